Source: an optimization exercise on an open RTL-to-GDS flow (aim: a short achievable clock period and few clock cycles). Production flows keep margins and buffers that such runs may drop.
Only simulation tests tie the RTL to the original design; equivalence was not proved.
Order is by start time. A run may have started before the one above it ended, and the first run may already hold edits.
The series may have gaps, and a smaller design here may also do less where the tests do not look.
Power figures rest on the tool's default switching activity, not on a simulated workload.

===== flow/design.v =====
module Reg #(WIDTH = 1, RESET_VAL = 0) (
  input clk,
  input rst,
  input [WIDTH-1:0] din,
  output reg [WIDTH-1:0] dout,
  input wen
);
  always @(posedge clk) begin
    if (rst) dout <= RESET_VAL;
    else if (wen) dout <= din;
  end
endmodule
module MuxKeyInternal #(NR_KEY = 2, KEY_LEN = 1, DATA_LEN = 1, HAS_DEFAULT = 0) (
  output reg [DATA_LEN-1:0] out,
  input [KEY_LEN-1:0] key,
  input [DATA_LEN-1:0] default_out,
  input [NR_KEY*(KEY_LEN + DATA_LEN)-1:0] lut
);
  localparam PAIR_LEN = KEY_LEN + DATA_LEN;
  wire [PAIR_LEN-1:0] pair_list [NR_KEY-1:0];
  wire [KEY_LEN-1:0] key_list [NR_KEY-1:0];
  wire [DATA_LEN-1:0] data_list [NR_KEY-1:0];
  generate
    for (genvar n = 0; n < NR_KEY; n = n + 1) begin
      assign pair_list[n] = lut[PAIR_LEN*(n+1)-1 : PAIR_LEN*n];
      assign data_list[n] = pair_list[n][DATA_LEN-1:0];
      assign key_list[n]  = pair_list[n][PAIR_LEN-1:DATA_LEN];
    end
  endgenerate
  reg [DATA_LEN-1 : 0] lut_out;
  reg hit;
  integer i;
  always @(*) begin
    lut_out = 0;
    hit = 0;
    for (i = 0; i < NR_KEY; i = i + 1) begin
      lut_out = lut_out | ({DATA_LEN{key == key_list[i]}} & data_list[i]);
      hit = hit | (key == key_list[i]);
    end
    if (!HAS_DEFAULT) out = lut_out;
    else out = (hit ? lut_out : default_out);
  end
endmodule
module MuxKey #(NR_KEY = 2, KEY_LEN = 1, DATA_LEN = 1) (
  output [DATA_LEN-1:0] out,
  input [KEY_LEN-1:0] key,
  input [NR_KEY*(KEY_LEN + DATA_LEN)-1:0] lut
);
  MuxKeyInternal #(NR_KEY, KEY_LEN, DATA_LEN, 0) i0 (out, key, {DATA_LEN{1'b0}}, lut);
endmodule
module ysyx_040729_IDU_Decoder #(INST_WIDTH = 32, DATA_WIDTH = 64) (
  input  [INST_WIDTH-1:0] instruction,
  output ecall,
  output mret,
  output csr_enable,
  output rf_we,  
  output [2:0] rf_wdata_src,
  output [1:0] npc_src,
  output alu_len_dw,
  output alu_src2_ri,
  output mem_wen,
  output [DATA_WIDTH-1:0] immediate
);
localparam R_TYPE    = 3'd1;
localparam I_TYPE    = 3'd2;
localparam S_TYPE    = 3'd3;
localparam B_TYPE    = 3'd4;
localparam U_TYPE    = 3'd5;
localparam J_TYPE    = 3'd6;
localparam SYS_TYPE  = 3'd7;
wire [6:0] opcode;
assign opcode = instruction[6:0];
wire [2:0] inst_type;
assign ecall = instruction==32'h00000073;
assign mret  = instruction==32'h30200073;
assign csr_enable = inst_type==SYS_TYPE;
MuxKey #(12, 7, 9) opcode_decode (
  {rf_wdata_src, npc_src, alu_len_dw, inst_type},
  opcode[6:0], {
  7'b0110111, 3'b010, 2'b00, 1'b0, U_TYPE,      
  7'b0010111, 3'b100, 2'b00, 1'b0, U_TYPE,      
  7'b1101111, 3'b101, 2'b01, 1'b0, J_TYPE,      
  7'b1100111, 3'b101, 2'b10, 1'b0, I_TYPE,      
  7'b1100011, 3'b000, 2'b11, 1'b0, B_TYPE,      
  7'b0000011, 3'b001, 2'b00, 1'b0, I_TYPE,      
  7'b0100011, 3'b000, 2'b00, 1'b0, S_TYPE,      
  7'b0010011, 3'b000, 2'b00, 1'b0, I_TYPE,      
  7'b0110011, 3'b000, 2'b00, 1'b0, R_TYPE,      
  7'b0011011, 3'b000, 2'b00, 1'b1, I_TYPE,      
  7'b0111011, 3'b000, 2'b00, 1'b1, R_TYPE,      
  7'b1110011, 3'b000, 2'b00, 1'b0, SYS_TYPE}    
);
MuxKey #(7, 3, 3) inst_type_decode (
  {rf_we, mem_wen, alu_src2_ri},
  inst_type, {
  R_TYPE,   1'b1, 1'b0, 1'b0,
  I_TYPE,   1'b1, 1'b0, 1'b1,
  S_TYPE,   1'b0, 1'b1, 1'b1,
  B_TYPE,   1'b0, 1'b0, 1'b0,
  U_TYPE,   1'b1, 1'b0, 1'b0,
  J_TYPE,   1'b1, 1'b0, 1'b0,
  SYS_TYPE, 1'b1, 1'b0, 1'b1}
);
assign immediate[63:31] = {33{instruction[31]}};
assign immediate[30:20] = inst_type==U_TYPE ? instruction[30:20] : {11{instruction[31]}};
assign immediate[19:12] = (inst_type==U_TYPE || inst_type==J_TYPE) ? instruction[19:12] : {8{instruction[31]}};
assign immediate[11:11] = (inst_type==I_TYPE || inst_type==S_TYPE) ? instruction[31] :
                          (inst_type==J_TYPE) ? instruction[20] :
                          (inst_type==B_TYPE) ? instruction[7] : 1'b0;
assign immediate[10: 5] = (inst_type==I_TYPE || inst_type==S_TYPE || inst_type==B_TYPE || inst_type==J_TYPE) ? instruction[30:25] : 6'b0;
assign immediate[ 4: 1] = (inst_type==I_TYPE || inst_type==J_TYPE) ? instruction[24:21] : (inst_type==S_TYPE || inst_type==B_TYPE) ? instruction[11:8] : 4'b0;
assign immediate[ 0: 0] = inst_type==I_TYPE ? instruction[20] : inst_type==S_TYPE ? instruction[7] : 1'b0;
endmodule
module ysyx_040729_IDU_RegisterFile #(REGI_DEPTH = 32, DATA_WIDTH = 64) (
  input  clock,
  input  reset,
  input  wen,
  input  [$clog2(REGI_DEPTH)-1:0] waddr,
  input  [$clog2(REGI_DEPTH)-1:0] raddr1,
  input  [$clog2(REGI_DEPTH)-1:0] raddr2,
  input  [DATA_WIDTH-1:0] wdata,
  output [DATA_WIDTH-1:0] rdata1,
  output [DATA_WIDTH-1:0] rdata2
);
reg [DATA_WIDTH-1:0] rf [REGI_DEPTH-1:0];
assign rdata1 = reset ? '0 : raddr1=='0 ? '0 : (wen & raddr1==waddr) ? wdata : rf[raddr1];
assign rdata2 = reset ? '0 : raddr2=='0 ? '0 : (wen & raddr2==waddr) ? wdata : rf[raddr2];
always @(posedge clock) begin
  if (wen&!reset) rf[waddr] <= waddr=='0 ? '0 : wdata;
end
endmodule
module ysyx_040729_IDU #(
    parameter DATA_WIDTH = 64,
    parameter ADDR_WIDTH = 64,
    parameter INST_WIDTH = 32,
    parameter REG_ADDR_W = 5
)(
  input  clock,
  input  reset,
  input  [INST_WIDTH-1:0] instruction_i,
  input  [ADDR_WIDTH-1:0] pc_i,
  input  system_jump_i,
  input  [ADDR_WIDTH-1:0] system_jump_entry_i,
  input  rf_we_i,
  input  [REG_ADDR_W-1:0] rf_waddr_i,
  input  [DATA_WIDTH-1:0] rf_wdata_i,
  input                   rf_we_exe_i,
  input                   rf_we_mem_i,
  input  [2:0]            rf_wdata_src_exe_i,
  input  [2:0]            rf_wdata_src_mem_i,
  input  [REG_ADDR_W-1:0] dst_addr_exe_i,
  input  [REG_ADDR_W-1:0] dst_addr_mem_i,
  input  [DATA_WIDTH-1:0] ALU_result_exe_i,
  input  [DATA_WIDTH-1:0] immediate_exe_i,
  input  [DATA_WIDTH-1:0] pc_exe_i,
  input  [DATA_WIDTH-1:0] ALU_result_mem_i,
  input  [DATA_WIDTH-1:0] immediate_mem_i,
  input  [DATA_WIDTH-1:0] pc_mem_i,
  output                  mem_hazard_o,
  output rf_we_o,
  output [REG_ADDR_W-1:0] rf_waddr_o,
  output [DATA_WIDTH-1:0] rf_rdata1_o,
  output [DATA_WIDTH-1:0] rf_rdata2_o,
  output mem_wen_o,
  output alu_src2_ri_o,
  output alu_len_dw_o,
  output ecall_o,
  output mret_o,
  output csr_enable_o,
  output [2:0] rf_wdata_src_o,
  output [DATA_WIDTH-1:0] immediate_o,
  output [ADDR_WIDTH-1:0] npc,
  output [ADDR_WIDTH-1:0] pc_next_o
);
wire [1:0] npc_src;
ysyx_040729_IDU_Decoder #(32, 64) Decoder_inst(
  .instruction  (instruction_i),
  .ecall        (ecall_o),
  .mret         (mret_o),
  .csr_enable   (csr_enable_o),
  .rf_we        (rf_we_o),
  .rf_wdata_src (rf_wdata_src_o),
  .npc_src      (npc_src),
  .alu_len_dw   (alu_len_dw_o),
  .mem_wen      (mem_wen_o),
  .alu_src2_ri  (alu_src2_ri_o),
  .immediate    (immediate_o)
);
wire [REG_ADDR_W-1:0] rf_raddr1, rf_raddr2;
wire [DATA_WIDTH-1:0] rf_rdata1, rf_rdata2;
ysyx_040729_IDU_RegisterFile #(32, DATA_WIDTH) RF_inst (
  .clock    (clock),
  .reset    (reset),
  .wen      (rf_we_i),
  .waddr    (rf_waddr_i),
  .wdata    (rf_wdata_i),
  .raddr1   (rf_raddr1),
  .rdata1   (rf_rdata1),
  .raddr2   (rf_raddr2),
  .rdata2   (rf_rdata2)
);
assign rf_raddr1  = instruction_i[19:15];
assign rf_raddr2  = instruction_i[24:20];
assign rf_waddr_o = instruction_i[11:7];
wire                  rf_we_exe    = rf_we_exe_i;
wire                  rf_we_mem    = rf_we_mem_i;
wire [REG_ADDR_W-1:0] dst_addr_exe = dst_addr_exe_i;
wire [REG_ADDR_W-1:0] dst_addr_mem = dst_addr_mem_i;
wire [DATA_WIDTH-1:0] rf_wdata_exe = ({DATA_WIDTH{rf_wdata_src_exe_i == 3'b000}} & (ALU_result_exe_i  )) |
                                     ({DATA_WIDTH{rf_wdata_src_exe_i == 3'b010}} & (immediate_exe_i   )) |
                                     ({DATA_WIDTH{rf_wdata_src_exe_i == 3'b100}} & (pc_exe_i + immediate_exe_i)) |
                                     ({DATA_WIDTH{rf_wdata_src_exe_i == 3'b101}} & (pc_exe_i + 64'd4  ));
wire [DATA_WIDTH-1:0] rf_wdata_mem = ({DATA_WIDTH{rf_wdata_src_mem_i == 3'b000}} & (ALU_result_mem_i  )) |
                                     ({DATA_WIDTH{rf_wdata_src_mem_i == 3'b010}} & (immediate_mem_i   )) |
                                     ({DATA_WIDTH{rf_wdata_src_mem_i == 3'b100}} & (pc_mem_i + immediate_mem_i)) |
                                     ({DATA_WIDTH{rf_wdata_src_mem_i == 3'b101}} & (pc_mem_i + 64'd4  ));
wire src1_forward_exe = (|rf_raddr1) & (rf_raddr1==dst_addr_exe) & rf_we_exe;
wire src1_forward_mem = (|rf_raddr1) & (rf_raddr1==dst_addr_mem) & rf_we_mem;
wire src2_forward_exe = (|rf_raddr2) & (rf_raddr2==dst_addr_exe) & rf_we_exe;
wire src2_forward_mem = (|rf_raddr2) & (rf_raddr2==dst_addr_mem) & rf_we_mem;
assign rf_rdata1_o = src1_forward_exe ? rf_wdata_exe : src1_forward_mem ? rf_wdata_mem : rf_rdata1;
assign rf_rdata2_o = src2_forward_exe ? rf_wdata_exe : src2_forward_mem ? rf_wdata_mem : rf_rdata2;
assign mem_hazard_o = (rf_wdata_src_mem_i==3'b001 | rf_wdata_src_exe_i==3'b001) &
                      (npc_src[1] | (csr_enable_o&~instruction_i[14])) &  
                      (src1_forward_mem | src2_forward_mem | src1_forward_exe | src2_forward_exe);
wire [DATA_WIDTH-1:0] snpc, dnpc, rnpc, bnpc;
wire branch_switch;
wire [DATA_WIDTH:0] sub_result = rf_rdata1_o - rf_rdata2_o;
wire signed_lt = (rf_rdata1_o[DATA_WIDTH-1] ^ rf_rdata2_o[DATA_WIDTH-1]) ? rf_rdata1_o[DATA_WIDTH-1] : sub_result[DATA_WIDTH-1];
MuxKey #(6, 3, 1) mux_branch (
  branch_switch,
  instruction_i[14:12], {
    3'b000, !(|sub_result),               
    3'b001, |sub_result,                  
    3'b100, signed_lt,                    
    3'b101, !signed_lt,                   
    3'b110, sub_result[DATA_WIDTH],       
    3'b111, !sub_result[DATA_WIDTH]}      
);
assign snpc = pc_i + 4;
assign dnpc = pc_i + immediate_o;
assign rnpc = rf_rdata1_o + immediate_o;
assign bnpc = branch_switch ? dnpc : snpc;
assign pc_next_o =  system_jump_i ? system_jump_entry_i : npc;
assign npc =  ({DATA_WIDTH{npc_src == 2'b00}} & snpc) |
              ({DATA_WIDTH{npc_src == 2'b01}} & dnpc) |
              ({DATA_WIDTH{npc_src == 2'b10}} & rnpc) |
              ({DATA_WIDTH{npc_src == 2'b11}} & bnpc) ;
endmodule
module ysyx_040729_EXE_ALU_Multiplier#(
	 parameter	Multiplier_WIDTH		= 64
)(
	input	wire         clock		, 
	input	wire         reset		, 
	input	wire         mul_valid	, 
	input	wire         flush		, 
	input	wire         mulw		, 
	input	wire  [1:0]  mul_signed	, 
	input	wire  [Multiplier_WIDTH-1:0]   multiplicand	, 
	input	wire  [Multiplier_WIDTH-1:0]   multiplier	, 
	output	wire         mul_ready	, 
	output	wire         out_valid	, 
	output	wire  [Multiplier_WIDTH-1:0]   result_hi, 
	output	wire  [Multiplier_WIDTH-1:0]   result_lo  
);
wire[Multiplier_WIDTH*2+3:0] x_ext;
wire[Multiplier_WIDTH+2:0]   y_ext; 
assign x_ext = mulw ? {(mul_signed[1] ? {(Multiplier_WIDTH+36){multiplicand[31]}} : {(Multiplier_WIDTH+36){1'b0}}), multiplicand[31:0]} :
						{(mul_signed[1] ? {(Multiplier_WIDTH+4){multiplicand[63]}} : {(Multiplier_WIDTH+4){1'b0}}), multiplicand};
assign y_ext = mulw ? {(mul_signed[0] ? {34{multiplier[31]}} : 34'b0), multiplier[31:0], 1'b0} :
						{(mul_signed[0] ? {2{multiplier[63]}} : 2'b0), multiplier, 1'b0};
wire mul_doing;
wire [Multiplier_WIDTH*2+3:0] res;
wire [Multiplier_WIDTH+2  :0] y_shift;
wire [Multiplier_WIDTH*2+3:0] x_shift;
wire [5:0]                    cnt;
wire[131:0] x_comp = (~x_shift) + 1;
wire[131:0] z = {132{y_shift[2:0] == 3'b000 || y_shift[2:0] == 3'b111}} & 132'b0  |
  				{132{y_shift[2:0] == 3'b001 || y_shift[2:0] == 3'b010}} & x_shift |
  				{132{y_shift[2:0] == 3'b101 || y_shift[2:0] == 3'b110}} & x_comp  |
  				{132{y_shift[2:0] == 3'b011}} & {x_shift[130:0], 1'b0}            |
  				{132{y_shift[2:0] == 3'b100}} & {x_comp[130:0], 1'b0};
assign mul_ready = ~mul_doing;
wire mul_done = ~|y_shift | cnt==(mulw?6'd17:6'd33);
assign out_valid = mul_done & mul_doing;
Reg #(Multiplier_WIDTH*2+4, {(Multiplier_WIDTH*2+4){1'b0}}) x_shift_inst (clock, reset, mul_valid ? x_ext : x_shift<<2, x_shift, mul_valid | mul_doing);
Reg #(Multiplier_WIDTH+3, {(Multiplier_WIDTH+3){1'b0}}) y_shift_inst (clock, reset, mul_valid ? y_ext : y_shift>>2, y_shift, mul_valid | mul_doing);
Reg #(Multiplier_WIDTH*2+4, {(Multiplier_WIDTH*2+4){1'b0}}) res_inst (clock, reset, mul_valid ? {(Multiplier_WIDTH*2+4){1'b0}} : z + res, res, mul_valid | (mul_doing&!mul_done));
Reg #(6, 6'b0) cnt_inst (clock, reset, mul_valid ? 6'b0 : cnt+1'b1, cnt, mul_valid | mul_doing);
Reg #(1, 1'b0) mul_doing_inst (clock, reset, mul_valid & mul_ready & ~flush, mul_doing, (mul_valid & mul_ready) | flush | mul_done);
assign result_hi = res[127:64];
assign result_lo = res[63:0];
endmodule
module ysyx_040729_EXE_ALU_Divider#(
	parameter	DIVISOR_WIDTH		= 32,
	parameter	DIVIDEND_WIDTH		= 32
)(
	input  clock,
    input  reset,
	input  [DIVISOR_WIDTH-1:0]	dividend,
	input  [DIVIDEND_WIDTH-1:0]	divisor,
    input  div_valid,
    input  divw,
    input  flush,
    output div_ready,
    output out_valid,
	output [DIVIDEND_WIDTH-1:0]	quotient,
	output [DIVISOR_WIDTH-1:0]	remainder
);
wire [DIVISOR_WIDTH+DIVIDEND_WIDTH-1:0] dividend_shift, dividend_shift_next;
wire [DIVISOR_WIDTH-1:0]  divisor_shift;
wire [$clog2(DIVIDEND_WIDTH):0] cnt;
wire div_doing;
wire div_done = cnt==(divw?DIVIDEND_WIDTH/2:DIVIDEND_WIDTH);
assign div_ready = ~div_doing;
assign out_valid = div_done & div_doing;
Reg #(DIVISOR_WIDTH+DIVIDEND_WIDTH, {(DIVISOR_WIDTH+DIVIDEND_WIDTH){1'b0}}) dividend_shift_inst (clock, reset, dividend_shift_next, dividend_shift, div_valid | (div_doing&!div_done));
Reg #(DIVISOR_WIDTH, {(DIVISOR_WIDTH){1'b0}}) divisor_shift_inst (clock, reset, divw?{{DIVIDEND_WIDTH/2{1'b0}},divisor[DIVIDEND_WIDTH-1:DIVIDEND_WIDTH/2]}:divisor, divisor_shift, div_valid);
Reg #($clog2(DIVIDEND_WIDTH)+1, {($clog2(DIVIDEND_WIDTH)+1){1'b0}}) cnt_inst (clock, reset,
	div_valid ? {($clog2(DIVIDEND_WIDTH)+1){1'b0}} : cnt+1'b1, cnt, div_valid | div_doing);
Reg #(1, 1'b0) div_doing_inst (clock, reset, div_valid & div_ready & ~flush, div_doing, (div_valid & div_ready) | flush | div_done);
assign dividend_shift_next = div_valid ? {{(DIVISOR_WIDTH){1'b0}}, dividend} :
                             subres[DIVISOR_WIDTH] ? {dividend_shift[DIVISOR_WIDTH+DIVIDEND_WIDTH-2:0], 1'b0} :
							 {subres[DIVISOR_WIDTH-1:0], dividend_shift[DIVIDEND_WIDTH-2:0], 1'b1};
wire [DIVISOR_WIDTH:0] subres;
assign subres = {dividend_shift[DIVISOR_WIDTH+DIVIDEND_WIDTH-2:DIVIDEND_WIDTH-1]} - divisor_shift; 
assign remainder = dividend_shift[DIVISOR_WIDTH+DIVIDEND_WIDTH-1:DIVIDEND_WIDTH];
assign quotient  = dividend_shift[DIVIDEND_WIDTH-1:0];
endmodule
module ysyx_040729_EXE_ALU #(DATA_WIDTH = 64)(
  input  clock,
  input  reset,
  input  exe_flow,
  input  [DATA_WIDTH-1:0] src1,
  input  [DATA_WIDTH-1:0] src2,
  input  [2:0] alu_func3,
  input  [6:0] alu_func7,
  input  alu_src2_ri,
  input  alu_len_dw,
  input  alu_m_en,
  input  mem_hazard,
  output alu_busy,
  output [DATA_WIDTH-1:0] result
);
wire [DATA_WIDTH-1:0] result_before_dw;
assign result = alu_len_dw ? {{33{result_before_dw[31]}}, result_before_dw[30:0]} : result_before_dw;
wire [DATA_WIDTH-1:0] result_rbasic, result_ibasic;
assign result_before_dw = alu_src2_ri ? result_ibasic : result_rbasic;
wire [DATA_WIDTH:0] add_result;
assign add_result = src1 + src2;
wire [DATA_WIDTH:0] sub_result;
assign sub_result = src1 - src2;
wire [DATA_WIDTH-1:0] sll_result;
assign sll_result = src1 << {alu_len_dw ? 1'b0 : src2[5], src2[4:0]};  
wire [DATA_WIDTH-1:0] slt_result;
assign slt_result = {{DATA_WIDTH-1{1'b0}}, (src1[DATA_WIDTH-1] ^ src2[DATA_WIDTH-1]) ? src1[DATA_WIDTH-1] : sub_result[DATA_WIDTH-1]};  
wire [DATA_WIDTH-1:0] sltu_result;
assign sltu_result = {{DATA_WIDTH-1{1'b0}}, sub_result[DATA_WIDTH]};
wire [DATA_WIDTH-1:0] xor_result;
assign xor_result = src1 ^ src2;
wire [DATA_WIDTH-1:0] srla_result, srl_result, sra_result, srl_result_t, srlw_result_t, sra_result_t, sraw_result_t, eff_mask, eff_mask_w;
wire [5:0] shift_amount = {alu_len_dw ? 1'b0 : src2[5], src2[4:0]};
assign eff_mask = {DATA_WIDTH{1'b1}} >> shift_amount;
assign eff_mask_w = {{DATA_WIDTH/2{1'b0}}, eff_mask[DATA_WIDTH-1:DATA_WIDTH/2]};
assign srl_result_t = src1 >> shift_amount;
assign srlw_result_t = srl_result_t & eff_mask_w;
assign sra_result_t = (srl_result_t & eff_mask) | ({DATA_WIDTH{src1[DATA_WIDTH-1]}} & (~eff_mask));
assign sraw_result_t = (srl_result_t & eff_mask_w) | ({DATA_WIDTH{src1[DATA_WIDTH/2-1]}} & (~eff_mask_w));
assign srl_result = alu_len_dw ? srlw_result_t : srl_result_t;
assign sra_result = alu_len_dw ? sraw_result_t : sra_result_t;
assign srla_result = alu_func7[5] ? sra_result : srl_result;
wire [DATA_WIDTH-1:0] or_result;
assign or_result = src1 | src2;
wire [DATA_WIDTH-1:0] and_result;
assign and_result = src1 & src2;
wire [2*DATA_WIDTH-1:0] mul_result;
wire mul_src1_sign, mul_src2_sign;
wire mul_cal, mul_ready, mul_out_valid, mul_valid;
Reg #(1, 1'b0) mul_cal_inst (clock, reset, exe_flow, mul_cal, exe_flow | mul_out_valid);
wire mul_busy = alu_m_en & {alu_func7[0],alu_func3[2]}==2'b10 & mul_cal & !mul_out_valid & ~mem_hazard;
assign mul_valid = alu_m_en & {alu_func7[0],alu_func3[2]}==2'b10 & mul_cal & mul_ready & ~mem_hazard;
assign mul_src1_sign = alu_func3[1:0]!=2'b11;
assign mul_src2_sign = !alu_func3[1];
ysyx_040729_EXE_ALU_Multiplier #(DATA_WIDTH) multiplier_inst(
  .clock          (clock),
	.reset          (reset),
	.mul_valid      (mul_valid),
	.flush          (exe_flow),
	.mulw	          (alu_len_dw),
	.mul_signed     ({mul_src1_sign, mul_src2_sign}),
	.multiplicand   (src1),
	.multiplier     (src2),
	.mul_ready      (mul_ready),
	.out_valid      (mul_out_valid),
	.result_hi      (mul_result[127:64]),
	.result_lo      (mul_result[63:0])
);
wire [DATA_WIDTH-1:0] div_quo, div_rem, div_quo_temp, div_rem_temp, div_dividend, div_divisor;
wire div_sign;
wire div_cal, div_ready, div_out_valid, div_valid;
Reg #(1, 1'b0) div_cal_inst (clock, reset, exe_flow, div_cal, exe_flow | div_out_valid);
wire div_busy = alu_m_en & {alu_func7[0],alu_func3[2]}==2'b11 & div_cal & !div_out_valid & ~mem_hazard;
assign div_valid = alu_m_en & {alu_func7[0],alu_func3[2]}==2'b11 & div_cal & div_ready & ~mem_hazard;
ysyx_040729_EXE_ALU_Divider #(DATA_WIDTH, DATA_WIDTH) divider_inst( 
  .clock       (clock),
  .reset       (reset),
  .dividend    (div_dividend),
  .divisor     (div_divisor),
  .div_valid   (div_valid),
  .divw        (alu_len_dw),
  .flush       (exe_flow),
  .div_ready   (div_ready),
  .out_valid   (div_out_valid),
  .quotient    (div_quo_temp),
  .remainder   (div_rem_temp)
);
wire [DATA_WIDTH-1:0] div_dividend_t = alu_len_dw ? {src1[DATA_WIDTH/2-1:0], {DATA_WIDTH/2{1'b0}}} : src1;
wire [DATA_WIDTH-1:0] div_divisor_t  = alu_len_dw ? {src2[DATA_WIDTH/2-1:0], {DATA_WIDTH/2{1'b0}}} : src2;
assign div_sign = !alu_func3[0];
assign div_dividend = div_sign & div_dividend_t[DATA_WIDTH-1] ? ~div_dividend_t + 1'b1 : div_dividend_t;
assign div_divisor  = div_sign & div_divisor_t[DATA_WIDTH-1] ? ~div_divisor_t + 1'b1 : div_divisor_t;
assign div_quo      = ~|div_divisor_t ? {DATA_WIDTH{1'b1}} :  
                      (div_sign & (div_dividend_t[DATA_WIDTH-1] ^ div_divisor_t[DATA_WIDTH-1])) ? ~div_quo_temp + 1'b1 : div_quo_temp;
assign div_rem      = (div_sign & div_dividend_t[DATA_WIDTH-1]) ? ~div_rem_temp + 1'b1 : div_rem_temp;
assign alu_busy = mul_busy | div_busy;
MuxKey #(16, 4, DATA_WIDTH) mux_rbasic (
  result_rbasic,
  {alu_func7[0],alu_func3}, {
    4'b0000, alu_func7[5] ? sub_result[DATA_WIDTH-1:0] : add_result[DATA_WIDTH-1:0],  
    4'b0001, sll_result,     
    4'b0010, slt_result,     
    4'b0011, sltu_result,    
    4'b0100, xor_result,     
    4'b0101, srla_result,    
    4'b0110, or_result,      
    4'b0111, and_result,     
    4'b1000, mul_result[DATA_WIDTH-1:0],               
    4'b1001, mul_result[2*DATA_WIDTH-1:DATA_WIDTH],    
    4'b1010, mul_result[2*DATA_WIDTH-1:DATA_WIDTH],    
    4'b1011, mul_result[2*DATA_WIDTH-1:DATA_WIDTH],    
    4'b1100, div_quo,                                  
    4'b1101, div_quo,                                  
    4'b1110, div_rem,                                  
    4'b1111, div_rem}                                  
);
MuxKey #(8, 3, DATA_WIDTH) mux_ibasic (
  result_ibasic,
  alu_func3, {
    3'b000, add_result[DATA_WIDTH-1:0],   
    3'b001, sll_result,                   
    3'b010, slt_result,                   
    3'b011, sltu_result,                  
    3'b100, xor_result,                   
    3'b101, srla_result,                  
    3'b110, or_result,                    
    3'b111, and_result}                   
);
endmodule
module ysyx_040729_EXE #(
    parameter DATA_WIDTH = 64,
    parameter INST_WIDTH = 32,
    parameter REG_ADDR_W = 5
)(
  input  clock,
  input  reset,
  input  exe_flow,
  input  [DATA_WIDTH-1:0] rf_rdata1_i,
  input  [DATA_WIDTH-1:0] rf_rdata2_i,
  input  alu_src2_ri_i,
  input  alu_len_dw_i,
  input  [DATA_WIDTH-1:0] immediate_i,
  input  [INST_WIDTH-1:0] instruction_i,
  input  [DATA_WIDTH-1:0] csr_rdata_i,
  input                   rf_we_wb_i,
  input                   rf_we_mem_i,
  input  [2:0]            rf_wdata_src_mem_i,
  input  [REG_ADDR_W-1:0] dst_addr_wb_i,
  input  [REG_ADDR_W-1:0] dst_addr_mem_i,
  input  [DATA_WIDTH-1:0] rf_wdata_wb_i,
  output                  alu_busy,
  output                  mem_hazard_o,
  output [DATA_WIDTH-1:0] mem_wdata_exe_o,
  output [DATA_WIDTH-1:0] ALU_result_o
);
wire mem_cmd = {instruction_i[6], instruction_i[4:2]}==4'b0;
wire csr_cmd = instruction_i[6:2]==5'b11100;
wire std_cmd = !(mem_cmd | csr_cmd);
wire m_cmd = instruction_i[6:0]==7'b0110011 | instruction_i[6:0]==7'b0111011;
wire [REG_ADDR_W-1:0] src1_addr    = instruction_i[19:15];
wire [REG_ADDR_W-1:0] src2_addr    = instruction_i[24:20];
wire                  rf_we_wb     = rf_we_wb_i;
wire                  rf_we_mem    = rf_we_mem_i;
wire [REG_ADDR_W-1:0] dst_addr_wb  = dst_addr_wb_i;
wire [REG_ADDR_W-1:0] dst_addr_mem = dst_addr_mem_i;
wire [DATA_WIDTH-1:0] rf_wdata_wb  = rf_wdata_wb_i;
wire src1_forward_wb  = (|src1_addr) & (src1_addr==dst_addr_wb ) & rf_we_wb ;
wire src1_forward_mem = (|src1_addr) & (src1_addr==dst_addr_mem) & rf_we_mem;
wire src2_forward_wb  = (|src2_addr) & (src2_addr==dst_addr_wb ) & rf_we_wb ;
wire src2_forward_mem = (|src2_addr) & (src2_addr==dst_addr_mem) & rf_we_mem;
wire src1_forward_wbed, src2_forward_wbed;
wire [DATA_WIDTH-1:0] rf_wdata_wbed;
Reg #(1, 1'b0) src1_forward_wbed_inst (clock, reset, (mem_hazard_o&src1_forward_wb) | (src1_forward_wbed&~exe_flow), src1_forward_wbed, 1);
Reg #(1, 1'b0) src2_forward_wbed_inst (clock, reset, (mem_hazard_o&src2_forward_wb) | (src2_forward_wbed&~exe_flow), src2_forward_wbed, 1);
Reg #(DATA_WIDTH, {DATA_WIDTH{1'b0}}) rf_wdata_wbed_inst (clock, reset, rf_wdata_wb, rf_wdata_wbed, mem_hazard_o&(src1_forward_wb|src2_forward_wb));
assign mem_wdata_exe_o = src2_forward_wb ? rf_wdata_wb : rf_rdata2_i;
assign mem_hazard_o = (rf_wdata_src_mem_i == 3'b001) & (src1_forward_mem|src2_forward_mem) & ~mem_cmd;
wire [DATA_WIDTH-1:0] ALU_src1, ALU_src2, ALU_result;
wire [2:0] alu_func3 = instruction_i[14:12];
wire [6:0] alu_func7 = instruction_i[31:25];
ysyx_040729_EXE_ALU #(DATA_WIDTH) ALU_inst (
  .clock        (clock),
	.reset        (reset),
  .exe_flow     (exe_flow),
  .src1         (ALU_src1),
  .src2         (ALU_src2),
  .alu_func3    (alu_func3),
  .alu_func7    (alu_func7),
  .alu_src2_ri  (alu_src2_ri_i),
  .alu_len_dw   (alu_len_dw_i),
  .alu_m_en     (m_cmd),
  .mem_hazard   (mem_hazard_o),
  .alu_busy     (alu_busy),
  .result       (ALU_result)
);
assign ALU_src1 = src1_forward_mem ? rf_rdata1_i :
                  src1_forward_wb ? rf_wdata_wb : 
                  src1_forward_wbed ? rf_wdata_wbed : rf_rdata1_i;
assign ALU_src2 = alu_src2_ri_i ? immediate_i : 
                  src2_forward_mem ? rf_rdata2_i :
                  src2_forward_wb ? rf_wdata_wb :
                  src2_forward_wbed ? rf_wdata_wbed : rf_rdata2_i;
assign ALU_result_o = ({DATA_WIDTH{std_cmd}} & (ALU_result )) |
                      ({DATA_WIDTH{mem_cmd}} & (ALU_src1   )) |
                      ({DATA_WIDTH{csr_cmd}} & (csr_rdata_i));
endmodule
module ysyx_040729_CSR #(DATA_WIDTH = 64)(
    input  [11:0] csr_addr,
    input  [2:0]  csr_wfunc,
    input  [4:0]  csr_uimm,
    input  [DATA_WIDTH-1:0] csr_wsrc,
    output [DATA_WIDTH-1:0] csr_rdata,
    output [DATA_WIDTH-1:0] csr_mtvec_vis,
    output [DATA_WIDTH-1:0] csr_mepc_vis,
    input  [DATA_WIDTH-1:0] csr_mepc_hwdata,
    input  [DATA_WIDTH-1:0] csr_mcause_hwdata,
    input  exception,
    input  mret,
    input  eirp_i,
    input  tirp_i,
    output eirp_o,
    output tirp_o,
    input  flow_i,
    input  clock,
    input  reset
);
wire [DATA_WIDTH-1:0] csr_wdata, csr_wdata_temp;
assign csr_wdata_temp = csr_wfunc[2] ? {{DATA_WIDTH-5{1'b0}}, csr_uimm} : csr_wsrc;
assign csr_wdata  = ({DATA_WIDTH{csr_wfunc[1:0]==2'b01}} & ( csr_wdata_temp            )) |
                    ({DATA_WIDTH{csr_wfunc[1:0]==2'b10}} & ( csr_wdata_temp | csr_rdata)) |
                    ({DATA_WIDTH{csr_wfunc[1:0]==2'b11}} & (~csr_wdata_temp & csr_rdata)) ;
assign csr_rdata =  ({DATA_WIDTH{csr_mstatus_sel}} &  csr_mstatus) |
                    ({DATA_WIDTH{csr_mie_sel    }} &  csr_mie    ) |
                    ({DATA_WIDTH{csr_mtvec_sel  }} &  csr_mtvec  ) |
                    ({DATA_WIDTH{csr_mepc_sel   }} &  csr_mepc   ) |
                    ({DATA_WIDTH{csr_mcause_sel }} &  csr_mcause ) |
                    ({DATA_WIDTH{csr_mip_sel    }} &  csr_mip    ) ;
wire [DATA_WIDTH-1:0] csr_mstatus; 
wire csr_mstatus_sel = csr_addr==12'h300;
wire csr_mstatus_mie, csr_mstatus_mie_next, csr_mstatus_mie_hwdata;  
wire csr_mstatus_mie_wen, csr_mstatus_mie_hwwen;
Reg #(1, 1'b0) CSR_mstatus_mie (clock, reset, csr_mstatus_mie_next, csr_mstatus_mie, csr_mstatus_mie_wen);
assign csr_mstatus_mie_next = csr_mstatus_mie_hwwen ? csr_mstatus_mie_hwdata : csr_wdata[3];
assign csr_mstatus_mie_hwdata = mret ? csr_mstatus_mpie : 0;
assign csr_mstatus_mie_wen = (csr_mstatus_sel & |csr_wfunc[1:0]) | csr_mstatus_mie_hwwen;
assign csr_mstatus_mie_hwwen = (exception | mret) & flow_i;
wire csr_mstatus_mpie, csr_mstatus_mpie_next, csr_mstatus_mpie_hwdata;  
wire csr_mstatus_mpie_wen, csr_mstatus_mpie_hwwen;
Reg #(1, 1'b0) CSR_mstatus_mpie (clock, reset, csr_mstatus_mpie_next, csr_mstatus_mpie, csr_mstatus_mpie_wen);
assign csr_mstatus_mpie_next = csr_mstatus_mpie_hwwen ? csr_mstatus_mpie_hwdata : csr_wdata[7];
assign csr_mstatus_mpie_hwdata = csr_mstatus_mie & flow_i;
assign csr_mstatus_mpie_wen = (csr_mstatus_sel & |csr_wfunc[1:0]) | csr_mstatus_mpie_hwwen;
assign csr_mstatus_mpie_hwwen = exception & flow_i;  
assign csr_mstatus = {28'h0, 2'b10, 2'b10, 19'b0, 2'b11, 3'b0, csr_mstatus_mpie, 3'b0, csr_mstatus_mie, 3'b0};
wire [DATA_WIDTH-1:0] csr_mie_next, csr_mie; 
wire csr_mie_wen, csr_mie_sel;
wire csr_mie_meie, csr_mie_mtie;
Reg #(1, 1'b0) CSR_mie_meie (clock, reset, csr_mie_next[11], csr_mie_meie, csr_mie_wen);
Reg #(1, 1'b0) CSR_mie_mtie (clock, reset, csr_mie_next[ 7], csr_mie_mtie, csr_mie_wen);
assign csr_mie = {52'b0, csr_mie_meie, 3'b0, csr_mie_mtie, 7'b0};
assign csr_mie_next = csr_wdata;
assign csr_mie_sel = csr_addr==12'h304;
assign csr_mie_wen = csr_mie_sel & |csr_wfunc[1:0];
assign eirp_o = csr_mstatus_mie & csr_mie_meie & eirp_i;
assign tirp_o = csr_mstatus_mie & csr_mie_mtie & tirp_i;
wire [DATA_WIDTH-1:0] csr_mtvec_next, csr_mtvec; 
wire csr_mtvec_wen, csr_mtvec_sel;
Reg #(DATA_WIDTH, {DATA_WIDTH{1'b0}}) CSR_mtvec (clock, reset, csr_mtvec_next, csr_mtvec, csr_mtvec_wen);
assign csr_mtvec_next = csr_wdata;
assign csr_mtvec_sel = csr_addr==12'h305;
assign csr_mtvec_wen = csr_mtvec_sel & |csr_wfunc[1:0];
assign csr_mtvec_vis = csr_mtvec;
wire [DATA_WIDTH-1:0] csr_mepc_next, csr_mepc; 
wire csr_mepc_wen, csr_mepc_wen_hw, csr_mepc_sel;
Reg #(DATA_WIDTH, {DATA_WIDTH{1'b0}}) CSR_mepc (clock, reset, csr_mepc_next, csr_mepc, csr_mepc_wen);
assign csr_mepc_next = csr_mepc_wen_hw ? csr_mepc_hwdata : csr_wdata;
assign csr_mepc_sel = csr_addr==12'h341;
assign csr_mepc_wen = (csr_mepc_sel & |csr_wfunc[1:0]) | csr_mepc_wen_hw;
assign csr_mepc_wen_hw = exception & flow_i;
assign csr_mepc_vis = csr_mepc;
wire [DATA_WIDTH-1:0] csr_mcause_next, csr_mcause; 
wire csr_mcause_wen, csr_mcause_wen_hw, csr_mcause_sel;
Reg #(DATA_WIDTH, {DATA_WIDTH{1'b0}}) CSR_mcause (clock, reset, csr_mcause_next, csr_mcause, csr_mcause_wen);
assign csr_mcause_next = csr_mcause_wen_hw ? csr_mcause_hwdata : csr_wdata;
assign csr_mcause_sel = csr_addr==12'h342;
assign csr_mcause_wen = (csr_mcause_sel & |csr_wfunc[1:0]) | csr_mcause_wen_hw;
assign csr_mcause_wen_hw = exception & flow_i;
wire [DATA_WIDTH-1:0] csr_mip; 
wire csr_mip_sel;
wire csr_mip_meip, csr_mip_mtip;
Reg #(1, 1'b0) CSR_mip_meip (clock, reset, eirp_i, csr_mip_meip, 1'b1);
Reg #(1, 1'b0) CSR_mip_mtip (clock, reset, tirp_i, csr_mip_mtip, 1'b1);
assign csr_mip = {52'b0, csr_mip_meip, 3'b0, csr_mip_mtip, 7'b0};
assign csr_mip_sel = csr_addr==12'h344;
endmodule
module ysyx_040729_Excp #(DATA_WIDTH = 64)(
    input  ext_irq,
    input  tmr_irq,
    input  ecall,
    output [DATA_WIDTH-1:0]excp_mcause,
    output epc_select,
    output exception
);
wire interrupt = ext_irq | tmr_irq;
wire [3:0] itrpt_cause, error_cause;
assign exception = ext_irq | tmr_irq | ecall;
assign epc_select = interrupt;
assign excp_mcause[DATA_WIDTH-1] = interrupt;
assign excp_mcause[DATA_WIDTH-2:4] = {DATA_WIDTH-5{1'b0}};
assign excp_mcause[3:0] = interrupt ? itrpt_cause : error_cause;
assign itrpt_cause = ext_irq ? 4'hb :
                     tmr_irq ? 4'h7 :
                     4'h0;
assign error_cause = 4'hb;
endmodule
module ysyx_040729_CPU #(
    parameter DATA_WIDTH = 64,
    parameter ADDR_WIDTH = 32,
    parameter INST_WIDTH = 32,
    parameter REG_ADDR_W = 5,
    parameter RESET_ADDR = 64'h80000000,
    parameter RESET_INST = 32'h00000013
)(
  input  clock,
  input  reset,
  output fence_o,
  output                      mem_valid,
  input                       mem_ready,
  input   [DATA_WIDTH-1:0]    mem_data_read,
  output  [DATA_WIDTH-1:0]    mem_data_write,
  output  [ADDR_WIDTH-1:0]    mem_addr,
  output  [2:0]               mem_size,
  output                      mem_wen,
  output                      if_valid,
  input                       if_ready,
  input   [INST_WIDTH-1:0]    if_data_read,
  output  [ADDR_WIDTH-1:0]    if_addr
);
wire flow_if, flow_id, flow_exe, flow_mem, flow_wb;
wire flush_if, flush_id, flush_exe, flush_mem;  
wire stall_if, stall_id, stall_exe, stall_mem, stall_wb;
wire if_hs  = if_valid & if_ready;
wire mem_hs = mem_valid & mem_ready;
wire alu_busy;
wire flow   = (if_hs | ~if_valid) & (mem_hs | ~mem_valid) & (~fence_o | mem_ready) & !alu_busy;
wire mem_hazard_id, mem_hazard_exe;
assign flow_if   = flow & ~stall_if;
assign flow_id   = flow & ~stall_id;
assign flow_exe  = flow & ~stall_exe;
assign flow_mem  = flow & ~stall_mem;
assign flow_wb   = flow & ~stall_wb;
assign stall_if  = mem_hazard_exe | mem_hazard_id;
assign stall_id  = mem_hazard_exe | mem_hazard_id;
assign stall_exe = mem_hazard_exe;
assign stall_mem = 0;
assign stall_wb  = 0;
wire boot;
wire [INST_WIDTH-1:0] instruction, instruction_load;
wire [DATA_WIDTH-1:0] pc, pc_next, pc_id;
Reg #(1, 1'b1) if_valid_inst (clock, reset, flow_if, if_valid, flow_if | if_ready);
assign if_addr = pc[ADDR_WIDTH-1:0];
Reg #(1, 0) boot_inst (clock, reset, 1, boot, flow_if);
Reg #(DATA_WIDTH, RESET_ADDR) PC_inst (clock, reset, flush_if ? pc_next : pc+4, pc, flow_if);
assign instruction = boot ? if_data_read : RESET_INST;
Reg #(INST_WIDTH, RESET_INST) instruction_load_inst (clock, reset, instruction, instruction_load, if_hs);
assign flush_if = !(pc_next==pc | flush_id | ~boot) | system_jump;
assign instruction_id = flush_id ? RESET_INST : if_hs ? instruction : instruction_load;
Reg #(1, 1'b0) flush_id_stage_inst (clock, reset, flush_if, flush_id, flow_id);
Reg #(DATA_WIDTH, {DATA_WIDTH{1'b0}}) PC_stage_inst (clock, reset, pc, pc_id, flow_id);
wire rf_we_exe, mem_wen_exe, alu_src2_ri_exe, alu_len_dw_exe;
wire rf_we_id, mem_wen_id, alu_src2_ri_id, alu_len_dw_id;
wire [2:0] rf_wdata_src_exe, rf_wdata_src_id;
wire [REG_ADDR_W-1:0] rf_waddr_exe, rf_waddr_id;
wire [INST_WIDTH-1:0] instruction_id, instruction_exe;
wire [DATA_WIDTH-1:0] immediate_exe, immediate_id, pc_exe;
wire [DATA_WIDTH-1:0] rf_rdata1_exe, rf_rdata2_exe, rf_rdata1_id, rf_rdata2_id;
wire rf_we_wb;
wire [REG_ADDR_W-1:0] rf_waddr_wb;
wire [DATA_WIDTH-1:0] rf_wdata_wb;
wire [DATA_WIDTH-1:0] npc;
wire ecall, mret, csr_enable;
wire system_jump;
wire [DATA_WIDTH-1:0] system_jump_entry;
ysyx_040729_IDU #(
  .DATA_WIDTH(DATA_WIDTH),
  .ADDR_WIDTH(DATA_WIDTH),
  .INST_WIDTH(INST_WIDTH),
  .REG_ADDR_W(REG_ADDR_W)
) IDU_inst (
  .clock                  (clock),
  .reset                  (reset),
  .instruction_i          (instruction_id),
  .pc_i                   (pc_id),
  .system_jump_i          (system_jump),
  .system_jump_entry_i    (system_jump_entry),
  .rf_we_i                (rf_we_wb),
  .rf_waddr_i             (rf_waddr_wb),
  .rf_wdata_i             (rf_wdata_wb),
  .rf_we_exe_i            (rf_we_exe),
  .rf_we_mem_i            (rf_we_mem),
  .rf_wdata_src_exe_i     (rf_wdata_src_exe),
  .rf_wdata_src_mem_i     (rf_wdata_src_mem),
  .dst_addr_exe_i         (rf_waddr_exe),
  .dst_addr_mem_i         (rf_waddr_mem),
  .ALU_result_exe_i       (ALU_result_exe),
  .immediate_exe_i        (immediate_exe),
  .pc_exe_i               (pc_exe),
  .ALU_result_mem_i       (ALU_result_mem),
  .immediate_mem_i        (immediate_mem),
  .pc_mem_i               (pc_mem),
  .mem_hazard_o           (mem_hazard_id),
  .rf_we_o                (rf_we_id),
  .rf_waddr_o             (rf_waddr_id),
  .rf_rdata1_o            (rf_rdata1_id),
  .rf_rdata2_o            (rf_rdata2_id),
  .mem_wen_o              (mem_wen_id),
  .alu_src2_ri_o          (alu_src2_ri_id),
  .alu_len_dw_o           (alu_len_dw_id),
  .rf_wdata_src_o         (rf_wdata_src_id),
  .immediate_o            (immediate_id),
  .ecall_o                (ecall),
  .mret_o                 (mret),
  .csr_enable_o           (csr_enable),
  .npc                    (npc),
  .pc_next_o              (pc_next)
);
wire exception, ext_irq, tmr_irq, epc_select;
wire [DATA_WIDTH-1:0] excp_mcause;
ysyx_040729_Excp Excp_inst(
  .ext_irq      (ext_irq),
  .tmr_irq      (tmr_irq),
  .ecall        (ecall),
  .excp_mcause  (excp_mcause),
  .epc_select   (epc_select),
  .exception    (exception)
);
wire [2:0] csr_wfunc;
wire clint_tirq;
wire [DATA_WIDTH-1:0] csr_rdata_id, csr_rdata_exe, csr_mtvec_vis, csr_mepc_hwdata, csr_mcause_hwdata, csr_mepc_vis;
ysyx_040729_CSR CSR_inst(
  .csr_addr           (instruction_id[31:20]),
  .csr_wfunc          (csr_wfunc),
  .csr_uimm           (instruction_id[19:15]),
  .csr_wsrc           (rf_rdata1_id),
  .csr_rdata          (csr_rdata_id),
  .csr_mtvec_vis      (csr_mtvec_vis),
  .csr_mepc_vis       (csr_mepc_vis),
  .csr_mepc_hwdata    (csr_mepc_hwdata),
  .csr_mcause_hwdata  (csr_mcause_hwdata),
  .exception          (exception),
  .mret               (mret),
  .eirp_i             (0),
  .tirp_i             (clint_tirq),
  .eirp_o             (ext_irq),
  .tirp_o             (tmr_irq),
  .flow_i             (flow_id),
  .clock              (clock),
  .reset              (reset)
);
assign system_jump_entry =({DATA_WIDTH{exception}} & csr_mtvec_vis) |
                          ({DATA_WIDTH{mret     }} & csr_mepc_vis ) |
                          ({DATA_WIDTH{!(mret | exception)}} & RESET_ADDR);
assign csr_wfunc = instruction_id[14:12] & {3{csr_enable & flow_id}};  
assign csr_mepc_hwdata = epc_select ? flush_id ? pc : npc : pc_id;
assign csr_mcause_hwdata = excp_mcause;
assign system_jump = exception | mret;
Reg #(1, 1'b0) flush_exe_stage_inst (clock, reset, flush_id | mem_hazard_id, flush_exe, flow_exe);
Reg #(1, 1'b0) rf_we_exe_stage_inst (clock, reset, mem_hazard_id?1'b0:rf_we_id, rf_we_exe, flow_exe);
Reg #(1, 1'b0) mem_wen_exe_stage_inst (clock, reset, mem_hazard_id?1'b0:mem_wen_id, mem_wen_exe, flow_exe);
Reg #(1, 1'b0) alu_src2_ri_exe_stage_inst (clock, reset, alu_src2_ri_id, alu_src2_ri_exe, flow_exe);
Reg #(1, 1'b0) alu_len_dw_exe_stage_inst (clock, reset, alu_len_dw_id, alu_len_dw_exe, flow_exe);
Reg #(3, 3'b0) rf_wdata_src_exe_stage_inst (clock, reset, mem_hazard_id?3'b0:rf_wdata_src_id, rf_wdata_src_exe, flow_exe);
Reg #(REG_ADDR_W, {REG_ADDR_W{1'b0}}) rf_waddr_exe_stage_inst (clock, reset, rf_waddr_id, rf_waddr_exe, flow_exe);
Reg #(INST_WIDTH, RESET_INST) instruction_exe_stage_inst (clock, reset, instruction_id, instruction_exe, flow_exe);
Reg #(DATA_WIDTH, {DATA_WIDTH{1'b0}}) rf_rdata1_exe_stage_inst (clock, reset, rf_rdata1_id, rf_rdata1_exe, flow_exe);
Reg #(DATA_WIDTH, {DATA_WIDTH{1'b0}}) rf_rdata2_exe_stage_inst (clock, reset, rf_rdata2_id, rf_rdata2_exe, flow_exe);
Reg #(DATA_WIDTH, {DATA_WIDTH{1'b0}}) csr_rdata_exe_stage_inst (clock, reset, csr_rdata_id, csr_rdata_exe, flow_exe);
Reg #(DATA_WIDTH, {DATA_WIDTH{1'b0}}) immediate_exe_stage_inst (clock, reset, immediate_id, immediate_exe, flow_exe);
Reg #(DATA_WIDTH, {DATA_WIDTH{1'b0}}) pc_exe_stage_inst (clock, reset, pc_id, pc_exe, flow_exe);
wire rf_we_mem, mem_wen_mem;
wire [2:0] rf_wdata_src_mem;
wire [REG_ADDR_W-1:0] rf_waddr_mem;
wire [INST_WIDTH-1:0] instruction_mem;
wire [DATA_WIDTH-1:0] mem_wdata_exe, mem_wdata_mem, pc_mem, immediate_mem;
wire [DATA_WIDTH-1:0] ALU_result_mem, ALU_result_exe;
ysyx_040729_EXE #(
  .DATA_WIDTH(DATA_WIDTH),
  .INST_WIDTH(INST_WIDTH),
  .REG_ADDR_W(REG_ADDR_W)
) EXE_inst(
  .clock               (clock),
  .reset               (reset),
  .exe_flow            (flow_exe),
  .rf_rdata1_i         (rf_rdata1_exe),
  .rf_rdata2_i         (rf_rdata2_exe),
  .alu_src2_ri_i       (alu_src2_ri_exe),
  .alu_len_dw_i        (alu_len_dw_exe),
  .immediate_i         (immediate_exe),
  .instruction_i       (instruction_exe),
  .csr_rdata_i         (csr_rdata_exe),
  .rf_we_wb_i          (rf_we_wb        ),
  .rf_we_mem_i         (rf_we_mem       ),
  .rf_wdata_src_mem_i  (rf_wdata_src_mem),
  .dst_addr_wb_i       (rf_waddr_wb     ),
  .dst_addr_mem_i      (rf_waddr_mem    ),
  .rf_wdata_wb_i       (rf_wdata_wb     ),
  .alu_busy            (alu_busy),
  .mem_hazard_o        (mem_hazard_exe),
  .mem_wdata_exe_o     (mem_wdata_exe),
  .ALU_result_o        (ALU_result_exe)
);
Reg #(1, 1'b0) flush_mem_stage_inst (clock, reset, flush_exe|mem_hazard_exe, flush_mem, flow_mem);
Reg #(1, 1'b0) rf_we_mem_stage_inst (clock, reset, mem_hazard_exe?1'b0:rf_we_exe, rf_we_mem, flow_mem);
Reg #(1, 1'b0) mem_wen_mem_stage_inst (clock, reset, mem_hazard_exe?1'b0:mem_wen_exe, mem_wen_mem, flow_mem);
Reg #(3, 3'b0) rf_wdata_src_mem_stage_inst (clock, reset, mem_hazard_exe?3'b0:rf_wdata_src_exe, rf_wdata_src_mem, flow_mem);
Reg #(REG_ADDR_W, {REG_ADDR_W{1'b0}}) rf_waddr_mem_stage_inst (clock, reset, rf_waddr_exe, rf_waddr_mem, flow_mem);
Reg #(DATA_WIDTH, {DATA_WIDTH{1'b0}}) ALU_result_mem_stage_inst (clock, reset, ALU_result_exe, ALU_result_mem, flow_mem);
Reg #(DATA_WIDTH, {DATA_WIDTH{1'b0}}) mem_wdata_mem_stage_inst (clock, reset, mem_wdata_exe, mem_wdata_mem, flow_mem);
Reg #(DATA_WIDTH, {DATA_WIDTH{1'b0}}) immediate_mem_stage_inst (clock, reset, immediate_exe, immediate_mem, flow_mem);
Reg #(DATA_WIDTH, {DATA_WIDTH{1'b0}}) pc_mem_stage_inst (clock, reset, pc_exe, pc_mem, flow_mem);
Reg #(INST_WIDTH, {INST_WIDTH{1'b0}}) instruction_mem_stage_inst (clock, reset, instruction_exe, instruction_mem, flow_mem);
wire [2:0] rf_wdata_src_wb;
wire [DATA_WIDTH-1:0] pc_wb, immediate_wb, ALU_result_wb, mem_rdata_wb;
wire mem_wdata_forward = (|instruction_mem[24:20]) & (instruction_mem[24:20]==rf_waddr_wb ) & rf_we_wb;
wire mem_addr_forward  = (|instruction_mem[19:15]) & (instruction_mem[19:15]==rf_waddr_wb ) & rf_we_wb;
wire clint_sel, clint_sel_wb;
wire mem_valid_set, mem_valid_clr, mem_valid_reg;
Reg #(1, 1'b0) mem_valid_inst (clock, reset, mem_valid_set, mem_valid_reg, mem_valid_set | mem_valid_clr);
assign mem_valid_set  = ((rf_wdata_src_exe==3'b001) | mem_wen_exe) & flow_mem;
assign mem_valid_clr  = mem_ready | clint_sel;
assign mem_valid      = mem_valid_reg & ~clint_sel;
assign mem_data_write = mem_wdata_forward ? rf_wdata_wb : mem_wdata_mem;  
assign mem_addr       = (mem_addr_forward ? rf_wdata_wb[31:0] : ALU_result_mem[31:0]) + immediate_mem[31:0];
assign mem_wen        = mem_wen_mem;
assign mem_size       = instruction_mem[14:12];
assign fence_o = {instruction_mem[14:12], instruction_mem[6:0]} == 10'b0010001111;
assign clint_tirq = 1'b0;
assign clint_sel = 1'b0;
Reg #(1, 1'b0) clint_sel_wb_stage_inst (clock, reset, clint_sel, clint_sel_wb, flow_wb);
assign mem_rdata_wb = mem_data_read;
Reg #(1, 1'b0) rf_we_wb_stage_inst (clock, reset, rf_we_mem, rf_we_wb, flow_wb);
Reg #(3, 3'b0) rf_wdata_src_wb_stage_inst (clock, reset, rf_wdata_src_mem, rf_wdata_src_wb, flow_wb);
Reg #(REG_ADDR_W, {REG_ADDR_W{1'b0}}) rf_waddr_wb_stage_inst (clock, reset, rf_waddr_mem, rf_waddr_wb, flow_wb);
Reg #(DATA_WIDTH, {DATA_WIDTH{1'b0}}) ALU_result_wb_stage_inst (clock, reset, ALU_result_mem, ALU_result_wb, flow_wb);
Reg #(DATA_WIDTH, {DATA_WIDTH{1'b0}}) immediate_wb_stage_inst (clock, reset, immediate_mem, immediate_wb, flow_wb);
Reg #(DATA_WIDTH, {DATA_WIDTH{1'b0}}) pc_wb_stage_inst (clock, reset, pc_mem, pc_wb, flow_wb);
wire exec_once;
wire [DATA_WIDTH-1:0] rf_wdata_wb_t, rf_wdata_wb_load;
assign rf_wdata_wb_t = ({DATA_WIDTH{rf_wdata_src_wb == 3'b000}} & (ALU_result_wb  )) |
                       ({DATA_WIDTH{rf_wdata_src_wb == 3'b001}} & (mem_rdata_wb   )) |
                       ({DATA_WIDTH{rf_wdata_src_wb == 3'b010}} & (immediate_wb   )) |
                       ({DATA_WIDTH{rf_wdata_src_wb == 3'b100}} & (pc_wb + immediate_wb)) |
                       ({DATA_WIDTH{rf_wdata_src_wb == 3'b101}} & (pc_wb + 64'd4  )) ;
Reg #(DATA_WIDTH, {DATA_WIDTH{1'b0}}) rf_wdata_wb_load_inst (clock, reset, rf_wdata_wb_t, rf_wdata_wb_load, exec_once);
assign rf_wdata_wb = exec_once ? rf_wdata_wb_t : rf_wdata_wb_load;
Reg #(1, 1'b0) exec_once_inst (clock, reset, flow_wb&~flush_mem, exec_once, 1);
endmodule

===== flow/constraint.sdc =====
create_clock -name core_clock -period 22.0 [get_ports {clock}]
set_input_delay 4.4000 -clock core_clock [delete_from_list [all_inputs] [get_ports {clock}]]
set_output_delay 4.4000 -clock core_clock [all_outputs]
set_load 0.01 [all_outputs]

===== flow/config.mk =====
export PLATFORM = sky130hd
export DESIGN_NAME = ysyx_040729_CPU
export DESIGN_NICKNAME = ysyx_040729_CPU
export VERILOG_FILES = /design/flow/design.v
export SDC_FILE = /design/flow/constraint.sdc
export NUM_CORES = 8
export LEC_CHECK = 0
export ABC_CLOCK_PERIOD_IN_PS = 16000
export CAP_MARGIN = 40
export CORE_MARGIN = 2
export CORE_UTILIZATION = 30
export SETUP_SLACK_MARGIN = 1.0
export SLEW_MARGIN = 40

===== flow/run.sh =====
#!/bin/bash
# synth_recipe.tcl (not shown) runs the flow's synth.tcl, then flattens the netlist and writes it again
# the make line also repeats each setting of config.mk as NAME=value (left out here)
make -C /OpenROAD-flow-scripts/flow DESIGN_CONFIG=/design/flow/config.mk WORK_HOME=/design/flow/orfs CLKGATE_MAP_FILE= SYNTH_SCRIPT=/design/flow/synth_recipe.tcl finish

==> results by group, run 1 <==
Run status
  – Run status: timing/DRC/antenna clean

Die
  – Initial standard-cell utilization of the core: 30.1%
  – Die Y: 936 µm
  – Die outline area: 0.876 mm²
  – Die W: 936 µm
  – Site Rows: ~340
  – IO Pins: 235
  – Standard cell core area: 0.867 mm²

Critical path
  – Slowest stage delay, CP: 0.62 ns
  – CP required: 22.96 ns
  – Element type at the critical path end: flip-flop
  – CP Buf/Inv Count: 16
  – WP data arrival: 21.88 ns
  – Most Frequent Cell on Critical Path: buf_4
  – Largest fanout of any net on the critical path: 13
  – Critical setup path kind: in2reg
  – Kind of cell adding the most delay to the critical path: compound AO/OA/AOI/OAI gates
  – Crit path launch type: input pin
  – Cell type of the slowest stage on the worst timing path: a221oi_1

Detailed routing
  – Drt first pass iters: 8
  – Routed length per instance: 43.9 µm
  – Iter 0 DRT Violations: 49.1k
  – Routed wire length: slightly below 2000000 µm
  – DRC errors left: 0
  – Vias after detailed routing: between 200k and 300k
  – Number of antenna-violating nets in the routed design: 0
  – Average via count per standard cell: 6.69

CTS
  – Maximum root-to-sink buffer count: 4
  – Number of clock buffers inserted by TritonCTS: 446
  – Clock Tree Root: clkbuf_16
  – CTS tree: done
  – Source-to-sink clock delay at the later pin of the worst-skew pair: 1.21 ns
  – Worst-path clk slew: about 0.060 ns
  – H-tree level count: 5
  – Sink count of the clock tree: 3817

Placement
  – Post-Place Setup Slack: -2.11 ns
  – Number of buffers added on ports: 234
  – RD Place Congestion: 1.14
  – HPWL after DPL: 1480000 µm

Timing
  – Clock period minus final worst setup slack: 20.92 ns
  – Normalized max-slew margin: 24.6%
  – Number of failing hold endpoints at the final stage: 0
  – Post-route fraction of the period consumed by the critical path: 95.1%
  – Tightest Pin Transition: 1.13 ns
  – Setup repair after global routing missed its margin: false
  – Highest attainable clock frequency: 47.8 MHz
  – Final WS setup: between 1 and 1.5 ns
  – Fin Clk Skew: 0.187 ns
  – Total count of max-transition violations in the final report: 0
  – Total of endpoints with negative setup slack in the final report: 0

Power and ir drop
  – Power density normalized to cell area: 76.4 mW/mm²
  – Peak VDD IR: 0.0817 mV
  – Total power: about 0.024 W
  – Switching part of the total power: ~40%
  – Gate power share: 33.5%
  – Part of the power in registers: 32.6%
  – Pleak: about 110 nW
  – Internal power component: 0.0143 W
  – Power dissipated by switching net loads: 0.00936 W
  – Portion of total power attributed to the clock network: between 30% and 40%

Synthesis
  – Netlist area before placement: between 0.2 and 0.3 mm²
  – Portion of the post-synthesis area used by sequential elements: between 30% and 40%
  – Synthesized netlist cell count: roughly 32k
  – Synth Flop Type: edfxtp_1
  – Total number of yosys warnings: 25
  – Average cell area after synthesis: 8.21 µm²
  – Number of flops mapped to enable cells by yosys: 2048
  – Async set-reset flop share out of synthesis: 0%
  – Synth cell types: 118
  – Post-synthesis register bit count: 3817
  – Syn nets: 32.6k

GRT
  – Vias in the first global route: 269k
  – Sum of overflow across all layers after global routing: 0
  – Pin count of the biggest net entering global routing: approximately 130
  – GRT Overall Usage: 42.5%
  – Antenna violations before repair: 300
  – First-pass GRT wire length: 2550000 µm

Layout
  – Filler Cells Inserted: roughly 90k
  – Layout net count: 33.3k
  – Area taken by flip-flops and latches: 0.0970 mm²
  – Share of post-route cells with drive strength above 1: 13.7%
  – Area growth from synthesis to final layout: 18.7%
  – Leading cell type in the layout, fill and taps excluded: nand2_1
  – Commonest cells after routing, fill and taps aside: nand2_1 (4361), nor2_1 (2776), a21oi_1 (2522)
  – Multi-input logic area: 0.156 mm²
  – Final standard cell utilization of the core: 35.7%

Worst hold path
  – Hold Crit Class: reg2reg

Run
  – Maxcap violations: 0
-- state kept, by name, summed over array words and instances, names as in the netlist, 66 cells and up --
register and count:
IDU_inst.RF_inst.rf 2048, EXE_inst.ALU_inst.divider_inst.dividend_shift_inst.dout 128, EXE_inst.ALU_inst.multiplier_inst.res_inst.dout 128, EXE_inst.ALU_inst.multiplier_inst.x_shift_inst.dout 128, EXE_inst.ALU_inst.multiplier_inst.y_shift_inst.dout 66
-- power by group through the flow --
stage	clock network (W)	registers [W]	logic, W
2_1_floorplan	0	0.00773	0.00288
3_3_place_gp	0	0.00784	0.00734
3_5_place_dp	0	0.00784	0.00732
4_1_cts	0.00798	0.00768	0.00737
5_1_grt	0.00823	0.00769	0.00777
6_report	0.00799	0.00770	0.00792
-- area by class of cell --
type                       count  share of cell area, %
clock inverter               250                  0.976
clock buffer                 576                   3.93
multi-input combinational  24700                   50.3
sequential                  3817                   31.4
inverter                     571                  0.699
antenna                      278                  0.225
tap                        11500                   4.66
timing repair buffer        2864                   7.81
-- stage by stage --
step,hold WS [ns],cell area [µm²],TNS [ns],cells
after floorplan,0.402,260000,0,31700
after global placement,0.408,290000,-156.95,43400
after detailed placement,0.425,292000,-127.22,43400
after CTS,0.454,307000,0,44300
after global routing,0.465,309000,0,44400
final,0.450,309000,0,44600
-- timing repair --
action | CTS | global route
setup endpoints to repair | 65 | 65
gates resized for setup | 45 | 70
cloned | 0 | 0
setup buffers | 3 | 1
hold buffers | 0 | 0
hold endpoints to repair | 0 | 0
pin swaps | 8 | 18
-- final timing paths --
kind	from	end	slack, ns	depth (start not counted)
max reg2reg	immediate_wb_stage_inst.dout[19]	PC_inst.dout[54]	1.77	71
max	mem_data_read[6]	PC_inst.dout[54]	1.08	71
min reg2reg	CSR_inst.CSR_mcause.dout[15]	CSR_inst.CSR_mcause.dout[15]	0.45	2
min	CSR_inst.CSR_mcause.dout[15]	CSR_inst.CSR_mcause.dout[15]	0.45	2
-- tightest hold or removal path, cell delays in order, from the launching register on --
cell     delay [ns]
dfxtp_1        0.31
nand2_1        0.06
nand2_1        0.04
-- kinds of logic (layout without fill, tap and decap cells) --
logic type	Yosys count	after routing	synth area share, %
AO/OA/AOI/OAI	11100	11100	27.8
flip-flops	3817	3817	37.2
buffers and inverters	3205	4261	4.72
XOR/XNOR	1244	1244	4.18
adder cells (fa/ha/maj)	821	821	3.98
AND/OR/NAND/NOR	10700	10700	18.4
other	0	278	0
multiplexers	795	795	3.74
-- routing by layer --
| layer | vias up | share of wire (%) | global-route usage, % |
|---|---|---|---|
| met3 | 6638 | 12 | 13.9 |
| met1 | 147000 | 35 | 48.5 |
| met4 | 100 | 12 | 42.3 |
| li1 | 120000 | - | - |
| met5 | - | 0.057 | 0.507 |
| met2 | 23900 | 41 | 61.4 |
-- Yosys cell counts, types with 143 or more instances --
| library cell | n | area, µm² |
|---|---|---|
| nand2_1 | 4383 | 16500 |
| nor2_1 | 2941 | 11000 |
| o21ai_0 | 2591 | 13000 |
| a21oi_1 | 2584 | 12900 |
| clkbuf_1 | 2189 | 8220 |
| edfxtp_1 | 2048 | 61500 |
| dfxtp_1 | 1769 | 35400 |
| ha_1 | 808 | 10100 |
| a31oi_1 | 789 | 4940 |
| xnor2_1 | 761 | 6670 |
| nand3_1 | 721 | 3610 |
| a211oi_1 | 636 | 4770 |
| a221oi_1 | 600 | 5260 |
| nor3_1 | 569 | 2850 |
| mux2i_1 | 558 | 5590 |
| inv_1 | 552 | 2070 |
| o22ai_1 | 515 | 3220 |
| xor2_1 | 483 | 4230 |
| a22oi_1 | 469 | 3520 |
| a21o_1 | 431 | 3240 |
| buf_1 | 332 | 1250 |
| o221ai_1 | 332 | 2910 |
| nand4_1 | 309 | 1930 |
| nor3b_1 | 294 | 2210 |
| and3_1 | 281 | 1760 |
| o211ai_1 | 254 | 1910 |
| a22o_1 | 238 | 2080 |
| or3_1 | 210 | 1310 |
| o21a_1 | 201 | 1510 |
| nand2b_1 | 181 | 1130 |
| o31ai_1 | 179 | 1340 |
| nor4_1 | 151 | 945 |
| o21bai_1 | 143 | 1070 |
Testbench counts, summed over its fixed seeds: cycles 1,669,400.
==> run 2: changes to the inputs <==
--- a/flow/config.mk
+++ b/flow/config.mk
@@ -10,4 +10,4 @@
 export CORE_MARGIN = 2
 export CORE_UTILIZATION = 30
-export SETUP_SLACK_MARGIN = 1.0
+export SETUP_SLACK_MARGIN = 5
 export SLEW_MARGIN = 40
==> run 2 against run 1 <==
  * Still clean
  * Sequential share of layout area fell by 0.29 points
  * Sequential power is essentially flat
  * Flip-flop and latch count did not move
  * Non-clock buffer count rose by 29
  * Clock skew fell by 0.037 ns
  * First-iteration DRC count shrank 7.5%
==> results by group, run 2 <==
Placement
  – RD Place Congestion: 1.10
  – HPWL after DPL: 1610000 µm
  – Number of buffers added on ports: 234

Timing
  – Number of failing hold endpoints at the final stage: 0
  – Total count of max-transition violations in the final report: 0
  – Clock period minus final worst setup slack: 19.43 ns
  – Fin Clk Skew: 0.150 ns
  – Tightest Pin Transition: 1.13 ns
  – Normalized max-slew margin: between 20% and 30%
  – Post-route fraction of the period consumed by the critical path: between 80% and 90%
  – Total of endpoints with negative setup slack in the final report: 0
  – Highest attainable clock frequency: 51.5 MHz
  – Setup repair after global routing missed its margin: true

Run
  – Maxcap violations: 0

Synthesis
  – Async set-reset flop share out of synthesis: 0%
  – Cell type with the largest total area after synthesis: edfxtp_1
  – Portion of the post-synthesis area used by sequential elements: 37.2%
  – Synth Flop Type: edfxtp_1
  – Total number of yosys warnings: 25
  – Post-synthesis register bit count: ~3.8k
  – Average cell area after synthesis: around 8.2 µm²
  – Number of flops mapped to enable cells by yosys: 2048
  – Proportion of netlist area held by the largest area contributor: 23.6%
  – Most area-consuming cells after synthesis: edfxtp_1 (24%), dfxtp_1 (14%), nand2_1 (6.3%), o21ai_0 (5.0%), a21oi_1 (5.0%)
  – Syn nets: 32.6k
  – Top cells by instance count after synthesis: nand2_1 (4383), nor2_1 (2941), o21ai_0 (2591)
  – Synth cell types: 118
  – Netlist area before placement: 0.260 mm²
  – Synthesized netlist cell count: 31.7k
  – Most common cell in the netlist: nand2_1

CTS
  – H-tree level count: 5
  – Hold buffers post-CTS: 0
  – Source-to-sink clock delay at the later pin of the worst-skew pair: 1.22 ns
  – Number of clock buffers inserted by TritonCTS: approximately 450
  – Maximum root-to-sink buffer count: 4
  – Sink count of the clock tree: 3817
  – CTS tree: done
  – Clock Tree Root: clkbuf_16
  – Worst-path clk slew: 0.06 ns

Critical path
  – Most Frequent Cell on Critical Path: buf_4
  – Slowest stage delay, CP: about 0.64 ns
  – Element type at the critical path end: flip-flop
  – Critical path origin: mem_data_read[45]
  – Critical setup path kind: in2reg
  – Crit Reg-Reg Startpoint: pc_wb_stage_inst.dout[19]
  – Largest fanout of any net on the critical path: 9
  – CP required: 23.00 ns
  – Crit path launch type: input pin
  – Cell type of the slowest stage on the worst timing path: a311oi_1
  – WP data arrival: 20.43 ns

Layout
  – Filler Cells Inserted: approximately 90k
  – Flip-flop count of the largest register, all copies and words added: roughly 2k
  – Leading cell type in the layout, fill and taps excluded: nand2_1
  – Commonest cells after routing, fill and taps aside: nand2_1 (4339), nor2_1 (2760), a21oi_1 (2475)
  – Area growth from synthesis to final layout: 19.8%
  – Layout net count: 33.3k
  – Reg with most FFs: IDU_inst.RF_inst.rf
  – Final standard cell utilization of the core: a little over a third
  – Share of post-route cells with drive strength above 1: 14.8%

Power and ir drop
  – Pleak: 109 nW
  – Total power: 0.0236 W
  – Power density normalized to cell area: approximately 76 mW/mm²
  – Peak VDD IR: ~0.085 mV

Die
  – Die W: slightly above 900 µm
  – Die Y: 936 µm
  – Die outline area: 0.876 mm²
  – Standard cell core area: 0.867 mm²
  – IO Pins: 235
  – Site Rows: 342
  – Initial standard-cell utilization of the core: 30.1%

Run status
  – Run status: timing/DRC/antenna clean

Detailed routing
  – Routed length per instance: 46.9 µm
  – Vias after detailed routing: 297k
  – Routed wire length: approximately 2100000 µm
  – Number of antenna-violating nets in the routed design: 0
  – DRC errors left: 0
  – Average via count per standard cell: 6.65
  – Iter 0 DRT Violations: 45.4k
  – Drt first pass iters: 9

Worst hold path
  – Min-delay src: CSR_inst.CSR_mcause.dout[15]
  – Hold Crit Class: reg2reg

GRT
  – Antenna violations before repair: around 360
  – Sum of overflow across all layers after global routing: 0
  – First-pass GRT wire length: 2700000 µm
  – GRT Overall Usage: 45.6%
  – Vias in the first global route: roughly 270k
  – Pin count of the biggest net entering global routing: 140
-- run 2: cell counts after synthesis --
No cell type changed its count.
-- run 2: timing repair --
item	4_1_cts	5_1_grt
cloned	2	1
pin swaps	133	84
endpoints found under the setup margin	66	67
setup buffers	129	31
gates resized for setup	373	143
-- run 2: through the flow --
step | TNS [ns] | hold WS [ns] | std cells | worst slack, ns | cell area [µm²]
after global placement | -47.80 | 0.431 | 43200 | -0.838 | 289000
final | 0 | 0.448 | 44700 | 2.57 | 312000
after CTS | 0 | 0.441 | 44300 | 3.17 | 310000
after detailed placement | -21.23 | 0.433 | 43300 | -0.433 | 292000
after floorplan | 0 | 0.402 | 31700 | 4.93 | 261000
after global routing | 0 | 0.452 | 44400 | 2.64 | 311000
-- run 2: layer usage --
layer | global-route usage [%] | share of wire (%) | vias up
li1 | - | - | 120000
met5 | 0.00545 | 0.039 | -
met1 | 53.6 | 36 | 149000
met4 | 42.0 | 11 | 124
met2 | 67.0 | 42 | 22100
met3 | 13.1 | 10 | 5604
-- run 2: worst max-delay path: cells and delay by family --
family                     cells  cell delay [ns]
adders and majority gates      2             0.90
and+or+nand+nor               15             3.27
AOI/OAI and AO/OA             30             7.94
muxes                          2             0.65
buffers and inverters         13             3.00
xor gates and xnor gates       1             0.13
-- run 2: path summary, 6_finish.rpt --
check	end	slack, ns	cells past startpoint
hold / removal	CSR_inst.CSR_mcause.dout[15]	0.45	2
setup reg to reg	PC_inst.dout[25]	2.88	77
hold reg to reg	CSR_inst.CSR_mcause.dout[15]	0.45	2
setup / recovery	PC_inst.dout[25]	2.57	63
-- run 2: area by class of cell --
type | instances | area (µm²) | share of cell area (%)
tap | 11500 | 14400 | 4.62
antenna | 326 | 816 | 0.262
clock buffer | 590 | 12400 | 3.99
multi-input combinational | 24700 | 158000 | 50.6
sequential | 3817 | 97000 | 31.1
inverter | 571 | 2180 | 0.699
clock inverter | 248 | 2590 | 0.829
timing repair buffer | 2893 | 24800 | 7.95
-- run 2: cells by family (layout without fill, tap and decap cells) --
logic type / Yosys count / count (layout) / synth area share (%)
multiplexers: 795 / 795 / 3.74
AND/OR/NAND/NOR: 10700 / 10700 / 18.4
flip-flops: 3817 / 3817 / 37.2
adder cells (fa/ha/maj): 821 / 821 / 3.98
XOR/XNOR: 1244 / 1244 / 4.18
buffers and inverters: 3205 / 4302 / 4.72
other: 0 / 326 / 0
AO/OA/AOI/OAI: 11100 / 11100 / 27.8
-- run 2: where the power goes --
group	switching (W)	leakage [nW]	internal [W]
sequential	0.000169	28.7	0.00753
combinational	0.00584	73.0	0.00218
clock	0.00356	7.37	0.00435
==> run 3: changes to the inputs <==
==> flow/flow/run.sh (new file) <==
#!/bin/bash
# Standard synthesis, then the standard ORFS layout with timing repair aimed
# below the clock period (larger setup slack margin) and ports buffered with
# buf_4 cells, with cell sizing not limited to the same footprint. Each tool's output goes to its own log file in the work folder.
set -euo pipefail
bash standard.sh synth > synth.log 2>&1
bash standard.sh SETUP_SLACK_MARGIN=16 TNS_END_PERCENT=100 MATCH_CELL_FOOTPRINT=0 \
  "BUFFER_PORTS_ARGS=-buffer_cell sky130_fd_sc_hd__buf_4" finish > layout.log 2>&1
==> flow/standard.sh (new file) <==
#!/bin/bash
# synth_recipe.tcl (not shown) runs the flow's synth.tcl, then flattens the netlist and writes it again
# the make line also repeats each setting of config.mk as NAME=value (left out here)
make -C /OpenROAD-flow-scripts/flow DESIGN_CONFIG=/design/flow/config.mk WORK_HOME=/design/flow/orfs CLKGATE_MAP_FILE= SYNTH_SCRIPT=/design/flow/synth_recipe.tcl "${@:-finish}"
--- a/flow/config.mk
+++ b/flow/config.mk
@@ -10,4 +10,4 @@
 export CORE_MARGIN = 2
 export CORE_UTILIZATION = 30
-export SETUP_SLACK_MARGIN = 5
+export SETUP_SLACK_MARGIN = 1.0
 export SLEW_MARGIN = 40
removed: flow/run.sh
==> run 3 against run 2 <==
  * The flow now stops in global routing (5_1_grt)
  * Synthesized cell count stayed put
  * Area after synthesis stayed put
==> results by group, run 3 <==
Synthesis
  – Cell type with the largest total area after synthesis: edfxtp_1
  – Simple-gate share of the synthesized area: 18.4%
  – Share of the synthesized area in compound gates (AO/OA/AOI/OAI): between 20% and 30%
  – Syn nets: approximately 33k
  – Synth Flop Type: edfxtp_1
  – Synthesized netlist cell count: 31.7k
  – Async set-reset flop share out of synthesis: 0%
  – Post-synthesis share of cell area spent on xor and xnor gates: 4.18%
  – Portion of the post-synthesis area used by sequential elements: 37.2%
  – Number of flops mapped to enable cells by yosys: 2048
  – Average cell area after synthesis: around 8.2 µm²
  – Post-synthesis register bit count: ~3.8k
  – Total number of yosys warnings: 25
  – Proportion of netlist area held by the largest area contributor: 23.6%
  – Top cells by instance count after synthesis: nand2_1 (4383), nor2_1 (2941), o21ai_0 (2591)
  – Adder-cell share of the synthesized area: 3.98%
  – Dominant combinational cell family by area after synthesis: compound AO/OA/AOI/OAI gates
  – Most common cell in the netlist: nand2_1
  – Most area-consuming cells after synthesis: edfxtp_1 (24%), dfxtp_1 (14%), nand2_1 (6.3%), o21ai_0 (5.0%), a21oi_1 (5.0%)
  – Mux share of post-synthesis cell area: 3.74%
  – Synth cell types: 118
  – Netlist area before placement: about 0.26 mm²

Die
  – Die W: between 900 and 1000 µm
  – Site Rows: 342
  – Initial standard-cell utilization of the core: 30.1%
  – Die Y: 936 µm
  – IO Pins: 235

Run status
  – Run status: aborted with a tool error
  – Step where the flow halted: global routing (5_1_grt)
  – Stop Error: [ERROR GRT-0232] Routing congestion too high. Check the congestion heatmap in the GUI.

GRT
  – Pin count of the biggest net entering global routing: 145
  – GRT Overall Usage: 44.6%
  – Sum of overflow across all layers after global routing: 1

Placement
  – Cell area after placement: roughly 0.29 mm²
  – HPWL after DPL: 1480000 µm
  – RD Place Congestion: 1.14
  – Number of buffers added on ports: 234
  – Number of placed cells counting well taps: 42.7k

CTS
  – H-tree level count: 5
  – Number of clock buffers inserted by TritonCTS: 452
  – Sink count of the clock tree: roughly 3.8k
  – Maximum root-to-sink buffer count: 4
  – Clock Tree Root: clkbuf_16
  – Hold buffers post-CTS: 0
## run 3: metrics by stage
stage               setup TNS (ns)  setup slack [ns]  utilization [%]
floorplan                        0              4.99                -
global placement           -124.55             -2.03             33.2
detailed placement          -47.80            -0.861             33.4
CTS                              0              2.81             37.9
## run 3: how the worst max path moves through the flow
| stage | start | end | cells past startpoint |
|---|---|---|---|
| CTS | mem_data_read[14] | PC_inst.dout[50] | 77 |
| detailed placement | mem_data_read[18] | PC_inst.dout[49] | 74 |
| global placement | mem_data_read[14] | PC_inst.dout[33] | 74 |
| floorplan | mem_data_read[1] | PC_inst.dout[60] | 74 |
## run 3: layer usage
layer / GRT usage [%] / GRT overflow
met1: 50.2 / 0
met2: 63.6 / 0
met3: 16.1 / 1
met4: 45.7 / 0
met5: 0.169 / 0
## run 3: cells by family after synthesis
family                   after synthesis
AO/OA/AOI/OAI                      11100
buffers and inverters               3205
AND/OR/NAND/NOR                    10700
flip-flops                          3817
multiplexers                         795
XOR/XNOR                            1244
adder cells (fa/ha/maj)              821
## run 3: what timing repair did
item / CTS
pin swaps: 829
setup endpoints to repair: 2547
setup buffers: 932
gates resized for setup: 3034
endpoints found under the hold margin: 0
cloned: 124
==> run 4: too many edits to list; what changed since run 3 <==
flow/design.v: 886 -> 8588 lines; modules unchanged: 10
  ysyx_040729_mul_tree_a: new, 6328 lines, shown in part
  ysyx_040729_mul_tree_b: new, 1240 lines, not shown
  ysyx_040729_div: new, 193 lines
  ysyx_040729_div_setup: new, 30 lines
  ysyx_040729_EXE_ALU: edited, 129 -> 120 lines
  removed: ysyx_040729_EXE_ALU_Multiplier, ysyx_040729_EXE_ALU_Divider
==> module ysyx_040729_mul_tree_a as of run 4, first 37 of 6328 lines <==
module ysyx_040729_mul_tree_a (
  input  [64:0]  a,
  input  [64:0]  b,
  output [767:0] rows
);
wire neg0 = b[1];
wire one0 = b[0] ^ 1'b0;
wire two0 = (b[1] & ~b[0] & ~1'b0) | (~b[1] & b[0] & 1'b0);
wire t1 = (((one0 & a[0]) | (two0 & 1'b0)) ^ neg0);
wire t2 = (((one0 & a[1]) | (two0 & a[0])) ^ neg0);
wire t3 = (((one0 & a[2]) | (two0 & a[1])) ^ neg0);
wire t4 = (((one0 & a[3]) | (two0 & a[2])) ^ neg0);
wire t5 = (((one0 & a[4]) | (two0 & a[3])) ^ neg0);
wire t6 = (((one0 & a[5]) | (two0 & a[4])) ^ neg0);
wire t7 = (((one0 & a[6]) | (two0 & a[5])) ^ neg0);
wire t8 = (((one0 & a[7]) | (two0 & a[6])) ^ neg0);
wire t9 = (((one0 & a[8]) | (two0 & a[7])) ^ neg0);
wire t10 = (((one0 & a[9]) | (two0 & a[8])) ^ neg0);
wire t11 = (((one0 & a[10]) | (two0 & a[9])) ^ neg0);
wire t12 = (((one0 & a[11]) | (two0 & a[10])) ^ neg0);
wire t13 = (((one0 & a[12]) | (two0 & a[11])) ^ neg0);
wire t14 = (((one0 & a[13]) | (two0 & a[12])) ^ neg0);
wire t15 = (((one0 & a[14]) | (two0 & a[13])) ^ neg0);
wire t16 = (((one0 & a[15]) | (two0 & a[14])) ^ neg0);
wire t17 = (((one0 & a[16]) | (two0 & a[15])) ^ neg0);
wire t18 = (((one0 & a[17]) | (two0 & a[16])) ^ neg0);
wire t19 = (((one0 & a[18]) | (two0 & a[17])) ^ neg0);
wire t20 = (((one0 & a[19]) | (two0 & a[18])) ^ neg0);
wire t21 = (((one0 & a[20]) | (two0 & a[19])) ^ neg0);
wire t22 = (((one0 & a[21]) | (two0 & a[20])) ^ neg0);
wire t23 = (((one0 & a[22]) | (two0 & a[21])) ^ neg0);
wire t24 = (((one0 & a[23]) | (two0 & a[22])) ^ neg0);
wire t25 = (((one0 & a[24]) | (two0 & a[23])) ^ neg0);
wire t26 = (((one0 & a[25]) | (two0 & a[24])) ^ neg0);
wire t27 = (((one0 & a[26]) | (two0 & a[25])) ^ neg0);
wire t28 = (((one0 & a[27]) | (two0 & a[26])) ^ neg0);
wire t29 = (((one0 & a[28]) | (two0 & a[27])) ^ neg0);
==> module ysyx_040729_div as of run 4 <==
module ysyx_040729_div (
  input         clock,
  input         reset,
  input         req,         
  input  [63:0] a,
  input  [63:0] b,
  input  [2:0]  f3,          
  input         is_w,
  input         hit,         
  input         lz_ok,       
  input  [6:0]  lzx_in,
  input  [6:0]  lzy_in,
  output        done,
  output        fin,         
  output [63:0] fin_q,
  output [63:0] fin_r,
  output [63:0] result       
);
  localparam ST_IDLE = 3'd0, ST_SETUP = 3'd1, ST_ITER = 3'd2, ST_OUT = 3'd3, ST_ZERO = 3'd4;
  function [1:0] lzc2(input [1:0] v);
    lzc2 = {~|v, ~v[1]};
  endfunction
  function [2:0] lzc4(input [3:0] v);
    reg [1:0] h, l;
    begin
      h = lzc2(v[3:2]); l = lzc2(v[1:0]);
      lzc4 = {h[1] & l[1], h[1] ? {1'b1, l[0]} : {1'b0, h[0]}};
    end
  endfunction
  function [3:0] lzc8(input [7:0] v);
    reg [2:0] h, l;
    begin
      h = lzc4(v[7:4]); l = lzc4(v[3:0]);
      lzc8 = {h[2] & l[2], h[2] ? {1'b1, l[1:0]} : {1'b0, h[1:0]}};
    end
  endfunction
  function [4:0] lzc16(input [15:0] v);
    reg [3:0] h, l;
    begin
      h = lzc8(v[15:8]); l = lzc8(v[7:0]);
      lzc16 = {h[3] & l[3], h[3] ? {1'b1, l[2:0]} : {1'b0, h[2:0]}};
    end
  endfunction
  function [5:0] lzc32(input [31:0] v);
    reg [4:0] h, l;
    begin
      h = lzc16(v[31:16]); l = lzc16(v[15:0]);
      lzc32 = {h[4] & l[4], h[4] ? {1'b1, l[3:0]} : {1'b0, h[3:0]}};
    end
  endfunction
  function [6:0] clz64(input [63:0] v);
    reg [5:0] h, l;
    begin
      h = lzc32(v[63:32]); l = lzc32(v[31:0]);
      clz64 = (h[5] & l[5]) ? 7'd64 : {1'b0, h[5] ? {1'b1, l[4:0]} : {1'b0, h[4:0]}};
    end
  endfunction
  reg  [2:0]  st;
  reg  [63:0] X, Y;           
  reg  [6:0]  LZX, LZY;       
  reg  [63:0] R, XL, Q;       
  reg  [67:0] M3, M5, M7, M9, M11, M13, M15;
  reg  [63:0] YD;             
  reg  [4:0]  cnt;
  reg         qneg, rneg;
  reg         sv_qneg, sv_rneg;
  reg  [63:0] sv_q, sv_r;
  wire sgn = ~f3[0];
  wire [63:0] x = is_w ? {{32{sgn & a[31]}}, a[31:0]} : a;
  wire [63:0] y = is_w ? {{32{sgn & b[31]}}, b[31:0]} : b;
  wire sx = sgn & x[63];
  wire sy = sgn & y[63];
  wire yz = ~|y;
  wire        idle = (st == ST_IDLE);
  wire [6:0]  lzxr = clz64(sx ? ~x : x);
  wire [6:0]  lzx0 = sx ? lzxr - 7'd1 : lzxr;
  wire [6:0]  lzy0 = clz64(sy ? ~y : y);
  wire        direct = idle & lz_ok & ~sx & ~sy;
  wire [4:0]   ja, jb;
  wire [63:0]  ra, rb, xla, xlb;
  wire [475:0] ma, mb;       
  ysyx_040729_div_setup SA (.xs(x), .ys(y), .lzx(lzx_in), .lzy(lzy_in),
                            .j(ja), .r_init(ra), .xl_init(xla), .mults(ma));
  ysyx_040729_div_setup SB (.xs(X), .ys(Y), .lzx(LZX), .lzy(LZY),
                            .j(jb), .r_init(rb), .xl_init(xlb), .mults(mb));
  wire [4:0]   j       = idle ? ja : jb;
  wire [63:0]  r_init  = idle ? ra : rb;
  wire [63:0]  xl_init = idle ? xla : xlb;
  wire [475:0] mults   = idle ? ma : mb;
  wire [63:0]  ys      = idle ? y : Y;
  wire [67:0] Y1 = {4'b0, YD};
  wire [67:0] T  = {R, XL[63:60]};
  wire [67:0] mk [1:15];
  assign mk[1]  = Y1;       assign mk[2]  = Y1 << 1;  assign mk[3]  = M3;
  assign mk[4]  = Y1 << 2;  assign mk[5]  = M5;       assign mk[6]  = M3 << 1;
  assign mk[7]  = M7;       assign mk[8]  = Y1 << 3;  assign mk[9]  = M9;
  assign mk[10] = M5 << 1;  assign mk[11] = M11;      assign mk[12] = M3 << 2;
  assign mk[13] = M13;      assign mk[14] = M7 << 1;  assign mk[15] = M15;
  wire [68:0] df [1:15];
  wire [16:0] ge;             
  assign ge[0] = 1'b1;
  assign ge[16] = 1'b0;
  genvar k;
  generate
    for (k = 1; k < 16; k = k + 1) begin : g_sub
      assign df[k] = {1'b0, T} - {1'b0, mk[k]};
      assign ge[k] = ~df[k][68];
    end
  endgenerate
  wire [15:0] oh = ge[15:0] & ~ge[16:1];           
  wire [3:0]  q_dig = {ge[8],
                       ge[12] | (ge[4] & ~ge[8]),
                       ge[14] | (ge[10] & ~ge[12]) | (ge[6] & ~ge[8]) | (ge[2] & ~ge[4]),
                       |(oh & 16'haaaa)};
  reg [63:0] r_next;
  integer i;
  always @(*) begin
    r_next = oh[0] ? T[63:0] : 64'd0;
    for (i = 1; i < 16; i = i + 1)
      r_next = r_next | ({64{oh[i]}} & df[i][63:0]);
  end
  wire [63:0] q_next = {Q[59:0], q_dig};
  wire        last = (st == ST_ITER) & (cnt == 5'd1);
  wire        neg_res = f3[1] ? rneg : qneg;
  assign fin   = req & last & ~neg_res;
  assign fin_q = q_next;
  assign fin_r = r_next;
  wire [63:0] qf  = qneg ? (~Q + 64'd1) : Q;
  wire [63:0] rf  = rneg ? (~R + 64'd1) : R;
  wire [63:0] sq  = sv_qneg ? (~sv_q + 64'd1) : sv_q;
  wire [63:0] sr  = sv_rneg ? (~sv_r + 64'd1) : sv_r;
  wire [63:0] res_out  = f3[1] ? rf : qf;
  wire [63:0] res_fuse = f3[1] ? sr : sq;
  wire [63:0] res_zero = f3[1] ? x : 64'hffff_ffff_ffff_ffff;
  wire [63:0] res = idle ? res_fuse : (st == ST_ZERO) ? res_zero : res_out;
  assign done = req & ((idle & hit) | (st == ST_ZERO) | (st == ST_OUT) | (last & ~neg_res));
  assign result = is_w ? {{32{res[31]}}, res[31:0]} : res;
  always @(posedge clock) begin
    if (req & ((last & ~neg_res) | (st == ST_OUT))) begin
      sv_qneg <= qneg; sv_rneg <= rneg;
      sv_q <= (st == ST_OUT) ? Q : q_next;
      sv_r <= (st == ST_OUT) ? R : r_next;
    end
    if (req & (st == ST_ZERO)) begin
      sv_qneg <= 1'b0; sv_rneg <= 1'b0;
      sv_q <= 64'hffff_ffff_ffff_ffff;
      sv_r <= x;
    end
    if (reset) begin
      st <= ST_IDLE;
    end else if (!req) begin
      st <= ST_IDLE;
    end else begin
      case (st)
        ST_IDLE: if (hit) begin
          st <= ST_IDLE;
        end else if (yz) begin
          st <= ST_ZERO;
        end else if (direct) begin
          qneg <= 1'b0;
          rneg <= 1'b0;
          st <= (j == 5'd0) ? ST_OUT : ST_ITER;
        end else begin
          st <= ST_SETUP;
        end
        ST_SETUP: st <= (j == 5'd0) ? ST_OUT : ST_ITER;
        ST_ITER:  if (last) st <= neg_res ? ST_OUT : ST_IDLE;
        default:  st <= ST_IDLE;
      endcase
    end
    if (idle & ~direct) begin
      qneg <= sx ^ sy;
      rneg <= sx;
      X <= sx ? (~x + 64'd1) : x;
      Y <= sy ? (~y + 64'd1) : y;
      LZX <= lzx0;
      LZY <= lzy0;
    end
    if ((st == ST_SETUP) | direct) begin
      R   <= r_init;
      XL  <= xl_init;
      Q   <= 64'd0;
      YD  <= ys;
      cnt <= j;
      {M15, M13, M11, M9, M7, M5, M3} <= mults;
    end else if (st == ST_ITER) begin
      R   <= r_next;
      XL  <= {XL[59:0], 4'b0};
      Q   <= q_next;
      cnt <= cnt - 5'd1;
    end
  end
endmodule
==> module ysyx_040729_div_setup as of run 4 <==
module ysyx_040729_div_setup (
  input  [63:0]  xs,
  input  [63:0]  ys,
  input  [6:0]   lzx,
  input  [6:0]   lzy,
  output [4:0]   j,
  output [63:0]  r_init,
  output [63:0]  xl_init,
  output [475:0] mults
);
  wire [7:0]  dd = {1'b0, lzy} - {1'b0, lzx} + 8'd4;    
  assign j = dd[7] ? 5'd0 : (dd[6:2] > 5'd16 ? 5'd16 : dd[6:2]);
  wire [6:0]  sh = {j, 2'b00};
  assign r_init  = (j == 5'd16) ? 64'd0 : (xs >> sh);
  assign xl_init = (j == 5'd0) ? 64'd0 : (xs << (7'd64 - sh));
  wire [67:0] y1 = {4'b0, ys};
  wire [67:0] m3  = y1 + (y1 << 1);
  wire [67:0] m5  = y1 + (y1 << 2);
  wire [67:0] m7  = (y1 << 3) - y1;
  wire [67:0] m9  = (y1 << 3) + y1;
  wire [67:0] c8 = y1 << 3, c2 = y1 << 1, c4 = y1 << 2;
  wire [67:0] s11 = c8 ^ c2 ^ y1;
  wire [67:0] k11 = ((c8 & c2) | (c8 & y1) | (c2 & y1)) << 1;
  wire [67:0] m11 = s11 + k11;
  wire [67:0] s13 = c8 ^ c4 ^ y1;
  wire [67:0] k13 = ((c8 & c4) | (c8 & y1) | (c4 & y1)) << 1;
  wire [67:0] m13 = s13 + k13;
  wire [67:0] m15 = (y1 << 4) - y1;
  assign mults = {m15, m13, m11, m9, m7, m5, m3};
endmodule
==> module ysyx_040729_EXE_ALU as of run 4 <==
module ysyx_040729_EXE_ALU #(DATA_WIDTH = 64)(
  input  clock,
  input  reset,
  input  exe_flow,
  input  [DATA_WIDTH-1:0] src1,
  input  [DATA_WIDTH-1:0] src2,
  input  [2:0] alu_func3,
  input  [6:0] alu_func7,
  input  alu_src2_ri,
  input  alu_len_dw,
  input  alu_m_en,
  input  mem_hazard,
  output alu_busy,
  output [DATA_WIDTH-1:0] result
);
wire [DATA_WIDTH-1:0] result_before_dw;
assign result = alu_len_dw ? {{33{result_before_dw[31]}}, result_before_dw[30:0]} : result_before_dw;
wire [DATA_WIDTH-1:0] result_rbasic, result_ibasic;
assign result_before_dw = alu_src2_ri ? result_ibasic : result_rbasic;
wire [DATA_WIDTH:0] add_result;
assign add_result = src1 + src2;
wire [DATA_WIDTH:0] sub_result;
assign sub_result = src1 - src2;
wire [DATA_WIDTH-1:0] sll_result;
assign sll_result = src1 << {alu_len_dw ? 1'b0 : src2[5], src2[4:0]};  
wire [DATA_WIDTH-1:0] slt_result;
assign slt_result = {{DATA_WIDTH-1{1'b0}}, (src1[DATA_WIDTH-1] ^ src2[DATA_WIDTH-1]) ? src1[DATA_WIDTH-1] : sub_result[DATA_WIDTH-1]};  
wire [DATA_WIDTH-1:0] sltu_result;
assign sltu_result = {{DATA_WIDTH-1{1'b0}}, sub_result[DATA_WIDTH]};
wire [DATA_WIDTH-1:0] xor_result;
assign xor_result = src1 ^ src2;
wire [DATA_WIDTH-1:0] srla_result, srl_result, sra_result, srl_result_t, srlw_result_t, sra_result_t, sraw_result_t, eff_mask, eff_mask_w;
wire [5:0] shift_amount = {alu_len_dw ? 1'b0 : src2[5], src2[4:0]};
assign eff_mask = {DATA_WIDTH{1'b1}} >> shift_amount;
assign eff_mask_w = {{DATA_WIDTH/2{1'b0}}, eff_mask[DATA_WIDTH-1:DATA_WIDTH/2]};
assign srl_result_t = src1 >> shift_amount;
assign srlw_result_t = srl_result_t & eff_mask_w;
assign sra_result_t = (srl_result_t & eff_mask) | ({DATA_WIDTH{src1[DATA_WIDTH-1]}} & (~eff_mask));
assign sraw_result_t = (srl_result_t & eff_mask_w) | ({DATA_WIDTH{src1[DATA_WIDTH/2-1]}} & (~eff_mask_w));
assign srl_result = alu_len_dw ? srlw_result_t : srl_result_t;
assign sra_result = alu_len_dw ? sraw_result_t : sra_result_t;
assign srla_result = alu_func7[5] ? sra_result : srl_result;
wire [DATA_WIDTH-1:0] or_result;
assign or_result = src1 | src2;
wire [DATA_WIDTH-1:0] and_result;
assign and_result = src1 & src2;
wire [2*DATA_WIDTH-1:0] mul_result;
wire mul_src1_sign, mul_src2_sign;
wire mul_cal, mul_valid;
reg  mul_doing;
reg  [127:0] mul_prod;
wire mul_out_valid = mul_doing;
Reg #(1, 1'b0) mul_cal_inst (clock, reset, exe_flow, mul_cal, exe_flow | mul_out_valid);
wire mul_busy = alu_m_en & {alu_func7[0],alu_func3[2]}==2'b10 & mul_cal & !mul_out_valid & ~mem_hazard;
assign mul_valid = alu_m_en & {alu_func7[0],alu_func3[2]}==2'b10 & mul_cal & ~mul_doing & ~mem_hazard;
assign mul_src1_sign = alu_func3[1:0]!=2'b11;
assign mul_src2_sign = !alu_func3[1];
wire [64:0] mul_x = alu_len_dw ? {{33{mul_src1_sign & src1[31]}}, src1[31:0]} : {mul_src1_sign & src1[63], src1};
wire [64:0] mul_y = alu_len_dw ? {{33{mul_src2_sign & src2[31]}}, src2[31:0]} : {mul_src2_sign & src2[63], src2};
wire [767:0] mul_rows;
wire [127:0] mul_s, mul_c;
ysyx_040729_mul_tree_a MTA (.a(mul_x), .b(mul_y), .rows(mul_rows));
ysyx_040729_mul_tree_b MTB (.rows(mul_rows), .s(mul_s), .c(mul_c));
always @(posedge clock) begin
  if (reset | exe_flow) mul_doing <= 1'b0;
  else if (mul_valid) mul_doing <= 1'b1;
  if (mul_valid) mul_prod <= mul_s + mul_c;
end
assign mul_result = mul_prod;
wire [DATA_WIDTH-1:0] div_quo, div_rem;
wire div_cal, div_out_valid;
wire div_req = alu_m_en & {alu_func7[0],alu_func3[2]}==2'b11 & div_cal & ~mem_hazard;
wire div_done, div_fin;
wire [63:0] div_y, div_fq, div_fr;
ysyx_040729_div DIV (
  .clock(clock), .reset(reset), .req(div_req), .a(src1), .b(src2), .f3(alu_func3), .is_w(alu_len_dw),
  .hit(1'b0), .lz_ok(1'b0), .lzx_in(7'd0), .lzy_in(7'd0), .done(div_done),
  .fin(div_fin), .fin_q(div_fq), .fin_r(div_fr), .result(div_y)
);
assign div_out_valid = div_done;
Reg #(1, 1'b0) div_cal_inst (clock, reset, exe_flow, div_cal, exe_flow | div_out_valid);
wire div_busy = div_req & !div_done;
wire [63:0] div_fv = alu_func3[1] ? div_fr : div_fq;
wire [63:0] div_res = div_fin ? (alu_len_dw ? {{32{div_fv[31]}}, div_fv[31:0]} : div_fv) : div_y;
assign div_quo = div_res;
assign div_rem = div_res;
assign alu_busy = mul_busy | div_busy;
MuxKey #(16, 4, DATA_WIDTH) mux_rbasic (
  result_rbasic,
  {alu_func7[0],alu_func3}, {
    4'b0000, alu_func7[5] ? sub_result[DATA_WIDTH-1:0] : add_result[DATA_WIDTH-1:0],  
    4'b0001, sll_result,     
    4'b0010, slt_result,     
    4'b0011, sltu_result,    
    4'b0100, xor_result,     
    4'b0101, srla_result,    
    4'b0110, or_result,      
    4'b0111, and_result,     
    4'b1000, mul_result[DATA_WIDTH-1:0],               
    4'b1001, mul_result[2*DATA_WIDTH-1:DATA_WIDTH],    
    4'b1010, mul_result[2*DATA_WIDTH-1:DATA_WIDTH],    
    4'b1011, mul_result[2*DATA_WIDTH-1:DATA_WIDTH],    
    4'b1100, div_quo,                                  
    4'b1101, div_quo,                                  
    4'b1110, div_rem,                                  
    4'b1111, div_rem}                                  
);
MuxKey #(8, 3, DATA_WIDTH) mux_ibasic (
  result_ibasic,
  alu_func3, {
    3'b000, add_result[DATA_WIDTH-1:0],   
    3'b001, sll_result,                   
    3'b010, slt_result,                   
    3'b011, sltu_result,                  
    3'b100, xor_result,                   
    3'b101, srla_result,                  
    3'b110, or_result,                    
    3'b111, and_result}                   
);
endmodule
removed: flow/flow/run.sh
removed: flow/standard.sh
==> flow/run.sh (new file) <==
#!/bin/bash
# synth_recipe.tcl (not shown) runs the flow's synth.tcl, then flattens the netlist and writes it again
# the make line also repeats each setting of config.mk as NAME=value (left out here)
make -C /OpenROAD-flow-scripts/flow DESIGN_CONFIG=/design/flow/config.mk WORK_HOME=/design/flow/orfs CLKGATE_MAP_FILE= SYNTH_SCRIPT=/design/flow/synth_recipe.tcl finish
--- a/flow/config.mk
+++ b/flow/config.mk
@@ -10,4 +10,4 @@
 export CORE_MARGIN = 2
 export CORE_UTILIZATION = 30
-export SETUP_SLACK_MARGIN = 1.0
+export SETUP_SLACK_MARGIN = 5
 export SLEW_MARGIN = 40
==> run 4 against run 3 <==
  * Now clean on timing, DRC and antenna
  * Area after synthesis rose by 80%
  * Synthesized cell count is 80% higher
==> results by group, run 4 <==
CTS
  – Number of clock buffers inserted by TritonCTS: 563
  – Maximum root-to-sink buffer count: 5
  – CTS tree: done
  – H-tree level count: 6
  – Worst-path clk slew: 0.06 ns
  – Sink count of the clock tree: approximately 4.4k
  – Hold buffers post-CTS: 0
  – Source-to-sink clock delay at the later pin of the worst-skew pair: 1.27 ns
  – Clock Tree Root: clkbuf_16

Critical path
  – Largest fanout of any net on the critical path: 8
  – Cell type of the slowest stage on the worst timing path: a311oi_2
  – Crit path launch type: input pin
  – Kind of cell adding the most delay to the critical path: compound AO/OA/AOI/OAI gates
  – WP data arrival: 22.67 ns
  – Most Frequent Cell on Critical Path: buf_4
  – Slowest stage delay, CP: approximately 0.55 ns
  – Element type at the critical path end: flip-flop
  – CP Buf/Inv Count: 19
  – CP required: 23.06 ns
  – Critical setup path kind: in2reg

GRT
  – Vias in the first global route: 480k
  – Antenna violations before repair: 587
  – Sum of overflow across all layers after global routing: 0
  – GRT Overall Usage: 41.3%
  – First-pass GRT wire length: 4440000 µm
  – Pin count of the biggest net entering global routing: roughly 160

Timing
  – Hold Slack: 0.443 ns
  – Number of failing hold endpoints at the final stage: 0
  – Tightest Pin Transition: 1.15 ns
  – Final WS setup: 0.390 ns
  – Fin Clk Skew: 0.113 ns
  – Post-route fraction of the period consumed by the critical path: 98.2%
  – Normalized max-slew margin: 23.4%
  – Clock period minus final worst setup slack: 21.61 ns
  – Setup repair after global routing missed its margin: true
  – Total of endpoints with negative setup slack in the final report: 0
  – Highest attainable clock frequency: 46.3 MHz
  – Total count of max-transition violations in the final report: 0

Detailed routing
  – Vias after detailed routing: ~520k
  – Iter 0 DRT Violations: 83.1k
  – Routed wire length: 3400000 µm
  – Met2 routed WL: 1370000 µm
  – DRC errors left: 0
  – Metal3 WL: 420000 µm
  – Number of antenna-violating nets in the routed design: 0
  – Drt first pass iters: 14
  – M1 WL: 1210000 µm
  – Highest routing layer actually used: met5
  – Routed length per instance: 41.9 µm
  – Average via count per standard cell: 6.45

Placement
  – RD Place Congestion: between 1 and 1.5
  – Post-Place Setup Slack: -2.86 ns
  – HPWL after DPL: between 2000000 and 3000000 µm
  – Number of buffers added on ports: approximately 230

Synthesis
  – Number of flops mapped to enable cells by yosys: 3037
  – Portion of the post-synthesis area used by sequential elements: about a quarter
  – Total number of yosys warnings: 22
  – Netlist area before placement: 0.470 mm²
  – Synthesized netlist cell count: roughly 57k
  – Synth Flop Type: edfxtp_1
  – Most area-consuming cells after synthesis: edfxtp_1 (19%), fa_1 (9.5%), ha_1 (7.6%), xnor2_1 (6.0%), dfxtp_1 (5.9%)
  – Average cell area after synthesis: 8.25 µm²
  – Syn nets: a little over 60k
  – Post-synthesis register bit count: between 4k and 5k
  – Synth cell types: 123
  – Cell type with the largest total area after synthesis: edfxtp_1
  – Most common cell in the netlist: nand2_1
  – Proportion of netlist area held by the largest area contributor: between 15 and 20%
  – Async set-reset flop share out of synthesis: 0%
  – Top cells by instance count after synthesis: nand2_1 (5954), a21oi_1 (4422), nor2_1 (4041)

Die
  – Die W: 1260 µm
  – Site Rows: 459
  – Die Y: 1260 µm
  – Initial standard-cell utilization of the core: 30.1%
  – Standard cell core area: around 1.6 mm²
  – IO Pins: 235
  – Die outline area: 1.58 mm²

Layout
  – Area growth from synthesis to final layout: 19.1%
  – Commonest cells after routing, fill and taps aside: nand2_1 (5856), buf_4 (4800), a21oi_1 (4270)
  – Share of post-route cells with drive strength above 1: 13.7%
  – Flip-flop count of the largest register, all copies and words added: 2048
  – Layout net count: 64.3k
  – Filler Cells Inserted: 163k
  – Leading cell type in the layout, fill and taps excluded: nand2_1
  – Reg with most FFs: IDU_inst.RF_inst.rf
  – Final standard cell utilization of the core: 35.8%

Run status
  – Run status: timing/DRC/antenna clean

Worst hold path
  – Hold Crit Class: reg2reg

Run
  – Maxcap violations: 0
==> run 4: cell types whose count changed after synthesis, sizes merged, moves of 1573 or more <==
cell	previous run	this run
a21oi	2586	4424
fa	13	2239
ha	808	2837
inv	555	3897
nand2	4383	5956
xnor2	761	3204
==> run 4: repair_timing <==
item / CTS / global route
endpoints found under the hold margin: 0 / 0
gates resized for setup: 456 / 124
cloned: 11 / 5
setup buffers: 169 / 28
endpoints found under the setup margin: 126 / 88
pin swaps: 150 / 48
==> run 4: worst paths after layout <==
check                                             startpoint                   to  slack [ns]  depth (start not counted)
worst min register to register     flush_mem_stage_inst.dout  exec_once_inst.dout        0.44                          1
worst max register to register  EXE_inst.ALU_inst.DIV.XL[60]     PC_inst.dout[62]        1.15                         81
worst max-delay path                       mem_data_read[10]     PC_inst.dout[62]        0.39                         94
worst min-delay path               flush_mem_stage_inst.dout  exec_once_inst.dout        0.44                          1
==> run 4: layout make-up <==
type	count	area, µm²	share of cell area, %
multi-input cells	44500	330000	58.9
flip-flops and latches	4411	119000	21.2
repair buffers	5689	49800	8.90
well taps	20700	26000	4.64
clock buffers	727	15300	2.73
inverters	3916	14800	2.65
clock inverters	290	3390	0.605
diodes	726	1820	0.325
==> run 4: routing by layer <==
layer / track usage (%) / vias to the layer above
li1: - / 211000
met1: 48.0 / 258000
met2: 58.6 / 41600
met3: 15.0 / 11600
met4: 38.2 / 204
met5: 1.16 / -
==> run 4: cell families (layout without fill, tap and decap cells) <==
family | after synthesis | count (layout) | share of synthesized area [%]
xor+xnor | 4835 | 4835 | 9.01
compound gates | 18800 | 18800 | 26.0
flops | 4411 | 4411 | 25.3
other cells | 0 | 726 | 0
mux | 818 | 818 | 1.83
buf+inv | 8008 | 10600 | 6.45
fa+ha+maj | 5076 | 5076 | 17.1
simple gates | 15000 | 15000 | 14.3
==> run 4: stage by stage <==
stage	TNS [ns]	instances	area, µm²
2_1_floorplan	0	56900	470000
3_3_place_gp	-230.27	78900	529000
3_5_place_dp	-177.28	79000	533000
4_1_cts	0	80200	555000
5_1_grt	0	80600	558000
6_report	0	81000	559000
==> run 4: worst reg2reg max path, delay by kind of cell, from the launching register on <==
family                     cells  cell delay, ns
buffers and inverters         21            3.98
adders and majority gates      4            1.28
AOI/OAI and AO/OA             33            8.77
DFF                            1            0.92
and+or+nand+nor               21            5.03
muxes                          1            0.48
xor gates and xnor gates       1            0.20
Testbench counts for the RTL of run 4, summed over its fixed seeds: cycles 887,175.
Power of run 4 is not shown: the default activity estimate is doubtful for this run.

port drivers added, routing unchanged:
The flow's constraints put no driver on any port. The routed layouts listed below were extracted and timed again, unchanged, in two steps.
Step 1, drivers: a clkbuf_16 drives clock and a buf_2 each remaining input, both assumed.
Step 2, shift: input delay + t, output delay - t, t = (earliest + latest rising clock arrival at the registers) / 2. This alone moves slack from input paths to output paths.
Slacks: ideal / step 1 / step 2; pairs: ideal / step 1.
run | t, ns | setup slack, ns | hold WS [ns] | worst register clock-pin slew, ns | worst slew at a driven data input, ns
run 1 | 1.276 | 1.081 / 1.201 / -0.076 | 0.450 / 0.450 / 0.450 | 0.10 / 0.10 | 0.14
run 2 | 1.301 | 2.573 / 2.704 / 1.403 | 0.448 / 0.448 / 0.448 | 0.10 / 0.10 | 0.21
run 4 | 1.432 | 0.390 / 0.532 / -0.899 | 0.443 / 0.443 / 0.443 | 0.09 / 0.09 | 0.15
Met with ideal ports but missed after step 2: setup timing in run 1 and run 4. The setup slack of run 4, which loses most, moves by +0.142 ns with the drivers and by -1.289 ns with both steps.
